Source: an optimization exercise on an open RTL-to-GDS flow (aim: a short achievable clock period and few clock cycles). Production flows keep margins and buffers that such runs may drop.
Only simulation tests tie the RTL to the original design; equivalence was not proved.
The runs stand in the order in which they began. Some may have run side by side, so a run need not build on the results above it, and the first need not be the original design.
Some runs may be left out. An edit can pass the tests and still lose a function that they never use.
Power figures rest on the tool's default switching activity, not on a simulated workload.

==> design/flow/run.sh <==
#!/bin/bash
# synth_recipe.tcl (not shown) runs the flow's synth.tcl, then flattens the netlist and writes it again
# the make line also repeats each setting of config.mk as NAME=value (left out here)
make -C /OpenROAD-flow-scripts/flow DESIGN_CONFIG=/design/flow/config.mk WORK_HOME=/design/flow/orfs CLKGATE_MAP_FILE= SYNTH_SCRIPT=/design/flow/synth_recipe.tcl finish
==> design/flow/config.mk <==
export PLATFORM = sky130hd
export DESIGN_NAME = SingleCycleMIPS
export DESIGN_NICKNAME = SingleCycleMIPS
export VERILOG_FILES = /design/flow/design.v
export SDC_FILE = /design/flow/constraint.sdc
export NUM_CORES = 4
export LEC_CHECK = 0
export CAP_MARGIN = 20
export CORE_MARGIN = 2
export CORE_UTILIZATION = 30
export SLEW_MARGIN = 20
==> design/flow/constraint.sdc <==
create_clock -name core_clock -period 11.0 [get_ports {clk}]
set_input_delay 2.2000 -clock core_clock [delete_from_list [all_inputs] [get_ports {clk}]]
set_output_delay 2.2000 -clock core_clock [all_outputs]
set_load 0.01 [all_outputs]
==> design/flow/design.v <==
module SingleCycleMIPS( 
    clk,
    rst_n,
    IR_addr,
    IR,
    ReadDataMem,
    CEN,
    WEN,
    A,
    Data2Mem,
    OEN
);
    input         clk, rst_n;
    input  [31:0] IR;
    output [31:0] IR_addr;
    input  [31:0] ReadDataMem;  
    output        CEN;  
    output        WEN;  
    output  [6:0] A;  
    output [31:0] Data2Mem;
    output        OEN;  
    wire        RegDst;
    wire        Jump;
    wire        Branch;
    wire        MemRead;
    wire        MemtoReg;
    wire  [1:0] ALUOp;
    wire        MemWrite;
    wire        ALUSrc;
    wire        RegWrite;
    wire        Jr;
    wire        Jal;
    wire  [4:0] reg_w;
    wire [31:0] alu_y;
    wire        alu_zero;
    wire [31:0] reg_bus_w;
    wire [31:0] reg_bus_x;
    wire [31:0] reg_bus_y;
    wire [31:0] alu_out;
    wire [31:0] branch_addr;
    wire [31:0] jump_addr;
    wire [31:0] jr_addr;
    wire [31:0] sign_extend;
    wire  [3:0] alu_ctrl;
    wire  [5:0] opcode;
    wire  [5:0] funct;
    wire  [4:0] shamt;
    wire [31:0] pc_w, pc_4, pc_8;
    reg  [31:0] pc_r;
    wire reg_WEN;
    ctrl_unit ctrl_unit_inst(
        .opcode(opcode),
        .funct(funct),
        .RegDst(RegDst),
        .Jump(Jump),
        .Branch(Branch),
        .MemRead(MemRead),
        .MemtoReg(MemtoReg),
        .ALUOp(ALUOp),
        .MemWrite(MemWrite),
        .ALUSrc(ALUSrc),
        .RegWrite(RegWrite),
        .Jr(Jr),
        .Jal(Jal)
    );
    register_file register_file_inst(
        .clk(clk),
        .rst_n(rst_n),
        .WEN(reg_WEN),
        .RW(reg_w),
        .busW(reg_bus_w),
        .RX(IR[25:21]),
        .RY(IR[20:16]),
        .busX(reg_bus_x),
        .busY(reg_bus_y)
    );
    alu_ctrl_unit alu_ctrl_unit_inst(
        .funct(funct),
        .ALUOp(ALUOp),
        .alu_ctrl(alu_ctrl)
    );
    alu alu_inst(
        .ctrl(alu_ctrl),
        .x(reg_bus_x),
        .y(alu_y),
        .shamt(shamt),
        .out(alu_out),
        .zero(alu_zero)
    );
    assign reg_WEN = RegWrite;
    assign reg_w = Jal? 5'd31 : RegDst ? IR[15:11] : IR[20:16];
    assign reg_bus_w = Jal? pc_4 : MemtoReg ? ReadDataMem : alu_out;
    assign alu_y = ALUSrc ? sign_extend: reg_bus_y;
    assign sign_extend = {{16{IR[15]}}, IR[15:0]};
    assign shamt = IR[10:6];
    assign opcode = IR[31:26];
    assign funct = IR[5:0];
    assign CEN = ~(MemWrite | MemRead);
    assign WEN = ~MemWrite;
    assign OEN = ~WEN;
    assign A = alu_out[8:2];  
    assign Data2Mem = reg_bus_y;
    assign pc_4 = pc_r + 4;
    assign pc_8 = pc_r + 8;
    assign branch_addr = (Branch & alu_zero)? pc_4 + ({sign_extend[29:0], 2'b0}): pc_4;
    assign jump_addr = Jump ? {pc_4[31:28], {IR[25:0], 2'b0}} : branch_addr;
    assign jr_addr = Jr ? reg_bus_x : jump_addr;
    assign pc_w = jr_addr;
    assign IR_addr = pc_r;
    always @ (posedge clk or negedge rst_n) begin
        if (~rst_n) pc_r <= 32'b0;
        else        pc_r <= pc_w;
    end
endmodule
module ctrl_unit(
    opcode,
    funct,
    RegDst,
    Jump,
    Branch,
    MemRead,
    MemtoReg,
    ALUOp,
    MemWrite,
    ALUSrc,
    RegWrite,
    Jr,
    Jal
);
    input         [5:0] opcode;
    input         [5:0] funct;
    output reg          RegDst;
    output reg          Jump;
    output reg          Branch;
    output reg          MemRead;
    output reg          MemtoReg;
    output reg    [1:0] ALUOp;
    output reg          MemWrite;
    output reg          ALUSrc;
    output reg          RegWrite;
    output reg          Jr;
    output reg          Jal;
    always @ (*) begin
        if (opcode == 6'h0) begin
            if (funct == 6'h8) begin
                RegDst = 0;
                ALUSrc = 0;
                MemtoReg = 0;
                RegWrite = 0;
                MemRead = 0;
                MemWrite = 0;
                Branch = 0;
                ALUOp[1] = 0;
                ALUOp[0] = 0;
                Jr = 1;
                Jump = 0;
                Jal = 0; 
            end
            else begin
                RegDst = 1;
                ALUSrc = 0;
                MemtoReg = 0;
                RegWrite = 1;
                MemRead = 0;
                MemWrite = 0;
                Branch = 0;
                ALUOp[1] = 1;
                ALUOp[0] = 0;
                Jr = 0;
                Jump = 0;
                Jal = 0;                
            end
        end
        else begin
        case (opcode)
            6'h8: begin
                RegDst = 0;
                ALUSrc = 1;
                MemtoReg = 0;
                RegWrite = 1;
                MemRead = 0;
                MemWrite = 0;
                Branch = 0;
                ALUOp[1] = 0;
                ALUOp[0] = 0;
                Jr = 0;
                Jump = 0;
                Jal = 0;
            end
            6'h23: begin
                RegDst = 0;
                ALUSrc = 1;
                MemtoReg = 1;
                RegWrite = 1;
                MemRead = 1;
                MemWrite = 0;
                Branch = 0;
                ALUOp[1] = 0;
                ALUOp[0] = 0;
                Jr = 0;
                Jump = 0;
                Jal = 0;             
            end
            6'h2b: begin
                RegDst = 0;
                ALUSrc = 1;
                MemtoReg = 0;
                RegWrite = 0;
                MemRead = 0;
                MemWrite = 1;
                Branch = 0;
                ALUOp[1] = 0;
                ALUOp[0] = 0;
                Jr = 0;
                Jump = 0;
                Jal = 0;
            end
            6'h4: begin
                RegDst = 0;
                ALUSrc = 0;
                MemtoReg = 0;
                RegWrite = 0;
                MemRead = 0;
                MemWrite = 0;
                Branch = 1;
                ALUOp[1] = 0;
                ALUOp[0] = 1;
                Jr = 0;
                Jump = 0;
                Jal = 0;
            end
            6'h5: begin
                RegDst = 0;
                ALUSrc = 0;
                MemtoReg = 0;
                RegWrite = 0;
                MemRead = 0;
                MemWrite = 0;
                Branch = 1;
                ALUOp[1] = 1;
                ALUOp[0] = 1;
                Jr = 0;
                Jump = 0;
                Jal = 0;
            end
            6'h2: begin
                RegDst = 0;
                ALUSrc = 0;
                MemtoReg = 0;
                RegWrite = 0;
                MemRead = 0;
                MemWrite = 0;
                Branch = 0;
                ALUOp[1] = 0;
                ALUOp[0] = 0;
                Jr = 0;
                Jump = 1;
                Jal = 0;
            end
            6'h3: begin
                RegDst = 0;
                ALUSrc = 0;
                MemtoReg = 0;
                RegWrite = 1;
                MemRead = 0;
                MemWrite = 0;
                Branch = 0;
                ALUOp[1] = 0;
                ALUOp[0] = 0;
                Jr = 0;
                Jump = 1;
                Jal = 1;
            end
            default: begin
                RegDst = 0;
                ALUSrc = 0;
                MemtoReg = 0;
                RegWrite = 0;
                MemRead = 0;
                MemWrite = 0;
                Branch = 0;
                ALUOp[1] = 0;
                ALUOp[0] = 0;
                Jr = 0;
                Jump = 0;
                Jal = 0;
            end
        endcase
        end
    end
endmodule
module register_file(
    clk,
    rst_n,
    WEN,
    RW,
    busW,
    RX,
    RY,
    busX,
    busY
);
    input               clk, WEN, rst_n;
    input [4:0]         RW, RX, RY;
    input [31:0]        busW;
    output reg [31:0]   busX, busY;
    reg [31:0]          r_r [31:0], r_w [31:0];
    integer i;
    always @(*) begin
        busX = r_r[RX];
        busY = r_r[RY];
        for(i = 0; i <= 5'd31; i = i + 1) begin
            if(i == 0) begin
                r_w[0] = 32'b0;
            end
            else begin
                r_w[i] = r_r[i];
            end
        end
        if(WEN && RW != 5'd0) begin
            r_w[RW] = busW;
        end
    end
    always @ (posedge clk or negedge rst_n) begin
        if(~rst_n) begin
            for(i = 0; i <= 5'd31; i = i + 1) begin
                r_r[i] <= 5'd0;
            end
        end
        else begin
            for(i = 0; i <= 5'd31; i = i + 1) begin
                r_r[i] <= r_w[i];
            end
        end
    end
endmodule
module alu_ctrl_unit(
    funct,
    ALUOp,
    alu_ctrl
);
    input [5:0] funct;
    input [1:0] ALUOp;
    output reg [3:0] alu_ctrl;
    always @ (*) begin
        if(ALUOp == 2'b10) begin
            case(funct)
                6'b100000: alu_ctrl = 4'b0010;
                6'b100010: alu_ctrl = 4'b0110;
                6'b100100: alu_ctrl = 4'b0000;
                6'b100101: alu_ctrl = 4'b0001;
                6'b101010: alu_ctrl = 4'b0111;
                6'b000000: alu_ctrl = 4'b1000;
                6'b000010: alu_ctrl = 4'b1001;
                default: alu_ctrl = 4'b0000;
            endcase
        end
        else begin
            case(ALUOp)
                2'b00: begin
                    alu_ctrl = 4'b0010;
                end
                2'b01: begin
                    alu_ctrl = 4'b0110;
                end
                2'b11: begin
                    alu_ctrl = 4'b1010;
                end
                default: begin
                    alu_ctrl = 4'b0000;
                end
            endcase
        end
    end
endmodule
module alu(
    ctrl,
    x,
    y,
    shamt,
    out,
    zero
);
    input [3:0] ctrl;
    input [31:0] x;
    input [31:0] y;
    input [4:0] shamt;
    output reg [31:0] out;
    output reg zero;
    always @ (*) begin
        zero = 1'b0;
        case(ctrl)
            4'b0000: begin
                out = x & y;
            end
            4'b0001: begin
                out = x | y;
            end
            4'b0010: begin
                out = x + y;
            end
            4'b0110: begin
                out = x - y;
                zero = (out == 32'b0) ? 1'b1: 1'b0;
            end
            4'b0111: begin
                out = ($signed(x) < $signed(y)) ? 1'b1: 1'b0;
            end
            4'b1000: begin
                out = y << shamt;
            end
            4'b1001: begin
                out = y >> shamt;
            end
            4'b1010: begin
                out = x - y;
                zero = (out != 32'b0) ? 1'b1: 1'b0;
            end
            default: out = 1'b0;
        endcase
    end
endmodule
==> results of run 1 <==
routing by layer:
metal | vias to the layer above | global-route usage (%) | wire (um)
met1 | 35100 | 46.0 | 155000
li1 | 28100 | - | -
met4 | 12 | 25.7 | 36600
met3 | 1828 | 14.3 | 56400
met5 | - | 0 | 77
met2 | 6077 | 53.6 | 171000
logic make-up after synthesis:
kind of cell    Yosys count  synth area share (%)
buf+inv                 835                  5.48
mux                     219                  4.10
compound gates         2315                  24.0
simple gates           2888                  21.4
other cells               1               0.00586
xor+xnor                 89                  1.22
fa+ha+maj               129                  2.56
flops                  1056                  41.3
through the flow:
step / power [mW] / cells / setup slack [ns] / util, %
global placement: 6.75 / 10300 / 0.157 / 33.5
global route: 11.4 / 10600 / 0.00702 / 35.5
finish: 11.2 / 10600 / 0.0327 / 35.5
detailed placement: 6.76 / 10300 / 0.250 / 33.5
floorplan: 5.52 / 7563 / 2.30 / -
CTS: 11.1 / 10600 / 0.231 / 35.5
power by group through the flow:
stage,Sequential (mW),Combinational (mW),Clock [mW]
finish,4.31,2.49,4.36
global route,4.32,2.60,4.52
CTS,4.29,2.41,4.36
detailed placement,4.36,2.39,0
global placement,4.36,2.39,0
floorplan,4.29,1.23,0
flip-flops by register name, summed over array words and instances, names as in the netlist:
signal,flops
pc_r,32
register_file_inst.r_r,1024
worst max-delay path, stage by stage:
cell and delay, ns:
clkbuf_4 0.37, buf_4 0.40, nor3b_1 1.15, o21ai_0 0.32, nand4_1 0.18, or4_1 0.16, o32a_1 0.41, nand2_1 0.11
nand2_1 0.11, ha_1 0.26, inv_1 0.10, o311ai_1 0.14, nor4b_1 0.20, or2_2 0.33, xnor2_1 0.20, o22ai_1 0.10
a221oi_1 0.55, buf_4 0.21, o21ai_0 0.06, or4_1 0.63, clkdlybuf4s50_1 0.54
cell type report:
cell class | count | area [um^2] | area share (%)
multi-input combinational | 5672 | 35000 | 46.4
sequential | 1056 | 26400 | 35.0
timing repair buffer | 667 | 5720 | 7.59
tap | 2821 | 3530 | 4.68
clock buffer | 154 | 3290 | 4.36
clock inverter | 66 | 911 | 1.21
inverter | 124 | 465 | 0.617
antenna | 19 | 47.5 | 0.0631
worst min-delay path by stage:
stage | start | to | slack, ns | depth (start not counted)
2_1_floorplan | register_file_inst.r_r[18][5] | register_file_inst.r_r[18][5] | 0.46 | 2
3_3_place_gp | register_file_inst.r_r[26][19] | register_file_inst.r_r[26][19] | 0.48 | 2
3_5_place_dp | register_file_inst.r_r[13][14] | register_file_inst.r_r[13][14] | 0.49 | 2
4_1_cts | register_file_inst.r_r[2][27] | register_file_inst.r_r[2][27] | 0.51 | 2
5_1_grt | register_file_inst.r_r[4][14] | register_file_inst.r_r[4][14] | 0.52 | 2
6_report | register_file_inst.r_r[23][27] | register_file_inst.r_r[23][27] | 0.51 | 2
synth_stat cells, types with 59 or more instances:
| cell type | n | area, um^2 |
|---|---|---|
| ha_1 | 126 | 1580 |
| nand2_1 | 1068 | 4010 |
| a221oi_1 | 189 | 1660 |
| dfrtp_1 | 1056 | 26400 |
| a22o_1 | 176 | 1540 |
| nand4_1 | 271 | 1700 |
| o21ai_1 | 76 | 380 |
| mux2_2 | 137 | 1540 |
| nor3_1 | 74 | 370 |
| mux2i_1 | 59 | 591 |
| nor4_1 | 65 | 407 |
| o21ai_0 | 866 | 4330 |
| a22oi_1 | 240 | 1800 |
| clkbuf_1 | 497 | 1870 |
| nand3_1 | 810 | 4050 |
| nor2_1 | 343 | 1290 |
| inv_1 | 118 | 443 |
| buf_2 | 140 | 701 |
| a21oi_1 | 231 | 1160 |
timing repair:
item / CTS / global route
setup buffers: 0 / 3
endpoints found under the hold margin: 0 / 0
setup endpoints to repair: 0 / 1
gates resized for setup: 0 / 2
==> out/metrics.cfg, run 1 <==
[clock_network]
cts.reportedPaths.clkPinSlew_ns=0.06
cts_root_buf=clkbuf_16
cts_tree=built
cts_sinks=1056
holdBufCountCts=0
cts_buffer_depth=3
htree_levels=3
cts-buffers-inserted=117
clock_latency_ns=0.86

[timing]
hold_viol=0
max_freq_mhz=91.2
setup_violations=0
fin_crit_ns=10.97
finalSetupTns_ns=0
worstMarginPinSlew_ns=1.40
rsz0062_at_grt=no
final-max-slew-violation-count=0
final.period_utilization_pct=99.7
hold-worst-slack_ns=0.509
clock_skew_ns=0.126
relSlewSlack_pct=6.34

[power]
switching_share_pct=34.0
power_density_mw_per_mm2=148
clkPwrFrac_pct=39.1
p_sw_mw=3.80
peakVddDrop_uv=137
power_frac_comb_pct=22.3
p_int_mw=7.36
power.leakage_nw=31.6
pwr-share-seq_pct=38.6

[setup_path]
criticalPathCategory=input port to primary output
rr_worst_depth=22
r2r_start=register_file_inst.r_r[21][16]
cp_data_required_time_ns=8.80
cp_data_arrival_time_ns=8.77
r2r_setup_slack_ns=3.14
crit_start=IR[18]
crit_end=A[5]
cp-end-kind=primary output
reg2reg_to=register_file_inst.r_r[24][29]
startpoint_type=input port
cp_max_fo=22

[logic_synthesis]
syn-cell-area_mm2=0.0640
synth.distinct_cells=114
synth-seq-cells=1056
synth.avg_cell_area_um2=8.50
synthCells=7532
synth_edf_count=0
synth_warnings=7
synth_flop_cell=dfrtp_1
async_flop_share_pct=100
ys_seq_area_share_pct=41.3

[floorplan]
core-area_mm2=0.212
die_w_um=466
rows=169
start_util_pct=30.2
io_pins=140
die_h_um=466
dieArea_mm2=0.217

[route]
first_pass_iters=12
ant_nets=0
drc=0
wl_per_cell_um=39.6
vias=71100
vias_per_cell=6.73
drt-initial-drc-count=12200
wirelength_um=419000

[place]
place.gp.congestion=1.06
placed_cell_area_mm2=0.0711
hpwlAfterDp_um=283000
io_buffer_count=139

[layout]
nNetsFinal=7833
mostFrequentLayoutCells=dfrtp_1 (1056), nand2_1 (1046), o21ai_0 (861), nand3_1 (806), buf_4 (497)
fillCellCount=21700
final_common_cell=dfrtp_1
postLayoutCellArea_mm2=0.0754
layout-drive-gt1-share_pct=14.5
area_growth_pct=17.8

[global_routing]
grt_pass1_wl_um=567000
grt_pass1_vias=66400
track_usage_pct=37.4
grt_overflow=0
grt_max_degree=160
antenna_found_initial=24

[worst_hold_path]
hold_class=flop to flop

[run_status]
status=timing/DRC/antenna clean

[flow_run]
cap_viol_max_count=0

Testbench counts, summed over its fixed seeds: cycles 21,072.
==> run 2, diff against run 1 <==
==> design/flow/design.v (replaced) <==
module SingleCycleMIPS(
    clk,
    rst_n,
    IR_addr,
    IR,
    ReadDataMem,
    CEN,
    WEN,
    A,
    Data2Mem,
    OEN
);
    input         clk, rst_n;
    input  [31:0] IR;
    output [31:0] IR_addr;
    input  [31:0] ReadDataMem;
    output        CEN;
    output        WEN;
    output  [6:0] A;
    output [31:0] Data2Mem;
    output        OEN;
    integer i;
    reg  [31:0] pc_f;
    reg         btb_v;
    reg  [29:0] btb_pc;
    reg  [29:0] btb_tgt;
    reg  [31:0] ras;
    reg         valid_d;
    reg  [31:0] ir_d;
    reg  [31:0] pc_d;
    reg  [31:0] pc4_d;
    reg  [31:0] pred_d;
    reg         btbu_d;
    reg         valid_x;
    reg         we_x;
    reg  [4:0]  rd_x;
    reg         load_x, store_x, br_x, bne_x, jr_x, jmp_x;
    reg         alusrc_x;
    reg         add_x, sub_x, and_x, or_x, slt_x, sll_x, srl_x;
    reg  [31:0] a_x, t_x, imm_x;
    reg  [4:0]  sh_x;
    reg         fwd_a_x, fwd_t_x;
    reg  [31:0] pc_x, pc4_x, tgt_x, pred_x;
    reg         pt_x;
    reg         we_m, load_m;
    reg  [4:0]  rd_m;
    reg  [31:0] res_m;
    reg         cen_r, wen_r, oen_r;
    reg  [6:0]  a_r;
    reg  [31:0] d_r;
    reg         we_w;
    reg  [4:0]  rd_w;
    reg  [31:0] res_w;
    reg  [31:0] rf [1:31];
    assign IR_addr  = pc_f;
    assign CEN      = cen_r;
    assign WEN      = wen_r;
    assign OEN      = oen_r;
    assign A        = a_r;
    assign Data2Mem = d_r;
    wire [31:0] pc4_f   = pc_f + 32'd4;
    wire        if_j    = (IR[31:27] == 5'b00001);
    wire        if_jr   = (IR[31:26] == 6'd0) && (IR[5:0] == 6'h08);
    wire [31:0] jtgt_f  = {pc4_f[31:28], IR[25:0], 2'b00};
    wire        btb_hit = btb_v && (btb_pc == pc_f[31:2]);
    wire [31:0] seq_f   = btb_hit ? {btb_tgt, 2'b00} : pc4_f;
    wire [31:0] pred_f  = if_j ? jtgt_f : (if_jr ? ras : seq_f);
    wire        btbu_f  = btb_hit & ~if_j & ~if_jr;
    wire [5:0]  op_d  = ir_d[31:26];
    wire [5:0]  fn_d  = ir_d[5:0];
    wire [4:0]  rs_d  = ir_d[25:21];
    wire [4:0]  rt_d  = ir_d[20:16];
    wire [4:0]  rdf_d = ir_d[15:11];
    wire [15:0] imm_d = ir_d[15:0];
    wire rtype_d = (op_d == 6'h00);
    wire jr_d    = rtype_d & (fn_d == 6'h08);
    wire add_d   = rtype_d & (fn_d == 6'h20);
    wire sub_d   = rtype_d & (fn_d == 6'h22);
    wire or_d    = rtype_d & (fn_d == 6'h25);
    wire slt_d   = rtype_d & (fn_d == 6'h2a);
    wire sll_d   = rtype_d & (fn_d == 6'h00);
    wire srl_d   = rtype_d & (fn_d == 6'h02);
    wire and_d   = rtype_d & ~(jr_d | add_d | sub_d | or_d | slt_d | sll_d | srl_d);
    wire addi_d  = (op_d == 6'h08);
    wire lw_d    = (op_d == 6'h23);
    wire sw_d    = (op_d == 6'h2b);
    wire beq_d   = (op_d == 6'h04);
    wire bne_d   = (op_d == 6'h05);
    wire j_d     = (op_d == 6'h02);
    wire jal_d   = (op_d == 6'h03);
    wire br_d    = beq_d | bne_d;
    wire       wr_d  = (rtype_d & ~jr_d) | addi_d | lw_d | jal_d;
    wire [4:0] dst_d = jal_d ? 5'd31 : (rtype_d ? rdf_d : rt_d);
    wire       we_d  = valid_d & wr_d & (dst_d != 5'd0);
    wire       urs_d = rtype_d | addi_d | lw_d | sw_d | br_d;
    wire       urt_d = rtype_d | sw_d | br_d;
    wire [31:0] val_m = load_m ? ReadDataMem : res_m;
    reg  [31:0] rsv_d, rtv_d;
    always @(*) begin
        if (rs_d == 5'd0)                rsv_d = 32'd0;
        else if (we_m && rd_m == rs_d)   rsv_d = val_m;
        else if (we_w && rd_w == rs_d)   rsv_d = res_w;
        else                             rsv_d = rf[rs_d];
        if (rt_d == 5'd0)                rtv_d = 32'd0;
        else if (we_m && rd_m == rt_d)   rtv_d = val_m;
        else if (we_w && rd_w == rt_d)   rtv_d = res_w;
        else                             rtv_d = rf[rt_d];
    end
    wire fwd_a_d = we_x & ~load_x & (rd_x == rs_d);
    wire fwd_t_d = we_x & ~load_x & (rd_x == rt_d);
    wire stall   = valid_d & we_x & load_x &
                   ((urs_d & (rs_d == rd_x)) | (urt_d & (rt_d == rd_x)));
    wire [31:0] sext_d = {{16{imm_d[15]}}, imm_d};
    wire [31:0] btgt_d = pc4_d + {sext_d[29:0], 2'b00};
    wire        ex_redir;
    wire [31:0] ex_tgt;
    wire id_redir = valid_d & ~stall & ~ex_redir & br_d & imm_d[15] & ~btbu_d;
    wire pt_d     = br_d & (imm_d[15] | btbu_d);
    wire [31:0] a_e = fwd_a_x ? res_m : a_x;
    wire [31:0] t_e = fwd_t_x ? res_m : t_x;
    wire [31:0] b_e = alusrc_x ? imm_x : t_e;
    wire [31:0] sum_e  = a_e + b_e;
    wire [31:0] diff_e = a_e - b_e;
    wire        lt_e   = (a_e[31] != b_e[31]) ? a_e[31] : diff_e[31];
    wire [31:0] res_e  = ({32{add_x}} & sum_e)
                       | ({32{sub_x}} & diff_e)
                       | ({32{and_x}} & (a_e & b_e))
                       | ({32{or_x}}  & (a_e | b_e))
                       | ({32{slt_x}} & {31'd0, lt_e})
                       | ({32{sll_x}} & (b_e << sh_x))
                       | ({32{srl_x}} & (b_e >> sh_x));
    wire [8:0]  addr_e = a_e[8:0] + imm_x[8:0];
    wire eq_e    = (a_e == t_e);
    wire taken_e = bne_x ? ~eq_e : eq_e;
    wire ne_tgt  = (pred_x != tgt_x);
    wire ne_pc4  = (pred_x != pc4_x);
    wire ne_jr   = (pred_x != a_e);
    assign ex_redir = valid_x & (br_x ? (taken_e ? ne_tgt : ne_pc4)
                                      : (jr_x ? ne_jr : (~jmp_x & ne_pc4)));
    assign ex_tgt   = br_x ? (taken_e ? tgt_x : pc4_x) : (jr_x ? a_e : pc4_x);
    wire        hold    = ex_redir | id_redir | stall;
    wire [31:0] pc_base = ex_redir ? ex_tgt : (id_redir ? btgt_d : (stall ? pc_f : seq_f));
    wire [31:0] pc_n    = (~hold & if_j) ? jtgt_f : ((~hold & if_jr) ? ras : pc_base);
    always @(posedge clk or negedge rst_n) begin
        if (~rst_n) begin
            pc_f    <= 32'd0;
            btb_v   <= 1'b0;
            btb_pc  <= 30'd0;
            btb_tgt <= 30'd0;
            ras     <= 32'd0;
            valid_d <= 1'b0;
            ir_d    <= 32'd0;
            pc_d    <= 32'd0;
            pc4_d   <= 32'd0;
            pred_d  <= 32'd0;
            btbu_d  <= 1'b0;
            valid_x <= 1'b0;
            we_x    <= 1'b0;
            rd_x    <= 5'd0;
            load_x  <= 1'b0;
            store_x <= 1'b0;
            br_x    <= 1'b0;
            bne_x   <= 1'b0;
            jr_x    <= 1'b0;
            jmp_x   <= 1'b0;
            alusrc_x <= 1'b0;
            add_x   <= 1'b0;
            sub_x   <= 1'b0;
            and_x   <= 1'b0;
            or_x    <= 1'b0;
            slt_x   <= 1'b0;
            sll_x   <= 1'b0;
            srl_x   <= 1'b0;
            a_x     <= 32'd0;
            t_x     <= 32'd0;
            imm_x   <= 32'd0;
            sh_x    <= 5'd0;
            fwd_a_x <= 1'b0;
            fwd_t_x <= 1'b0;
            pc_x    <= 32'd0;
            pc4_x   <= 32'd0;
            tgt_x   <= 32'd0;
            pred_x  <= 32'd0;
            pt_x    <= 1'b0;
            we_m    <= 1'b0;
            load_m  <= 1'b0;
            rd_m    <= 5'd0;
            res_m   <= 32'd0;
            cen_r   <= 1'b1;
            wen_r   <= 1'b1;
            oen_r   <= 1'b0;
            a_r     <= 7'd0;
            d_r     <= 32'd0;
            we_w    <= 1'b0;
            rd_w    <= 5'd0;
            res_w   <= 32'd0;
            for (i = 1; i < 32; i = i + 1) rf[i] <= 32'd0;
        end else begin
            pc_f <= pc_n;
            if (ex_redir | id_redir) valid_d <= 1'b0;
            else if (~stall)         valid_d <= 1'b1;
            if (~stall) begin
                ir_d   <= IR;
                pc_d   <= pc_f;
                pc4_d  <= pc4_f;
                pred_d <= pred_f;
                btbu_d <= btbu_f;
            end
            if (valid_d & jal_d & ~ex_redir) ras <= pc4_d;
            valid_x  <= valid_d & ~stall & ~ex_redir;
            we_x     <= we_d & ~stall & ~ex_redir;
            rd_x     <= dst_d;
            load_x   <= lw_d;
            store_x  <= sw_d;
            br_x     <= br_d;
            bne_x    <= bne_d;
            jr_x     <= jr_d;
            jmp_x    <= j_d | jal_d;
            alusrc_x <= addi_d | lw_d | sw_d | jal_d;
            add_x    <= add_d | addi_d | jal_d;
            sub_x    <= sub_d;
            and_x    <= and_d;
            or_x     <= or_d;
            slt_x    <= slt_d;
            sll_x    <= sll_d;
            srl_x    <= srl_d;
            a_x      <= jal_d ? 32'd0 : rsv_d;
            t_x      <= rtv_d;
            imm_x    <= jal_d ? pc4_d : sext_d;
            sh_x     <= ir_d[10:6];
            fwd_a_x  <= fwd_a_d & ~jal_d;
            fwd_t_x  <= fwd_t_d;
            pc_x     <= pc_d;
            pc4_x    <= pc4_d;
            tgt_x    <= btgt_d;
            pred_x   <= id_redir ? btgt_d : pred_d;
            pt_x     <= pt_d;
            if (valid_x & br_x & taken_e) begin
                btb_v   <= 1'b1;
                btb_pc  <= pc_x[31:2];
                btb_tgt <= tgt_x[31:2];
            end
            we_m   <= we_x;
            load_m <= load_x;
            rd_m   <= rd_x;
            res_m  <= res_e;
            cen_r  <= ~(valid_x & (load_x | store_x));
            wen_r  <= ~(valid_x & store_x);
            oen_r  <= valid_x & store_x;
            a_r    <= addr_e[8:2];
            d_r    <= t_e;
            we_w  <= we_m;
            rd_w  <= rd_m;
            res_w <= val_m;
            if (we_w) rf[rd_w] <= res_w;
        end
    end
endmodule
==> run 2 against run 1 <==
Final cell count increased by 11%. Clock power increased by 46%. Final area increased by 30%. Fmax increased by 42%. Critical path depth decreased by 2. Combinational power increased by 18%. Area after synthesis increased by 35%. Largest cell class unchanged.
==> out/metrics.cfg, run 2 <==
[run_status]
status=timing/DRC/antenna clean  ; unchanged

[worst_hold_path]
hold_depth=0  ; was 2
hold_class=flop to flop  ; unchanged

[setup_path]
startpoint_type=flop  ; was input port
crit_chain=inv_2, buf_4, mux2i_1, ha_1, nor3_1, nor4b_1, o31ai_1, o31ai_1, a221oi_1, o21ai_0, a211oi_1, o21bai_1, a21oi_1, fa_1, o22ai_1, a221oi_1, o21ai_0, a21oi_1, o21ai_0  ; was clkbuf_4, buf_4, nor3b_1, o21ai_0, nand4_1, or4_1, o32a_1, nand2_1, nand2_1, ha_1, inv_1, o311ai_1, nor4b_1, or2_2, xnor2_1, o22ai_1, a221oi_1, buf_4, o21ai_0, or4_1, clkdlybuf4s50_1
criticalPathCategory=flop to flop  ; was input port to primary output
critical_path.max_stage_delay_ns=0.87  ; was 1.15 ns
crit_end=res_m[31]  ; was A[5]
rr_worst_depth=19  ; was 22
cp-end-kind=flop  ; was primary output
worst_path_max_delay_cell=nor4b_1  ; was nor3b_1
cp_data_required_time_ns=11.68  ; was 8.80 ns
r2r_start=alusrc_x  ; was register_file_inst.r_r[21][16]
cp_max_fo=23  ; was 22
cp_data_arrival_time_ns=8.41  ; was 8.77 ns
worst_path_most_repeated_cell=o21ai_0
reg2reg_to=res_m[31]  ; was register_file_inst.r_r[24][29]
r2r_setup_slack_ns=3.27  ; was 3.14 ns
crit_start=alusrc_x  ; was IR[18]

[clock_network]
cts.reportedPaths.clkPinSlew_ns=0.06  ; about the same
htree_levels=4  ; was 3
cts_resized=0  ; unchanged
cts_buffer_depth=4  ; was 3
cts_tree=built  ; unchanged
cts-buffers-inserted=182  ; was 117
cts_root_buf=clkbuf_16  ; unchanged
cts_setup_buffers=0  ; unchanged
cts_sinks=1612  ; was 1056
clock_latency_ns=0.93  ; was 0.86 ns
holdBufCountCts=0  ; unchanged

[place]
io_buffer_count=139  ; unchanged
hpwlAfterDp_um=263000  ; was 283000 um
place.gp.congestion=1.01  ; was 1.06
dp.cells=11500  ; was 10300
placed_cell_area_mm2=0.0922  ; was 0.0711 mm^2

[logic_synthesis]
synth_top_area_share_pct=46.8  ; was 41.3%
synth_edf_count=0  ; unchanged
synthCells=7997  ; was 7532
ys_seq_area_share_pct=46.8  ; was 41.3%
synth_top_cell_by_area=dfrtp_1  ; unchanged
netlist_top_cells_count=dfrtp_1 (1610), mux2_2 (1143), a22oi_1 (813), nand2_1 (599), clkbuf_1 (518)  ; was nand2_1 (1068), dfrtp_1 (1056), o21ai_0 (866), nand3_1 (810), clkbuf_1 (497)
syn-cell-area_mm2=0.0862  ; was 0.0640 mm^2
synth_flop_cell=dfrtp_1  ; unchanged
synth.avg_cell_area_um2=10.8  ; was 8.50 um^2
synth_warnings=2  ; was 7
synth-seq-cells=1612  ; was 1056
synth.distinct_cells=87  ; was 114
synth_area_leaders=dfrtp_1 (47%), mux2_2 (15%), a22oi_1 (7.1%), nand2_1 (2.6%), clkbuf_1 (2.3%)  ; was dfrtp_1 (41%), o21ai_0 (6.8%), nand3_1 (6.3%), nand2_1 (6.3%), clkbuf_1 (2.9%)
synth.most_common_cell=dfrtp_1  ; was nand2_1
async_flop_share_pct=100  ; unchanged

[layout]
nNetsFinal=8077  ; was 7833
seqCellArea_mm2=0.0404  ; was 0.0264 mm^2
area_growth_pct=14.1  ; was 17.8%
final_common_cell=dfrtp_1  ; unchanged
postLayoutCellArea_mm2=0.0983  ; was 0.0754 mm^2
regMostFlops=rf  ; was register_file_inst.r_r
multi_input_area_mm2=0.0433  ; was 0.0350 mm^2
stdcell_count=11800  ; was 10600
mostFrequentLayoutCells=dfrtp_1 (1591), mux2_2 (1143), a22oi_1 (813), nand2_1 (587), nor2_1 (340)  ; was dfrtp_1 (1056), nand2_1 (1046), o21ai_0 (861), nand3_1 (806), buf_4 (497)
fillCellCount=28300  ; was 21700
largest_reg_flops=992  ; was 1024
layout-drive-gt1-share_pct=23.6  ; was 14.5%

[power]
peakVddDrop_uv=124  ; was 137 uV
switching_share_pct=32.1  ; was 34.0%
pwr-share-seq_pct=43.9  ; was 38.6%
p_sw_mw=5.33  ; was 3.80 mW
totalPowerFinal_mw=16.6  ; was 11.2 mW
power_density_mw_per_mm2=169  ; was 148 mW/mm^2
clkPwrFrac_pct=38.4  ; was 39.1%
power_frac_comb_pct=17.7  ; was 22.3%
power.leakage_nw=43.8  ; was 31.6 nW
p_int_mw=11.3  ; was 7.36 mW

[global_routing]
grt_overflow=0  ; unchanged
grt_pass1_wl_um=586000  ; was 567000 um
track_usage_pct=28.0  ; was 37.4%
grt_max_degree=179  ; was 160
grt_pass1_vias=73700  ; was 66400
antenna_found_initial=27  ; was 24

[flow_run]
cap_viol_max_count=0  ; unchanged

[floorplan]
core-area_mm2=0.285  ; was 0.212 mm^2
dieArea_mm2=0.292  ; was 0.217 mm^2
die_w_um=540  ; was 466 um
start_util_pct=30.2  ; about the same
die_h_um=540  ; was 466 um
io_pins=140  ; unchanged
rows=196  ; was 169

[timing]
setup_violations=0  ; unchanged
fin_crit_ns=7.73  ; was 10.97 ns
final.period_utilization_pct=70.3  ; was 99.7%
finalSetupTns_ns=0  ; unchanged
clock_skew_ns=0.144  ; was 0.126 ns
worstMarginPinSlew_ns=1.23  ; was 1.40 ns
rsz0062_at_grt=no  ; unchanged
max_freq_mhz=129  ; was 91.2 MHz
relSlewSlack_pct=15.6  ; was 6.34%
hold_viol=0  ; unchanged
final-max-slew-violation-count=0  ; unchanged
hold-worst-slack_ns=0.372  ; was 0.509 ns

[route]
vias_per_cell=6.49  ; was 6.73
vias=76500  ; was 71100
drt-initial-drc-count=13400  ; was 12200
drc=0  ; unchanged
first_pass_iters=11  ; was 12
ant_nets=0  ; unchanged
wirelength_um=424000  ; was 419000 um
wl_per_cell_um=36.0  ; was 39.6 um

-- run 2: changes by cell type after synthesis, sizes merged, moves of 110 or more --
cell,change
nand3,-698
nand2,-469
a22o,-154
xnor2,+117
dfrtp,+554
a221oi,-160
o21ai,-773
a22oi,+573
mux2i,+110
a211oi,+181
mux2,+1067
-- run 2: through the flow --
stage                     setup slack, ns  util [%]
after floorplan                      5.60         -
after global placement               3.36      32.3
after detailed placement             3.62      32.3
after CTS                            3.56      34.4
after global routing                 3.07      34.4
final                                3.27      34.4
-- run 2: worst max-delay path, delay by kind of cell (launching register included) --
| family | cells | cell delay [ns] |
|---|---|---|
| AND/OR/NAND/NOR | 2 | 1.24 |
| adder cells (fa/ha/maj) | 2 | 1.00 |
| flip-flops | 1 | 0.43 |
| multiplexers | 1 | 0.72 |
| buffers and inverters | 2 | 0.94 |
| AO/OA/AOI/OAI | 12 | 3.19 |
-- run 2: layout make-up --
| cell class | count | share of cell area, % |
|---|---|---|
| diodes | 15 | 0.0382 |
| clock buffers | 250 | 5.29 |
| clock inverters | 73 | 0.892 |
| inverters | 162 | 0.618 |
| multi-input cells | 5553 | 44.0 |
| flip-flops and latches | 1612 | 41.0 |
| well taps | 3762 | 4.79 |
| repair buffers | 364 | 3.31 |
-- run 2: power by group through the flow --
| stage | clock network, mW | logic (mW) | registers [mW] |
|---|---|---|---|
| after CTS | 6.40 | 2.87 | 7.26 |
| after floorplan | 0 | 1.77 | 6.92 |
| after detailed placement | 0 | 2.85 | 7.36 |
| final | 6.37 | 2.94 | 7.28 |
| after global placement | 0 | 2.81 | 7.35 |
| after global routing | 6.63 | 3.11 | 7.31 |
-- run 2: worst min path at each step --
| stage | start | end | slack (ns) |
|---|---|---|---|
| 6_report | pc_d[22] | pc_x[22] | 0.37 |
| 3_5_place_dp | pc_d[13] | pc_x[13] | 0.36 |
| 4_1_cts | pc_d[22] | pc_x[22] | 0.37 |
| 5_1_grt | pc_d[29] | pc_x[29] | 0.38 |
| 2_1_floorplan | pc_d[10] | pc_x[10] | 0.35 |
| 3_3_place_gp | pc_d[19] | pc_x[19] | 0.36 |
-- run 2: cells by family after synthesis --
family / Yosys count / synth area share (%)
adder cells (fa/ha/maj): 136 / 2.01
AND/OR/NAND/NOR: 1711 / 9.30
multiplexers: 1392 / 18.4
flip-flops: 1612 / 46.8
XOR/XNOR: 289 / 2.94
AO/OA/AOI/OAI: 2025 / 16.7
buffers and inverters: 832 / 3.80
-- run 2: per-layer routing --
layer | share of wire, % | GRT usage, % | wire length, um
met2 | 42 | 40.6 | 177000
met1 | 37 | 34.6 | 155000
met3 | 13 | 10.2 | 55600
met4 | 8.5 | 19.2 | 35900
met5 | 0.034 | 0.115 | 144
Testbench counts for the RTL of run 2, summed over its fixed seeds: cycles 22,441.
==> run 3, diff against run 2 <==
==> design/flow/design.v (replaced) <==
module SingleCycleMIPS(
    clk,
    rst_n,
    IR_addr,
    IR,
    ReadDataMem,
    CEN,
    WEN,
    A,
    Data2Mem,
    OEN
);
    input         clk, rst_n;
    input  [31:0] IR;
    output [31:0] IR_addr;
    input  [31:0] ReadDataMem;
    output        CEN;
    output        WEN;
    output  [6:0] A;
    output [31:0] Data2Mem;
    output        OEN;
    integer i, k;
    reg  [31:0] pc_f;
    reg  [31:0] ras;
    reg         valid_d;
    reg  [31:0] ir_d;
    reg  [31:0] pc4_d;
    reg  [31:0] pred_d;
    reg  [31:0] ohs_d, oht_d;
    reg         valid_x;
    reg         we_x;
    reg  [4:0]  rd_x;
    reg         load_x, store_x, br_x, bne_x, jr_x, chk4_x;
    reg         add_x, sub_x, and_x, or_x, slt_x, sll_x, srl_x;
    reg  [31:0] a_x, b_x, t_x;
    reg  [8:0]  off_x;
    reg  [4:0]  sh_x;
    reg  [31:0] pc4_x, tgt_x, pred_x;
    reg         ne_tgt_x, ne_pc4_x;
    reg         we_m, load_m;
    reg  [4:0]  rd_m;
    reg  [31:0] res_m;
    reg         cen_r, wen_r, oen_r;
    reg  [6:0]  a_r;
    reg  [31:0] d_r;
    reg         we_w;
    reg  [4:0]  rd_w;
    reg  [31:0] res_w;
    reg  [31:0] rf [1:31];
    reg  [31:1] rv;
    assign IR_addr  = pc_f;
    assign CEN      = cen_r;
    assign WEN      = wen_r;
    assign OEN      = oen_r;
    assign A        = a_r;
    assign Data2Mem = d_r;
    function [31:0] ks_add;
        input [31:0] x, y;
        input        ci;
        reg   [31:0] g, p, p0, c;
        integer      l, n, d;
        begin
            p0 = x ^ y;
            g  = x & y;
            p  = p0;
            g[0] = g[0] | (p0[0] & ci);
            for (l = 0; l < 5; l = l + 1) begin
                d = 1 << l;
                for (n = 31; n >= 0; n = n - 1) begin
                    if (n >= d) begin
                        g[n] = g[n] | (p[n] & g[n - d]);
                        p[n] = p[n] & p[n - d];
                    end
                end
            end
            c = {g[30:0], ci};
            ks_add = p0 ^ c;
        end
    endfunction
    wire [31:0] pc4_f   = pc_f + 32'd4;
    wire        if_j    = (IR[31:27] == 5'b00001);
    wire        if_jr   = (IR[31:26] == 6'd0) && (IR[5:0] == 6'h08);
    wire [31:0] jtgt_f  = {pc4_f[31:28], IR[25:0], 2'b00};
    wire        if_bb   = (IR[31:27] == 5'b00010) & IR[15];
    wire [9:0]  btlo_f  = pc4_f[11:2] + IR[9:0];
    wire [31:0] btgt_f  = {pc4_f[31:12], btlo_f, 2'b00};
    wire [31:0] pred_f  = if_j ? jtgt_f : (if_jr ? ras : (if_bb ? btgt_f : pc4_f));
    reg  [31:0] ohs_f, oht_f;
    always @(*) begin
        for (k = 0; k < 32; k = k + 1) begin
            ohs_f[k] = (IR[25:21] == k);
            oht_f[k] = (IR[20:16] == k);
        end
    end
    wire [5:0]  op_d  = ir_d[31:26];
    wire [5:0]  fn_d  = ir_d[5:0];
    wire [4:0]  rs_d  = ir_d[25:21];
    wire [4:0]  rt_d  = ir_d[20:16];
    wire [4:0]  rdf_d = ir_d[15:11];
    wire [15:0] imm_d = ir_d[15:0];
    wire rtype_d = (op_d == 6'h00);
    wire jr_d    = rtype_d & (fn_d == 6'h08);
    wire add_d   = rtype_d & (fn_d == 6'h20);
    wire sub_d   = rtype_d & (fn_d == 6'h22);
    wire or_d    = rtype_d & (fn_d == 6'h25);
    wire slt_d   = rtype_d & (fn_d == 6'h2a);
    wire sll_d   = rtype_d & (fn_d == 6'h00);
    wire srl_d   = rtype_d & (fn_d == 6'h02);
    wire and_d   = rtype_d & ~(jr_d | add_d | sub_d | or_d | slt_d | sll_d | srl_d);
    wire addi_d  = (op_d == 6'h08);
    wire lw_d    = (op_d == 6'h23);
    wire sw_d    = (op_d == 6'h2b);
    wire beq_d   = (op_d == 6'h04);
    wire bne_d   = (op_d == 6'h05);
    wire j_d     = (op_d == 6'h02);
    wire jal_d   = (op_d == 6'h03);
    wire br_d    = beq_d | bne_d;
    wire isrc_d  = addi_d | lw_d | sw_d;
    wire       wr_d  = (rtype_d & ~jr_d) | addi_d | lw_d | jal_d;
    wire [4:0] dst_d = jal_d ? 5'd31 : (rtype_d ? rdf_d : rt_d);
    wire       we_d  = valid_d & wr_d & (dst_d != 5'd0);
    wire       urs_d = rtype_d | addi_d | lw_d | sw_d | br_d;
    wire       urt_d = rtype_d | sw_d | br_d;
    wire [31:0] val_m = load_m ? ReadDataMem : res_m;
    wire [31:0] vs_d = ohs_d & {rv, 1'b0};
    wire [31:0] vt_d = oht_d & {rv, 1'b0};
    reg  [31:0] rfs_d, rft_d;
    always @(*) begin
        rfs_d = 32'd0;
        rft_d = 32'd0;
        for (k = 1; k < 32; k = k + 1) begin
            rfs_d = rfs_d | (rf[k] & {32{vs_d[k]}});
            rft_d = rft_d | (rf[k] & {32{vt_d[k]}});
        end
    end
    wire ms_d = we_m & (rd_m == rs_d);
    wire ws_d = we_w & (rd_w == rs_d) & ~ms_d;
    wire fs_d = ~ms_d & ~ws_d;
    wire mt_d = we_m & (rd_m == rt_d);
    wire wt_d = we_w & (rd_w == rt_d) & ~mt_d;
    wire ft_d = ~mt_d & ~wt_d;
    wire [31:0] rsv_d = ({32{ms_d}} & val_m) | ({32{ws_d}} & res_w) | ({32{fs_d}} & rfs_d);
    wire [31:0] rtv_d = ({32{mt_d}} & val_m) | ({32{wt_d}} & res_w) | ({32{ft_d}} & rft_d);
    wire fwd_a_d = we_x & ~load_x & (rd_x == rs_d);
    wire fwd_t_d = we_x & ~load_x & (rd_x == rt_d);
    wire stall   = valid_d & we_x & load_x &
                   ((urs_d & (rs_d == rd_x)) | (urt_d & (rt_d == rd_x)));
    wire [31:0] sext_d = {{16{imm_d[15]}}, imm_d};
    wire [31:0] tgt_d  = ks_add(pc4_d, {sext_d[29:0], 2'b00}, 1'b0);
    wire ex_redir;
    wire ne_tgt_d = (pred_d != tgt_d);
    wire ne_pc4_d = (pred_d != pc4_d);
    wire [31:0] a_e = a_x;
    wire [31:0] b_e = b_x;
    wire [31:0] t_e = t_x;
    wire [31:0] sum_e  = ks_add(a_e, b_e, 1'b0);
    wire [31:0] diff_e = ks_add(a_e, ~b_e, 1'b1);
    wire        lt_e   = (a_e[31] != b_e[31]) ? a_e[31] : diff_e[31];
    wire [31:0] res_e  = ({32{add_x}} & sum_e)
                       | ({32{sub_x}} & diff_e)
                       | ({32{and_x}} & (a_e & b_e))
                       | ({32{or_x}}  & (a_e | b_e))
                       | ({32{slt_x}} & {31'd0, lt_e})
                       | ({32{sll_x}} & (b_e << sh_x))
                       | ({32{srl_x}} & (b_e >> sh_x));
    wire [8:0]  addr_e = a_e[8:0] + off_x;
    wire live_x  = valid_x;
    wire eq_e    = (a_e == t_e);
    wire taken_e = bne_x ? ~eq_e : eq_e;
    wire ne_jr   = (pred_x != a_e);
    assign ex_redir = live_x & (br_x ? (taken_e ? ne_tgt_x : ne_pc4_x)
                                  : (jr_x ? ne_jr : (chk4_x & ne_pc4_x)));
    wire [31:0] ex_tgt = br_x ? (taken_e ? tgt_x : pc4_x) : (jr_x ? a_e : pc4_x);
    wire        hold    = ex_redir | stall;
    wire [31:0] pc_base = ex_redir ? ex_tgt : (stall ? pc_f : pc4_f);
    wire [31:0] pc_n    = (~hold & if_j) ? jtgt_f : ((~hold & if_jr) ? ras :
                          ((~hold & if_bb) ? btgt_f : pc_base));
    always @(posedge clk or negedge rst_n) begin
        if (~rst_n) begin
            pc_f    <= 32'd0;
            ras     <= 32'd0;
            valid_d <= 1'b0;
            valid_x <= 1'b0;
            we_x    <= 1'b0;
            we_m    <= 1'b0;
            cen_r   <= 1'b1;
            wen_r   <= 1'b1;
            oen_r   <= 1'b0;
            we_w    <= 1'b0;
            rv      <= 31'd0;
        end else begin
            pc_f <= pc_n;
            if (valid_d & jal_d) ras <= pc4_d;
            if (ex_redir) valid_d <= 1'b0;
            else if (~stall)        valid_d <= 1'b1;
            valid_x <= valid_d & ~stall & ~ex_redir;
            we_x    <= we_d & ~stall & ~ex_redir;
            we_m    <= we_x;
            cen_r   <= ~(live_x & (load_x | store_x));
            wen_r   <= ~(live_x & store_x);
            oen_r   <= live_x & store_x;
            we_w    <= we_m;
            if (we_w) rv[rd_w] <= 1'b1;
        end
    end
    always @(posedge clk) begin
        if (~stall) begin
            ir_d   <= IR;
            pc4_d  <= pc4_f;
            pred_d <= pred_f;
            ohs_d  <= ohs_f;
            oht_d  <= oht_f;
        end
        rd_x     <= dst_d;
        load_x   <= lw_d;
        store_x  <= sw_d;
        br_x     <= br_d;
        bne_x    <= bne_d;
        jr_x     <= jr_d;
        chk4_x   <= ~(j_d | jal_d);
        add_x    <= add_d | addi_d | jal_d;
        sub_x    <= sub_d;
        and_x    <= and_d;
        or_x     <= or_d;
        slt_x    <= slt_d;
        sll_x    <= sll_d;
        srl_x    <= srl_d;
        a_x      <= (fwd_a_d & ~jal_d) ? res_e : (jal_d ? 32'd0 : rsv_d);
        b_x      <= (fwd_t_d & ~(jal_d | isrc_d)) ? res_e : (jal_d ? pc4_d : (isrc_d ? sext_d : rtv_d));
        t_x      <= fwd_t_d ? res_e : rtv_d;
        off_x    <= imm_d[8:0];
        sh_x     <= ir_d[10:6];
        pc4_x    <= pc4_d;
        tgt_x    <= tgt_d;
        pred_x   <= pred_d;
        ne_tgt_x <= ne_tgt_d;
        ne_pc4_x <= ne_pc4_d;
        rd_m   <= rd_x;
        load_m <= load_x;
        res_m  <= res_e;
        a_r    <= addr_e[8:2];
        d_r    <= t_e;
        rd_w  <= rd_m;
        res_w <= val_m;
        if (we_w) rf[rd_w] <= res_w;
    end
endmodule
==> design/flow/flow/run.sh (new file) <==
#!/bin/bash
set -euo pipefail
bash standard.sh SETUP_SLACK_MARGIN=8 TNS_END_PERCENT=100 finish > standard_flow.log 2>&1
==> design/flow/standard.sh (new file) <==
#!/bin/bash
# synth_recipe.tcl (not shown) runs the flow's synth.tcl, then flattens the netlist and writes it again
# the make line also repeats each setting of config.mk as NAME=value (left out here)
make -C /OpenROAD-flow-scripts/flow DESIGN_CONFIG=/design/flow/config.mk WORK_HOME=/design/flow/orfs CLKGATE_MAP_FILE= SYNTH_SCRIPT=/design/flow/synth_recipe.tcl "${@:-finish}"
--- a/design/flow/config.mk
+++ b/design/flow/config.mk
@@ -8,4 +8,4 @@
 export CAP_MARGIN = 20
 export CORE_MARGIN = 2
-export CORE_UTILIZATION = 30
+export CORE_UTILIZATION = 45
 export SLEW_MARGIN = 20
removed: design/flow/run.sh
==> run 3 against run 2 <==
Critical path type unchanged. Routed wire length down 13%. Via count down 14%. Core utilization up 22 points. Fmax up 86%. Worst setup slack better by 3.6 ns. Combinational power up 12%. Worst hold slack worse by 0.011 ns. Area after synthesis down 13%. Still clean. Die area down 42%. Global-route usage up 14 points.
==> out/metrics.cfg, run 3 <==
[timing]
final-max-slew-violation-count=0  ; unchanged
setup_violations=0  ; unchanged
fin_crit_ns=4.15  ; was 7.73 ns
final.period_utilization_pct=37.7  ; was 70.3%
max_freq_mhz=241  ; was 129 MHz
finalSetupTns_ns=0  ; unchanged
hold_viol=0  ; unchanged
relSlewSlack_pct=17.1  ; was 15.6%
worstMarginPinSlew_ns=1.24  ; was 1.23 ns
clock_skew_ns=0.0818  ; was 0.144 ns
rsz0062_at_grt=yes  ; was no

[route]
ant_nets=0  ; unchanged
first_pass_iters=14  ; was 11
vias=65600  ; was 76500
drc=0  ; unchanged
drt-initial-drc-count=13600  ; was 13400
wl_per_cell_um=41.3  ; was 36.0 um
vias_per_cell=7.37  ; was 6.49
wirelength_um=368000  ; was 424000 um

[power]
switching_share_pct=29.6  ; was 32.1%
peakVddDrop_uv=153  ; was 124 uV
pwr-share-seq_pct=44.0  ; was 43.9%
power.leakage_nw=32.8  ; was 43.8 nW
p_sw_mw=4.88  ; was 5.33 mW
p_int_mw=11.6  ; was 11.3 mW
power_density_mw_per_mm2=178  ; was 169 mW/mm^2
power_frac_comb_pct=20.0  ; was 17.7%
clkPwrFrac_pct=36.0  ; was 38.4%
totalPowerFinal_mw=16.5  ; was 16.6 mW

[clock_network]
cts_sinks=1588  ; was 1612
cts_root_buf=clkbuf_16  ; unchanged
cts_buffer_depth=3  ; was 4
cts-buffers-inserted=169  ; was 182
cts_tree=built  ; unchanged
holdBufCountCts=0  ; unchanged
htree_levels=4  ; unchanged
clock_latency_ns=0.88  ; was 0.93 ns
cts.reportedPaths.clkPinSlew_ns=0.07  ; was 0.06 ns

[logic_synthesis]
synth_flop_cell=edfxtp_1  ; was dfrtp_1
synth_top_cell_by_area=edfxtp_1  ; was dfrtp_1
synth.avg_cell_area_um2=12.0  ; was 10.8 um^2
synth_edf_count=1150  ; was 0
async_flop_share_pct=6.49  ; was 100%
synth.distinct_cells=98  ; was 87
synthCells=6229  ; was 7997
syn-cell-area_mm2=0.0749  ; was 0.0862 mm^2
synth_warnings=1  ; was 2
netlist_top_cells_count=edfxtp_1 (1150), a22oi_1 (485), clkbuf_1 (377), nor2_1 (377), dfxtp_1 (335)  ; was dfrtp_1 (1610), mux2_2 (1143), a22oi_1 (813), nand2_1 (599), clkbuf_1 (518)
ys_seq_area_share_pct=58.5  ; was 46.8%
synth_area_leaders=edfxtp_1 (46%), dfxtp_1 (9.0%), a22oi_1 (4.9%), dfrtp_1 (3.4%), a221oi_1 (2.7%)  ; was dfrtp_1 (47%), mux2_2 (15%), a22oi_1 (7.1%), nand2_1 (2.6%), clkbuf_1 (2.3%)
synth_top_area_share_pct=46.1  ; was 46.8%
synth-seq-cells=1588  ; was 1612
synth.most_common_cell=edfxtp_1  ; was dfrtp_1

[setup_path]
cp_data_arrival_time_ns=4.85  ; was 8.41 ns
startpoint_type=flop  ; unchanged
worst_path_max_delay_cell=fa_2  ; was nor4b_1
r2r_start=b_x[5]  ; was alusrc_x
cp-end-kind=flop  ; unchanged
path_buf_inv=2  ; unchanged
crit_chain=inv_4, ha_4, nor4_4, nand2b_1, or2_4, a31oi_4, o21ai_4, nand2_4, a31oi_4, o211ai_1, a21oi_1, o21ba_2, fa_2, o22ai_1, nand3b_1, a2111oi_4, o21ai_1, a211oi_2, buf_4, a21oi_1  ; was inv_2, buf_4, mux2i_1, ha_1, nor3_1, nor4b_1, o31ai_1, o31ai_1, a221oi_1, o21ai_0, a211oi_1, o21bai_1, a21oi_1, fa_1, o22ai_1, a221oi_1, o21ai_0, a21oi_1, o21ai_0
criticalPathCategory=flop to flop  ; unchanged
critPathTopFamily=compound AO/OA/AOI/OAI gates  ; unchanged
cp_data_required_time_ns=11.70  ; was 11.68 ns
critical_path.max_stage_delay_ns=0.52  ; was 0.87 ns
crit_start=b_x[5]  ; was alusrc_x
cp_max_fo=4  ; was 23

[global_routing]
track_usage_pct=41.6  ; was 28.0%
grt_max_degree=64  ; was 179
grt_pass1_vias=61400  ; was 73700
antenna_found_initial=14  ; was 27
grt_overflow=0  ; unchanged
grt_pass1_wl_um=491000  ; was 586000 um

[worst_hold_path]
min_from=t_x[30]  ; was pc_d[22]
hold_class=flop to flop  ; unchanged

[layout]
area_growth_pct=23.5  ; was 14.1%
postLayoutCellArea_mm2=0.0925  ; was 0.0983 mm^2
final_common_cell=edfxtp_1  ; was dfrtp_1
nNetsFinal=6788  ; was 8077
layout-drive-gt1-share_pct=25.7  ; was 23.6%
largest_reg_flops=992  ; unchanged
mostFrequentLayoutCells=edfxtp_1 (1150), a22oi_1 (468), buf_4 (324), nor2_1 (315), dfxtp_1 (256)  ; was dfrtp_1 (1591), mux2_2 (1143), a22oi_1 (813), nand2_1 (587), nor2_1 (340)
regMostFlops=rf  ; unchanged

[floorplan]
core-area_mm2=0.165  ; was 0.285 mm^2
start_util_pct=45.3  ; was 30.2%
io_pins=140  ; unchanged
dieArea_mm2=0.170  ; was 0.292 mm^2
rows=149  ; was 196
die_w_um=412  ; was 540 um
die_h_um=412  ; was 540 um

[place]
placed_cell_area_mm2=0.0794  ; was 0.0922 mm^2
place.gp.congestion=1.02  ; was 1.01
io_buffer_count=139  ; unchanged
hpwlAfterDp_um=212000  ; was 263000 um

[run_status]
status=timing/DRC/antenna clean  ; unchanged

[flow_run]
cap_viol_max_count=0  ; unchanged

run 3: changes by cell type after synthesis, moves of 141 or more:
cell | previous run | this run
edfxtp_1 | 0 | 1150
clkbuf_1 | 518 | 377
a221oi_1 | 30 | 230
dfrtp_1 | 1610 | 101
dfxtp_1 | 0 | 335
mux2_2 | 1143 | 63
nand2_1 | 599 | 271
a22o_1 | 22 | 229
a22oi_1 | 813 | 485
run 3: through the flow:
stage          std cells  hold WS [ns]  utilization [%]  worst slack, ns
2_1_floorplan       6229         0.343                -             6.92
3_3_place_gp        8259         0.357             48.0             5.83
3_5_place_dp        8259         0.357             48.1             5.80
4_1_cts             8775         0.355             54.1             6.92
5_1_grt             8892         0.365             56.0             6.72
6_report            8898         0.361             56.0             6.85
run 3: routing by layer:
layer  part of all wire (%)  GRT usage [%]  vias to the layer above
met5                  0.077          0.283                        -
met4                    9.6           30.8                       20
met3                     16           17.4                     1989
met2                     41           60.0                     6570
met1                     33           49.5                    31800
li1                       -              -                    25200
run 3: kinds of logic after synthesis:
group	share of synthesized area [%]
muxes	4.48
DFF	58.5
xor gates and xnor gates	2.93
adders and majority gates	2.72
AOI/OAI and AO/OA	18.7
and+or+nand+nor	9.38
buffers and inverters	3.29
run 3: final cells by class:
type	instances	area, um^2
clock buffers	220	4610
inverters	159	609
flip-flops and latches	1588	44000
repair buffers	634	6470
well taps	2189	2740
diodes	6	15.0
clock inverters	92	1090
fillers	13600	72700
multi-input cells	4010	32900
run 3: power groups by stage:
stage,Sequential [mW],Combinational (mW),Clock (mW)
4_1_cts,7.24,3.03,5.92
3_5_place_dp,7.42,2.47,0
2_1_floorplan,7.19,1.68,0
3_3_place_gp,7.42,2.46,0
6_report,7.26,3.30,5.94
5_1_grt,7.27,3.49,6.16
run 3: path summary, 6_finish.rpt:
| check | endpoint | slack [ns] | cells after the start |
|---|---|---|---|
| setup / recovery | t_x[31] | 6.85 | 20 |
| hold / removal | d_r[30] | 0.36 | 0 |
| setup reg to reg | t_x[31] | 6.85 | 20 |
| hold reg to reg | d_r[30] | 0.36 | 0 |
| max in group asynchronous | pc_f[20] | 8.51 | 2 |
| min in group asynchronous | ras[3] | 1.35 | 1 |
run 3: repair_timing:
action	CTS	global route
setup endpoints to repair	563	670
pin swaps	143	188
setup buffers	195	107
endpoints found under the hold margin	0	0
gates resized for setup	1061	445
cloned	9	10
run 3: worst register-to-register path: stages (launching register included):
cell	delay, ns
dfxtp_4	0.37
inv_4	0.04
ha_4	0.24
nor4_4	0.29
nand2b_1	0.12
or2_4	0.26
a31oi_4	0.30
o21ai_4	0.12
nand2_4	0.11
a31oi_4	0.11
o211ai_1	0.21
a21oi_1	0.09
o21ba_2	0.21
fa_2	0.52
o22ai_1	0.07
nand3b_1	0.22
a2111oi_4	0.21
o21ai_1	0.14
a211oi_2	0.15
buf_4	0.17
a21oi_1	0.07
Testbench counts for the RTL of run 3, summed over its fixed seeds: cycles 22,205.
==> run 4, diff against run 3 <==
--- a/design/flow/design.v
+++ b/design/flow/design.v
@@ -23,8 +23,19 @@
     reg  [31:0] pc_f;
     reg  [31:0] ras;
+    reg         lb_v;
+    reg  [31:0] lb_pc, lb_tgt;
+    reg         lb_bne;
+    reg  [4:0]  lb_rx;
+    reg  [31:0] lb_fall;     
+    reg         lb_nx;       
     reg         valid_d;
     reg  [31:0] ir_d;
     reg  [31:0] pc4_d;
     reg  [31:0] pred_d;
+    reg         ptk_d;       
+    reg         fz_d, fbne_d;  
+    reg         fpt_d;         
+    reg  [31:0] ftgt_d;        
+    reg  [4:0]  frx_d;         
     reg  [31:0] ohs_d, oht_d;
     reg         valid_x;
@@ -37,5 +48,7 @@
     reg  [4:0]  sh_x;
     reg  [31:0] pc4_x, tgt_x, pred_x;
-    reg         ne_tgt_x, ne_pc4_x;
+    reg         zk_x, z_x;
+    reg         addi_x, fz_x, fbne_x, fpt_x, nx_x;
+    reg  [31:0] fall_x, ftgt_x;
     reg         we_m, load_m;
     reg  [4:0]  rd_m;
@@ -78,4 +91,25 @@
         end
     endfunction
+    function ks_c31;
+        input [31:0] x, y;
+        input        ci;
+        reg   [31:0] g, p;
+        integer      l, n, d;
+        begin
+            p = x ^ y;
+            g = x & y;
+            g[0] = g[0] | (p[0] & ci);
+            for (l = 0; l < 5; l = l + 1) begin
+                d = 1 << l;
+                for (n = 31; n >= 0; n = n - 1) begin
+                    if (n >= d) begin
+                        g[n] = g[n] | (p[n] & g[n - d]);
+                        p[n] = p[n] & p[n - d];
+                    end
+                end
+            end
+            ks_c31 = g[30];
+        end
+    endfunction
     wire [31:0] pc4_f   = pc_f + 32'd4;
     wire        if_j    = (IR[31:27] == 5'b00001);
@@ -85,5 +119,9 @@
     wire [9:0]  btlo_f  = pc4_f[11:2] + IR[9:0];
     wire [31:0] btgt_f  = {pc4_f[31:12], btlo_f, 2'b00};
-    wire [31:0] pred_f  = if_j ? jtgt_f : (if_jr ? ras : (if_bb ? btgt_f : pc4_f));
+    wire        fuse_f  = lb_v & (pc_f == lb_pc);
+    wire [31:0] lb_next = lb_nx ? lb_fall : lb_tgt;
+    wire [31:0] seq_f   = fuse_f ? lb_next : pc4_f;
+    wire        ifc_f   = if_j | if_jr | if_bb;
+    wire [31:0] pred_f  = if_j ? jtgt_f : (if_jr ? ras : (if_bb ? btgt_f : seq_f));
     reg  [31:0] ohs_f, oht_f;
     always @(*) begin
@@ -149,12 +187,25 @@
     wire [31:0] tgt_d  = ks_add(pc4_d, {sext_d[29:0], 2'b00}, 1'b0);
     wire ex_redir;
-    wire ne_tgt_d = (pred_d != tgt_d);
-    wire ne_pc4_d = (pred_d != pc4_d);
+    wire [31:0] nimm_d = ~sext_d + 32'd1;
+    wire zk_d    = addi_d & ~fwd_a_d;
+    wire z_d     = (rsv_d == nimm_d);
+    wire [31:0] n2imm_d = {nimm_d[30:0], 1'b0};
+    wire nx_d    = (rsv_d == n2imm_d);
+    wire known_d = br_d & (rt_d == 5'd0) & we_x & zk_x & (rd_x == rs_d);
+    wire tk_d    = bne_d ? ~z_x : z_x;
+    wire unfold_d = fz_d & (fwd_a_d | ~addi_d | (rt_d != frx_d));
+    wire id_redir = valid_d & ~stall & ~ex_redir & ((known_d & (tk_d != ptk_d)) | unfold_d);
+    wire [31:0] id_tgt = (tk_d & ~fz_d) ? tgt_d : pc4_d;
+    wire learn_d = valid_d & ~stall & ~ex_redir & br_d & imm_d[15] & (rt_d == 5'd0) &
+                   we_x & addi_x & (rd_x == rs_d) & (fall_x == pc4_d);
     wire [31:0] a_e = a_x;
     wire [31:0] b_e = b_x;
     wire [31:0] t_e = t_x;
     wire [31:0] sum_e  = ks_add(a_e, b_e, 1'b0);
-    wire [31:0] diff_e = ks_add(a_e, ~b_e, 1'b1);
-    wire        lt_e   = (a_e[31] != b_e[31]) ? a_e[31] : diff_e[31];
+    wire [31:0] difl_e = ks_add(a_e, ~b_e, 1'b1);
+    wire        dc31_e = ks_c31(a_e, ~b_e, 1'b1);
+    wire        x31_e  = a_e[31] ^ b_e[31];
+    wire [31:0] diff_e = {~x31_e ^ dc31_e, difl_e[30:0]};
+    wire        lt_e   = x31_e ? a_e[31] : ~dc31_e;
     wire [31:0] res_e  = ({32{add_x}} & sum_e)
                        | ({32{sub_x}} & diff_e)
@@ -168,10 +219,14 @@
     wire eq_e    = (a_e == t_e);
     wire taken_e = bne_x ? ~eq_e : eq_e;
-    wire ne_jr   = (pred_x != a_e);
-    assign ex_redir = live_x & (br_x ? (taken_e ? ne_tgt_x : ne_pc4_x)
-                                  : (jr_x ? ne_jr : (chk4_x & ne_pc4_x)));
-    wire [31:0] ex_tgt = br_x ? (taken_e ? tgt_x : pc4_x) : (jr_x ? a_e : pc4_x);
-    wire        hold    = ex_redir | stall;
-    wire [31:0] pc_base = ex_redir ? ex_tgt : (stall ? pc_f : pc4_f);
+    wire ne_jr    = (pred_x != a_e);
+    wire ne_tgt_x = (pred_x != tgt_x);
+    wire ne_pc4_x = (pred_x != pc4_x);
+    wire taken_f = fbne_x ? ~z_x : z_x;
+    assign ex_redir = live_x & (fz_x ? (taken_f != fpt_x) :
+                                br_x ? (taken_e ? ne_tgt_x : ne_pc4_x)
+                                     : (jr_x ? ne_jr : (chk4_x & ne_pc4_x)));
+    wire [31:0] ex_tgt = fz_x ? (taken_f ? ftgt_x : fall_x) : (br_x ? (taken_e ? tgt_x : pc4_x) : (jr_x ? a_e : pc4_x));
+    wire        hold    = ex_redir | id_redir | stall;
+    wire [31:0] pc_base = ex_redir ? ex_tgt : (id_redir ? id_tgt : (stall ? pc_f : seq_f));
     wire [31:0] pc_n    = (~hold & if_j) ? jtgt_f : ((~hold & if_jr) ? ras :
                           ((~hold & if_bb) ? btgt_f : pc_base));
@@ -180,4 +235,5 @@
             pc_f    <= 32'd0;
             ras     <= 32'd0;
+            lb_v    <= 1'b0;
             valid_d <= 1'b0;
             valid_x <= 1'b0;
@@ -192,5 +248,6 @@
             pc_f <= pc_n;
             if (valid_d & jal_d) ras <= pc4_d;
-            if (ex_redir) valid_d <= 1'b0;
+            if (learn_d) lb_v <= 1'b1;
+            if (ex_redir | id_redir) valid_d <= 1'b0;
             else if (~stall)        valid_d <= 1'b1;
             valid_x <= valid_d & ~stall & ~ex_redir;
@@ -209,7 +266,28 @@
             pc4_d  <= pc4_f;
             pred_d <= pred_f;
+            ptk_d  <= if_bb;
+            fz_d   <= fuse_f & ~ifc_f;
+            frx_d  <= lb_rx;
+            fbne_d <= lb_bne;
+            fpt_d  <= ~lb_nx;
+            ftgt_d <= lb_tgt;
             ohs_d  <= ohs_f;
             oht_d  <= oht_f;
         end
+        if (learn_d) begin
+            lb_pc   <= pc4_x - 32'd4;
+            lb_fall <= fall_x;
+            lb_tgt  <= tgt_d;
+            lb_bne  <= bne_d;
+            lb_rx   <= rs_d;
+        end
+        if (learn_d | (live_x & fz_x)) lb_nx <= nx_x;
+        nx_x     <= nx_d & ~fwd_a_d;
+        fpt_x    <= fpt_d;
+        ftgt_x   <= ftgt_d;
+        addi_x   <= addi_d;
+        fz_x     <= fz_d & ~unfold_d;
+        fbne_x   <= fbne_d;
+        fall_x   <= pc4_d + 32'd4;
         rd_x     <= dst_d;
         load_x   <= lw_d;
@@ -233,7 +311,7 @@
         pc4_x    <= pc4_d;
         tgt_x    <= tgt_d;
-        pred_x   <= pred_d;
-        ne_tgt_x <= ne_tgt_d;
-        ne_pc4_x <= ne_pc4_d;
+        pred_x   <= id_redir ? id_tgt : pred_d;
+        zk_x     <= zk_d;
+        z_x      <= z_d;
         rd_m   <= rd_x;
         load_m <= load_x;
==> design/flow/flow/run.sh (replaced) <==
#!/bin/bash
set -euo pipefail
bash standard.sh SETUP_SLACK_MARGIN=8 TNS_END_PERCENT=100 \
  "BUFFER_PORTS_ARGS=-buffer_cell sky130_fd_sc_hd__buf_4" finish > standard_flow.log 2>&1
--- a/design/flow/config.mk
+++ b/design/flow/config.mk
@@ -10,2 +10,3 @@
 export CORE_UTILIZATION = 45
 export SLEW_MARGIN = 20
+export TNS_END_PERCENT = 100
==> run 4 against run 3 <==
Die area increased by 16%. Fmax is 6.2% higher. First-iteration DRC count rose by 32%. Area after synthesis is 16% higher. Critical endpoint is now z_x.
==> out/metrics.cfg, run 4 <==
[route]
vias=84000  ; was 65600
vias_per_cell=7.55  ; was 7.37
drt-initial-drc-count=18000  ; was 13600
drc=0  ; unchanged
wl_per_cell_um=43.7  ; was 41.3 um
first_pass_iters=17  ; was 14
ant_nets=0  ; unchanged
wirelength_um=487000  ; was 368000 um

[timing]
finalSetupTns_ns=0  ; unchanged
worstMarginPinSlew_ns=1.24  ; about the same
hold-worst-slack_ns=0.334  ; was 0.361 ns
rsz0062_at_grt=yes  ; unchanged
hold_viol=0  ; unchanged
setup_violations=0  ; unchanged
final-max-slew-violation-count=0  ; unchanged
final.period_utilization_pct=35.5  ; was 37.7%
relSlewSlack_pct=17.3  ; was 17.1%
max_freq_mhz=256  ; was 241 MHz
clock_skew_ns=0.0579  ; was 0.0818 ns
fin_crit_ns=3.91  ; was 4.15 ns

[power]
power_frac_comb_pct=28.0  ; was 20.0%
pwr-share-seq_pct=40.2  ; was 44.0%
peakVddDrop_uv=182  ; was 153 uV
p_int_mw=14.2  ; was 11.6 mW
p_sw_mw=7.10  ; was 4.88 mW
power.leakage_nw=41.5  ; was 32.8 nW
totalPowerFinal_mw=21.3  ; was 16.5 mW
switching_share_pct=33.3  ; was 29.6%
clkPwrFrac_pct=31.8  ; was 36.0%
power_density_mw_per_mm2=185  ; was 178 mW/mm^2

[setup_path]
cp-end-kind=flop  ; unchanged
criticalPathCategory=flop to flop  ; unchanged
cp_data_required_time_ns=11.75  ; was 11.70 ns
startpoint_type=flop  ; unchanged
cp_max_fo=11  ; was 4
cp_data_arrival_time_ns=4.65  ; was 4.85 ns

[logic_synthesis]
synth.distinct_cells=112  ; was 98
async_flop_share_pct=5.78  ; was 6.49%
synth_top_cell_by_area=edfxtp_1  ; unchanged
synth_flop_cell=edfxtp_1  ; unchanged
synth_area_leaders=edfxtp_1 (45%), dfxtp_1 (9.2%), a22oi_1 (3.7%), dfrtp_1 (2.9%), nand3_1 (2.7%)  ; was edfxtp_1 (46%), dfxtp_1 (9.0%), a22oi_1 (4.9%), dfrtp_1 (3.4%), a221oi_1 (2.7%)
synth.avg_cell_area_um2=11.4  ; was 12.0 um^2
synth_warnings=1  ; unchanged
synth-seq-cells=1798  ; was 1588
synth.most_common_cell=edfxtp_1  ; unchanged
synth_edf_count=1292  ; was 1150
synth_top_area_share_pct=44.5  ; was 46.1%
ys_seq_area_share_pct=56.7  ; was 58.5%
syn-cell-area_mm2=0.0871  ; was 0.0749 mm^2
netlist_top_cells_count=edfxtp_1 (1292), nor2_1 (498), nand2_1 (475), nand3_1 (470), clkbuf_1 (434)  ; was edfxtp_1 (1150), a22oi_1 (485), clkbuf_1 (377), nor2_1 (377), dfxtp_1 (335)
synthCells=7613  ; was 6229

[place]
place.gp.congestion=1.02  ; about the same
io_buffer_count=139  ; unchanged
placed_cell_area_mm2=0.0929  ; was 0.0794 mm^2
hpwlAfterDp_um=274000  ; was 212000 um

[clock_network]
cts_sinks=1798  ; was 1588
cts_tree=built  ; unchanged
htree_levels=4  ; unchanged
cts_buffer_depth=3  ; unchanged
clock_latency_ns=0.90  ; was 0.88 ns
cts_root_buf=clkbuf_16  ; unchanged
cts.reportedPaths.clkPinSlew_ns=0.06  ; was 0.07 ns
cts-buffers-inserted=188  ; was 169

[run_status]
status=timing/DRC/antenna clean  ; unchanged

[global_routing]
track_usage_pct=47.1  ; was 41.6%
grt_overflow=0  ; unchanged
grt_max_degree=77  ; was 64
grt_pass1_vias=77100  ; was 61400
grt_pass1_wl_um=642000  ; was 491000 um
antenna_found_initial=35  ; was 14

[layout]
fin_util_pct=59.7  ; was 56.0%
nNetsFinal=8638  ; was 6788
final_common_cell=edfxtp_1  ; unchanged
postLayoutCellArea_mm2=0.115  ; was 0.0925 mm^2
mostFrequentLayoutCells=edfxtp_1 (1292), buf_4 (633), nand3_1 (451), nor2_1 (432), nand2_1 (416)  ; was edfxtp_1 (1150), a22oi_1 (468), buf_4 (324), nor2_1 (315), dfxtp_1 (256)
largest_reg_flops=992  ; unchanged
layout-drive-gt1-share_pct=32.4  ; was 25.7%
regMostFlops=rf  ; unchanged
area_growth_pct=31.7  ; was 23.5%

[floorplan]
start_util_pct=45.3  ; about the same
dieArea_mm2=0.197  ; was 0.170 mm^2
die_h_um=444  ; was 412 um
core-area_mm2=0.192  ; was 0.165 mm^2
die_w_um=444  ; was 412 um
rows=161  ; was 149
io_pins=140  ; unchanged

[worst_hold_path]
hold_class=flop to flop  ; unchanged

[flow_run]
cap_viol_max_count=0  ; unchanged

[run 4: stage by stage]
step	setup WS, ns	instances
floorplan	6.82	7613
global placement	5.60	10000
detailed placement	5.52	10000
CTS	7.23	10900
global route	7.23	11100
finish	7.09	11100
[run 4: layer usage]
metal  vias to the layer above  share of wire [%]  GRT usage [%]
met5                         -               0.20           2.22
met4                        38                 12           39.7
met3                      3271                 16           21.3
met2                      9349                 40           66.7
met1                     40200                 32           54.1
li1                      31200                  -              -
[run 4: cell type report]
type,instances,area [um^2]
diodes,35,87.6
well taps,2526,3160
clock inverters,97,1220
fillers,15200,77600
repair buffers,1127,12500
multi-input cells,5106,42000
flip-flops and latches,1798,49800
inverters,182,753
clock buffers,254,5240
repair inverters,6,70.1
[run 4: repair_timing]
| item | 4_1_cts | 5_1_grt |
|---|---|---|
| hold buffers | 0 | 0 |
| resized for setup | 1423 | 551 |
| buffers inserted | 499 | 154 |
| cloned | 55 | 11 |
| endpoints found under the setup margin | 571 | 755 |
| pin swaps | 373 | 285 |
[run 4: worst max-delay path: stages, from the launching register on]
cell	delay, ns
dfrtp_1	0.40
buf_6	0.21
and2_4	0.20
clkbuf_16	0.19
a221o_1	0.32
nor4_1	0.25
and3_1	0.59
o31a_1	0.46
nand4_1	0.13
o21ai_0	0.33
nand4_1	0.27
a211oi_4	0.37
[run 4: power groups by stage]
stage	Clock [mW]	Combinational, mW	Sequential (mW)
after floorplan	0	2.20	8.38
after global placement	0	3.73	8.73
after detailed placement	0	3.72	8.73
after CTS	6.72	5.26	8.49
after global routing	6.98	6.04	8.56
final	6.76	5.96	8.56
[run 4: path summary, 6_finish.rpt]
kind | start | endpoint | slack, ns | cells past startpoint
worst max-delay path | rv[25] | z_x | 7.09 | 11
worst min-delay path | ftgt_d[31] | ftgt_x[31] | 0.33 | 0
worst max register to register | rv[25] | z_x | 7.09 | 11
worst min register to register | ftgt_d[31] | ftgt_x[31] | 0.33 | 0
max in group asynchronous | rst_n | rv[4] | 8.31 | 2
min in group asynchronous | rst_n | ras[4] | 1.35 | 1
[run 4: logic make-up (layout without fill, tap and decap cells)]
family	count (synthesis)	after routing	synth area share, %
buffers and inverters	727	1666	3.22
AND/OR/NAND/NOR	2311	2329	13.1
adder cells (fa/ha/maj)	163	163	2.37
other	0	35	0
flip-flops	1798	1798	56.7
XOR/XNOR	417	417	4.21
AO/OA/AOI/OAI	1904	1904	16.0
multiplexers	293	293	4.35
Testbench counts for the RTL of run 4, summed over its fixed seeds: cycles 20,271.
==> run 5, diff against run 4 <==
--- a/design/flow/design.v
+++ b/design/flow/design.v
@@ -197,5 +197,5 @@
     wire id_redir = valid_d & ~stall & ~ex_redir & ((known_d & (tk_d != ptk_d)) | unfold_d);
     wire [31:0] id_tgt = (tk_d & ~fz_d) ? tgt_d : pc4_d;
-    wire learn_d = valid_d & ~stall & ~ex_redir & br_d & imm_d[15] & (rt_d == 5'd0) &
+    wire learn_d = valid_d & br_d & imm_d[15] & (rt_d == 5'd0) &
                    we_x & addi_x & (rd_x == rs_d) & (fall_x == pc4_d);
     wire [31:0] a_e = a_x;
==> run 5 against run 4 <==
Worst setup slack got worse by 0.12 ns. Global-route usage down 3.1 points. Synthesized cell count shrank 4.1%. Final cell count fell by 4.5%. Sequential share of layout area up 1.5 points. Clock skew grew 0.020 ns. Total power fell by 1.5%. Largest power group unchanged.
==> out/metrics.cfg, run 5 <==
[global_routing]
grt_overflow=0  ; unchanged
track_usage_pct=44.0  ; was 47.1%
grt_pass1_wl_um=593000  ; was 642000 um
antenna_found_initial=19  ; was 35
grt_pass1_vias=73400  ; was 77100
grt_max_degree=75  ; was 77

[worst_hold_path]
whs_endpoint=ftgt_x[20]  ; was ftgt_x[31]
min_from=ftgt_d[20]  ; was ftgt_d[31]
hold_class=flop to flop  ; unchanged
hold_depth=0  ; unchanged

[layout]
stdcell_count=10600  ; was 11100
largest_reg_flops=992  ; unchanged
area_growth_pct=29.3  ; was 31.7%
mostFrequentLayoutCells=edfxtp_1 (1292), buf_4 (544), nor2_1 (424), a22oi_1 (413), nand2_1 (347)  ; was edfxtp_1 (1292), buf_4 (633), nand3_1 (451), nor2_1 (432), nand2_1 (416)
nNetsFinal=8167  ; was 8638
layout-drive-gt1-share_pct=32.2  ; was 32.4%
final_common_cell=edfxtp_1  ; unchanged
regMostFlops=rf  ; unchanged
fillCellCount=15000  ; was 15200

[setup_path]
path_buf_inv=1  ; was 2
r2r_setup_slack_ns=6.98  ; was 7.09 ns
reg2reg_to=pc_f[15]  ; was z_x
critPathTopFamily=compound AO/OA/AOI/OAI gates  ; unchanged
cp_data_required_time_ns=11.70  ; was 11.75 ns
cp_data_arrival_time_ns=4.72  ; was 4.65 ns
crit_chain=buf_4, xor2_1, nor4_1, nand2_1, or4_4, a21bo_2, o22ai_1, nor3_1, a21oi_1, a21oi_1  ; was buf_6, and2_4, clkbuf_16, a221o_1, nor4_1, and3_1, o31a_1, nand4_1, o21ai_0, nand4_1, a211oi_4
cp_max_fo=16  ; was 11
cp-end-kind=flop  ; unchanged
worst_path_max_delay_cell=a21oi_1  ; was and3_1
startpoint_type=flop  ; unchanged
rr_worst_depth=10  ; was 11
criticalPathCategory=flop to flop  ; unchanged
r2r_start=a_x[3]  ; was rv[25]
critical_path.max_stage_delay_ns=1.06  ; was 0.59 ns
worst_path_most_repeated_cell=a21oi_1  ; was nand4_1

[floorplan]
die_w_um=441  ; was 444 um
io_pins=140  ; unchanged
core-area_mm2=0.190  ; was 0.192 mm^2
dieArea_mm2=0.194  ; was 0.197 mm^2
start_util_pct=45.2  ; was 45.3%
rows=160  ; was 161
die_h_um=441  ; was 444 um

[route]
wirelength_um=446000  ; was 487000 um
vias_per_cell=7.39  ; was 7.55
first_pass_iters=12  ; was 17
drc=0  ; unchanged
wl_per_cell_um=42.0  ; was 43.7 um
vias=78500  ; was 84000
drt-initial-drc-count=16400  ; was 18000
ant_nets=0  ; unchanged

[timing]
hold_viol=0  ; unchanged
clock_skew_ns=0.0776  ; was 0.0579 ns
setup_violations=0  ; unchanged
final.period_utilization_pct=36.6  ; was 35.5%
rsz0062_at_grt=yes  ; unchanged
final-max-slew-violation-count=0  ; unchanged
hold-worst-slack_ns=0.339  ; was 0.334 ns
worstMarginPinSlew_ns=1.37  ; was 1.24 ns
fin_crit_ns=4.02  ; was 3.91 ns
max_freq_mhz=249  ; was 256 MHz
finalSetupTns_ns=0  ; unchanged
relSlewSlack_pct=8.61  ; was 17.3%

[logic_synthesis]
synth.distinct_cells=105  ; was 112
synth-seq-cells=1798  ; unchanged
synth.most_common_cell=edfxtp_1  ; unchanged
synthCells=7298  ; was 7613
synth_top_cell_by_area=edfxtp_1  ; unchanged
async_flop_share_pct=5.78  ; unchanged
synth_area_leaders=edfxtp_1 (45%), dfxtp_1 (9.4%), a22oi_1 (3.7%), dfrtp_1 (3.0%), a221oi_1 (2.7%)  ; was edfxtp_1 (45%), dfxtp_1 (9.2%), a22oi_1 (3.7%), dfrtp_1 (2.9%), nand3_1 (2.7%)
synth.avg_cell_area_um2=11.8  ; was 11.4 um^2
netlist_top_cells_count=edfxtp_1 (1292), nor2_1 (504), a22oi_1 (419), clkbuf_1 (417), nand2_1 (406)  ; was edfxtp_1 (1292), nor2_1 (498), nand2_1 (475), nand3_1 (470), clkbuf_1 (434)
syn-cell-area_mm2=0.0858  ; was 0.0871 mm^2
synth_flop_cell=edfxtp_1  ; unchanged
synth_top_area_share_pct=45.2  ; was 44.5%
synth_edf_count=1292  ; unchanged
synth_warnings=1  ; unchanged
ys_seq_area_share_pct=57.6  ; was 56.7%

[place]
place.gp.congestion=1.03  ; was 1.02
hpwlAfterDp_um=252000  ; was 274000 um
dp.cells=9622  ; was 10000
io_buffer_count=139  ; unchanged

[power]
peakVddDrop_uv=190  ; was 182 uV
power.leakage_nw=40.1  ; was 41.5 nW
power_density_mw_per_mm2=189  ; was 185 mW/mm^2

[clock_network]
cts_buffer_depth=3  ; unchanged
htree_levels=4  ; unchanged
cts-buffers-inserted=187  ; was 188
cts_tree=built  ; unchanged
cts_root_buf=clkbuf_16  ; unchanged
cts_sinks=1798  ; unchanged
clock_latency_ns=0.91  ; was 0.90 ns
cts.reportedPaths.clkPinSlew_ns=0.07  ; was 0.06 ns

[run_status]
status=timing/DRC/antenna clean  ; unchanged

[flow_run]
cap_viol_max_count=0  ; unchanged

==> run 5: where the power goes <==
part	switching (mW)	leakage [nW]	internal [mW]
clock network	2.93	3.10	3.83
registers	0.677	16.3	7.81
logic	3.32	20.6	2.40
==> run 5: metrics by stage <==
stage / utilization (%) / setup slack [ns] / power, mW / instance area, um^2
after global routing: 58.5 / 7.16 / 21.3 / 111000
after floorplan: - / 5.90 / 10.4 / 86600
after CTS: 56.3 / 7.22 / 20.1 / 107000
after detailed placement: 47.7 / 5.97 / 12.1 / 90500
after global placement: 47.7 / 6.01 / 12.1 / 90500
final: 58.5 / 6.98 / 21.0 / 111000
==> run 5: worst register-to-register path, stage by stage, from the launching register on <==
cell     delay, ns
dfxtp_4       0.37
buf_4         0.15
xor2_1        0.21
nor4_1        0.29
nand2_1       0.15
or4_4         0.57
a21bo_2       0.38
o22ai_1       0.34
nor3_1        0.14
a21oi_1       1.06
a21oi_1       0.22
==> run 5: cells by family (layout without fill, tap and decap cells) <==
kind of cell	after synthesis	after routing	share of synthesized area [%]
flip-flops	1798	1798	57.6
XOR/XNOR	426	426	4.36
multiplexers	250	250	3.95
other	0	13	0
AO/OA/AOI/OAI	2086	2087	17.9
adder cells (fa/ha/maj)	163	163	2.41
AND/OR/NAND/NOR	1838	1845	10.4
buffers and inverters	737	1532	3.36
==> run 5: cell type report <==
| class | count | area, um^2 | area share [%] |
|---|---|---|---|
| Antenna cell | 13 | 32.5 | 0.0293 |
| Clock buffer | 243 | 5080 | 4.58 |
| Clock inverter | 109 | 1340 | 1.21 |
| Inverter | 191 | 783 | 0.706 |
| Multi-Input combinational cell | 4771 | 40200 | 36.2 |
| Sequential cell | 1798 | 49800 | 44.9 |
| Tap cell | 2511 | 3140 | 2.83 |
| Timing Repair Buffer | 988 | 10500 | 9.50 |
| Timing Repair inverter | 1 | 16.3 | 0.0147 |
==> run 5: how the worst max path moves through the flow <==
stage,from,to,cells after the start
5_1_grt,a_x[0],pc_f[15],15
3_5_place_dp,IR[31],pc_f[23],10
2_1_floorplan,ir_d[16],lb_bne,5
3_3_place_gp,ir_d[24],pc_f[13],13
6_report,a_x[3],pc_f[15],10
4_1_cts,IR[0],pc_f[10],13
==> run 5: routing by layer <==
layer | wire length (um) | track usage, % | vias to the layer above | part of all wire [%]
met5 | 303 | 0.695 | - | 0.068
met4 | 49200 | 37.0 | 26 | 11
met3 | 67700 | 17.1 | 2742 | 15
met1 | 144000 | 51.3 | 37800 | 32
li1 | - | - | 29700 | -
met2 | 185000 | 63.7 | 8245 | 41
==> run 5: what timing repair did <==
action,4_1_cts,5_1_grt
gates resized for setup,1381,560
buffers inserted,424,177
cloned,29,8
setup endpoints to repair,669,826
pin swaps,338,305
hold buffers,0,0
Testbench counts for the RTL of run 5, summed over its fixed seeds: cycles 20,271.
==> run 6, diff against run 5 <==
--- a/design/flow/config.mk
+++ b/design/flow/config.mk
@@ -8,5 +8,5 @@
 export CAP_MARGIN = 20
 export CORE_MARGIN = 2
-export CORE_UTILIZATION = 45
+export CORE_UTILIZATION = 40
 export SLEW_MARGIN = 20
 export TNS_END_PERCENT = 100
==> run 6 against run 5 <==
Clock skew shrank 0.0013 ns. Register-to-register slack lost 0.06 ns. Worst setup slack lost 0.059 ns. Global-route usage shrank 4.3 points. Sequential power is essentially flat. Critical path type unchanged.
==> out/metrics.cfg, run 6 <==
[global_routing]
grt_pass1_wl_um=602000  ; was 593000 um
antenna_found_initial=32  ; was 19
track_usage_pct=39.7  ; was 44.0%
grt_max_degree=135  ; was 75
grt_pass1_vias=73500  ; was 73400
grt_overflow=0  ; unchanged

[layout]
largest_reg_flops=992  ; unchanged
stdcell_count=11200  ; was 10600
area_growth_pct=32.8  ; was 29.3%
final_common_cell=edfxtp_1  ; unchanged
fin_util_pct=53.3  ; was 58.5%
nNetsFinal=8382  ; was 8167
mostFrequentLayoutCells=edfxtp_1 (1292), buf_4 (701), nor2_1 (425), a22oi_1 (410), nand2_1 (350)  ; was edfxtp_1 (1292), buf_4 (544), nor2_1 (424), a22oi_1 (413), nand2_1 (347)
regMostFlops=rf  ; unchanged
layout-drive-gt1-share_pct=34.3  ; was 32.2%

[logic_synthesis]
synth_top_cell_by_area=edfxtp_1  ; unchanged
synthSimpleGateAreaFrac_pct=10.4  ; unchanged
synth-seq-cells=1798  ; unchanged
synth_fa_ha_area_share_pct=2.41  ; unchanged
synth_flop_cell=edfxtp_1  ; unchanged
netlist_top_cells_count=edfxtp_1 (1292), nor2_1 (504), a22oi_1 (419), clkbuf_1 (417), nand2_1 (406)  ; unchanged
synthMuxAreaShare_pct=3.95  ; unchanged
async_flop_share_pct=5.78  ; unchanged
synth.most_common_cell=edfxtp_1  ; unchanged
synth_edf_count=1292  ; unchanged
synth_top_area_share_pct=45.2  ; unchanged
synth.avg_cell_area_um2=11.8  ; unchanged
synth.distinct_cells=105  ; unchanged
ys_seq_area_share_pct=57.6  ; unchanged
syn-cell-area_mm2=0.0858  ; unchanged
synth_area_leaders=edfxtp_1 (45%), dfxtp_1 (9.4%), a22oi_1 (3.7%), dfrtp_1 (3.0%), a221oi_1 (2.7%)  ; unchanged
synth_top_family_by_area=compound AO/OA/AOI/OAI gates  ; unchanged
synthXorXnorAreaFrac_pct=4.36  ; unchanged
synthCells=7298  ; unchanged
synth_warnings=1  ; unchanged
synth_compound_area_share_pct=17.9  ; unchanged

[floorplan]
die_h_um=467  ; was 441 um
rows=170  ; was 160
die_w_um=467  ; was 441 um
dieArea_mm2=0.218  ; was 0.194 mm^2
io_pins=140  ; unchanged
core-area_mm2=0.214  ; was 0.190 mm^2
start_util_pct=40.1  ; was 45.2%

[power]
power.leakage_nw=41.5  ; was 40.1 nW
power_density_mw_per_mm2=186  ; was 189 mW/mm^2
peakVddDrop_uv=194  ; was 190 uV

[timing]
relSlewSlack_pct=6.29  ; was 8.61%
final-max-slew-violation-count=0  ; unchanged
rsz0062_at_grt=yes  ; unchanged
clock_skew_ns=0.0763  ; was 0.0776 ns
worstMarginPinSlew_ns=1.40  ; was 1.37 ns
final.period_utilization_pct=37.1  ; was 36.6%
max_freq_mhz=245  ; was 249 MHz
hold_viol=0  ; unchanged
finalSetupTns_ns=0  ; unchanged
setup_violations=0  ; unchanged
fin_crit_ns=4.08  ; was 4.02 ns

[clock_network]
cts_tree=built  ; unchanged
cts.reportedPaths.clkPinSlew_ns=0.06  ; was 0.07 ns
holdBufCountCts=0  ; unchanged
cts_buffer_depth=3  ; unchanged
cts_sinks=1798  ; unchanged
cts_root_buf=clkbuf_16  ; unchanged
htree_levels=4  ; unchanged
cts-buffers-inserted=185  ; was 187
clock_latency_ns=0.92  ; was 0.91 ns

[route]
vias_per_cell=7.21  ; was 7.39
wirelength_um=462000  ; was 446000 um
vias=80600  ; was 78500
ant_nets=0  ; unchanged
first_pass_iters=13  ; was 12
wl_per_cell_um=41.3  ; was 42.0 um
drt-initial-drc-count=17900  ; was 16400
drc=0  ; unchanged

[place]
dp.cells=9959  ; was 9622
io_buffer_count=139  ; unchanged
hpwlAfterDp_um=260000  ; was 252000 um
place.gp.congestion=1.03  ; about the same

[setup_path]
startpoint_type=flop  ; unchanged
worst_path_max_delay_cell=o211ai_1  ; was a21oi_1
crit_start=a_x[24]  ; was a_x[3]
cp_max_fo=11  ; was 16
critical_path.max_stage_delay_ns=1.11  ; was 1.06 ns
cp_data_required_time_ns=11.76  ; was 11.70 ns
r2r_start=a_x[24]  ; was a_x[3]
cp-end-kind=flop  ; unchanged
rr_worst_depth=15  ; was 10
crit_chain=xor2_1, nor4_2, nand4_1, buf_4, o31ai_4, buf_4, buf_6, a21bo_4, buf_6, nand2_8, o211ai_1, o21ai_1, o22ai_1, nand3_1, o221a_2  ; was buf_4, xor2_1, nor4_1, nand2_1, or4_4, a21bo_2, o22ai_1, nor3_1, a21oi_1, a21oi_1
criticalPathCategory=flop to flop  ; unchanged
cp_data_arrival_time_ns=4.84  ; was 4.72 ns

[flow_run]
cap_viol_max_count=0  ; unchanged

[run_status]
status=timing/DRC/antenna clean  ; unchanged

[worst_hold_path]
hold_class=flop to flop  ; unchanged
min_from=ftgt_d[16]  ; was ftgt_d[20]
hold_depth=0  ; unchanged

-- run 6: cell types whose count changed in the layout (fill, tap and decap cells not counted), sizes merged, moves of 3 or more --
cell      change
inv           +3
diode        +13
clkinvlp     -10
bufbuf        +4
and2          +4
buf         +196
clkbuf       +10
bufinv        +3
-- run 6: metrics by stage --
| step | total power [mW] | hold WS, ns | setup WS (ns) | instance area [um^2] |
|---|---|---|---|---|
| after floorplan | 10.4 | 0.323 | 5.90 | 86600 |
| after global placement | 12.3 | 0.324 | 5.72 | 90900 |
| after detailed placement | 12.3 | 0.327 | 5.67 | 90900 |
| after CTS | 20.1 | 0.334 | 7.20 | 108000 |
| after global routing | 21.4 | 0.337 | 7.08 | 114000 |
| final | 21.2 | 0.329 | 6.92 | 114000 |
-- run 6: final timing paths --
path | endpoint | slack (ns)
worst max register to register | pc_f[17] | 6.92
worst min-delay path | ftgt_x[16] | 0.33
min in group asynchronous | oen_r | 1.39
worst max-delay path | pc_f[17] | 6.92
max in group asynchronous | rv[16] | 8.34
worst min register to register | ftgt_x[16] | 0.33
-- run 6: cell families (layout without fill, tap and decap cells) --
logic type,Yosys count,count (layout)
AOI/OAI and AO/OA,2086,2087
and+or+nand+nor,1838,1851
DFF,1798,1798
buffers and inverters,737,1736
xor gates and xnor gates,426,426
muxes,250,250
adders and majority gates,163,163
other,0,26
-- run 6: worst max-delay path, delay by kind of cell, from the launching register on --
family | cells | cell delay [ns]
AOI/OAI and AO/OA | 6 | 2.11
xor gates and xnor gates | 1 | 0.19
and+or+nand+nor | 4 | 0.71
buffers and inverters | 4 | 0.58
DFF | 1 | 0.35
-- run 6: timing repair --
item                                    4_1_cts  5_1_grt
pin swaps                                   304      366
cloned                                       37       30
gates resized for setup                    1424      594
buffers inserted                            489      289
endpoints found under the setup margin      575      643
-- run 6: final cells by class --
class                           count  area (um^2)
Antenna cell                       26         65.1
Clock buffer                      242         5100
Clock inverter                    103         1390
Fill cell                       17700       100000
Inverter                          191          782
Multi-Input combinational cell   4777        40300
Sequential cell                  1798        49800
Tap cell                         2838         3550
Timing Repair Buffer             1199        12900
Timing Repair inverter              1         8.76
-- run 6: metal layers --
| layer | vias to the layer above | GRT usage (%) | share of wire [%] |
|---|---|---|---|
| li1 | 30200 | - | - |
| met1 | 38900 | 46.5 | 32 |
| met2 | 8587 | 57.4 | 41 |
| met3 | 2923 | 15.4 | 16 |
| met4 | 28 | 32.7 | 11 |
| met5 | - | 0.0439 | 0.042 |
-- run 6: power by group --
group | leakage (nW) | internal (mW) | switching, mW
Combinational | 22.0 | 2.39 | 3.48
Sequential | 16.3 | 7.81 | 0.662
Clock | 3.16 | 3.90 | 2.93

what the ideal ports hide:
Ports are ideal in the flow. The routed layouts listed here were re-timed in OpenROAD.
Step 1 assumes that a clkbuf_16 drives the clock port and a buf_2 every other input.
Step 2, shift: input delay + t, output delay - t, t = (earliest + latest rising clock arrival at the registers) / 2. This alone moves slack from input paths to output paths.
Three values: no drivers, after step 1, after step 2; two values: the first two.
run	t, ns	setup slack, ns	worst setup path at the end	latest minus earliest clock arrival (ns)
run 1	0.894	0.033 / -0.064 / -0.064	input to output	0.126 / 0.126
run 2	0.955	3.272 / 3.272 / 3.272	register to register	0.146 / 0.146
run 3	0.941	6.851 / 6.851 / 6.483	input to register	0.088 / 0.089
run 4	0.963	7.094 / 7.094 / 6.492	input to register	0.060 / 0.060
run 5	0.960	6.977 / 6.977 / 6.306	input to register	0.079 / 0.078
run 6	0.969	6.918 / 6.918 / 6.325	input to register	0.080 / 0.080
With both steps, setup timing fails in run 1, where it was met with ideal ports. The setup slack of run 5, which loses most, moves by 0.000 ns with the drivers and by -0.671 ns with both steps.
